Source: an optimization exercise on an open RTL-to-GDS flow (aim: small area, a short achievable clock period and few clock cycles per item). Production flows keep margins and buffers that such runs may drop.
Only simulation tests tie the RTL to the original design; equivalence was not proved.
The runs stand in the order in which they began. Some may have run side by side, so a run need not build on the results above it, and the first need not be the original design.
The series may have gaps, and a smaller design here may also do less where the tests do not look.

==> config.mk <==
export PLATFORM = sky130hd
export DESIGN_NAME = MiniCalc2Core
export DESIGN_NICKNAME = MiniCalc2Core
export VERILOG_FILES = /design/flow/design.v
export SDC_FILE = /design/flow/constraint.sdc
export NUM_CORES = 4
export LEC_CHECK = 0
export CAP_MARGIN = 20
export CORE_MARGIN = 2
export CORE_UTILIZATION = 40
export PLACE_DENSITY = 0.6
export SLEW_MARGIN = 20
==> constraint.sdc <==
create_clock -name core_clock -period 10.0 [get_ports {Clk}]
set_input_delay 2.0000 -clock core_clock [delete_from_list [all_inputs] [get_ports {Clk}]]
set_output_delay 2.0000 -clock core_clock [all_outputs]
set_load 0.01 [all_outputs]
==> design.v <==
`timescale 1ns / 1ps
module RAM #(
    parameter DATA_WIDTH = 8,
    parameter ADDR_WIDTH = 8
) (
    input wire Clk,
    input wire [ADDR_WIDTH-1:0] Addr,
    input wire Write,
    input wire [DATA_WIDTH-1:0] Input,
    output reg [DATA_WIDTH-1:0] Output
);
    reg [DATA_WIDTH-1:0] Memory [0:(1<<ADDR_WIDTH)-1]; 
    always @(posedge Clk)
    begin
        if(Write)
            begin
                Memory[Addr] <= Input;
            end
        else
            begin
                Output <= Memory[Addr];
            end     
    end
endmodule
`timescale 1ns / 1ps
module Multiplier
#(
    parameter DATA_WIDTH = 16
)
(
   input wire [DATA_WIDTH-1:0] InputA,
   input wire [DATA_WIDTH-1:0] InputB,
   input wire Start,
   input wire Clk,
   input wire Reset,
   output reg [(2*DATA_WIDTH)-1:0] Product,
   output wire Ready
);
   reg [DATA_WIDTH:0] InputACopy;
   reg [(2*DATA_WIDTH)-1:0] InputBCopy;
   reg [$clog2(DATA_WIDTH):0] Bit; 
   assign Ready = (Bit == 0);
   always @(posedge Clk)
   begin
        if(Reset)
            begin
                Bit <= 0;
            end
        else if(Ready && Start)
        begin
                Bit <= DATA_WIDTH;
                Product <= 0;
                InputBCopy <= { {DATA_WIDTH{1'd0}}, InputB };
                InputACopy <= InputA;
            end
        else if(Bit)
            begin
                if(InputACopy[0] == 1'b1)
                begin
                    Product <= Product + InputBCopy;
                end
                InputACopy <= InputACopy >> 1;
                InputBCopy <= InputBCopy << 1;
                Bit <= Bit - 1;
            end
   end
endmodule
`timescale 1ns / 1ps
module SignDivider
#(
    parameter INPUT_BIT_WIDTH = 8
)
(
    input wire Clk,
    input wire Reset,
    input wire Start,
    input wire Sign,
    input wire [INPUT_BIT_WIDTH-1:0] Dividend,
    input wire [INPUT_BIT_WIDTH-1:0] Divider,
    output reg [INPUT_BIT_WIDTH-1:0] Quotient,
    output wire [INPUT_BIT_WIDTH-1:0] Remainder,
    output wire Ready
);
    reg [INPUT_BIT_WIDTH-1:0] QuotientBuf;
    reg [INPUT_BIT_WIDTH*2-1:0] DividendBuf;
    reg [INPUT_BIT_WIDTH*2-1:0] DividerBuf;
    reg [INPUT_BIT_WIDTH*2-1:0] Diff;
    reg [INPUT_BIT_WIDTH-1:0] NextQuotientBuf;
    reg [5:0] Bit; 
    reg OutputNegative;
    assign Ready = !Bit;
    assign Remainder = (!OutputNegative)?
      (DividendBuf[INPUT_BIT_WIDTH-1:0]):
      (~DividendBuf[INPUT_BIT_WIDTH-1:0] + 1'b1);
    always @(*)
        begin
            Diff = DividendBuf - DividerBuf;
            NextQuotientBuf = {QuotientBuf[INPUT_BIT_WIDTH-2:0], !Diff[INPUT_BIT_WIDTH*2-1]};
        end
    always @(posedge Clk)
        if(Reset)
            begin
                Bit <= 0;
            end
        else if(Ready && Start)
            begin
                Bit <= INPUT_BIT_WIDTH;
                Quotient <= 0;
                QuotientBuf <= 0;
                DividendBuf <= (!Sign || !Dividend[INPUT_BIT_WIDTH-1])?
                    (
                        {{INPUT_BIT_WIDTH{1'd0}},Dividend}
                    ):( 
                        {{INPUT_BIT_WIDTH{1'd0}},~Dividend + 1'b1}
                    );
                DividerBuf <= (!Sign || !Divider[INPUT_BIT_WIDTH-1])?
                    (
                        {1'b0,Divider,{(INPUT_BIT_WIDTH-1){1'd0}}}
                    ):( 
                        {1'b0,~Divider + 1'b1,{(INPUT_BIT_WIDTH-1){1'd0}}}
                    );
                OutputNegative <= (
                        Sign &&
                        (
                            (Divider[INPUT_BIT_WIDTH-1] && !Dividend[INPUT_BIT_WIDTH-1]) 
                            || (!Divider[INPUT_BIT_WIDTH-1] && Dividend[INPUT_BIT_WIDTH-1])
                        )
                    );
        end 
        else if(Bit > 0)
            begin
                QuotientBuf <= NextQuotientBuf;
                if(!Diff[INPUT_BIT_WIDTH*2-1])
                    begin
                        DividendBuf <= Diff;
                    end
                Quotient <= (!OutputNegative)?
                    (NextQuotientBuf):
                    (~NextQuotientBuf + 1'b1);
                DividerBuf <= DividerBuf >> 1;
                Bit <= Bit - 1'b1;
        end
endmodule
`timescale 1ns / 1ps
module MiniCalc2Core
#(
    parameter INSTR_BIT_WIDTH  = 8,
    parameter INPUT_BIT_WIDTH = 32,
    parameter STACK_ADDR_SIZE = 5,
    parameter STATE_BIT_WIDTH = 4,
    parameter CODE_INSTR_NOP    = 8'b00001111,
    parameter CODE_INSTR_ECHO   = 8'b00011111,
    parameter CODE_INSTR_PUSH   = 8'b00000001,
    parameter CODE_INSTR_POP    = 8'b00000010,
    parameter CODE_INSTR_COPY   = 8'b00000011,
    parameter CODE_INSTR_ADD    = 8'b00000100,
    parameter CODE_INSTR_SUB    = 8'b00000101,
    parameter CODE_INSTR_MUL    = 8'b00000110,
    parameter CODE_INSTR_DIV    = 8'b00001000,
    parameter CODE_INSTR_SWAP   = 8'b00001001,
    parameter CODE_INSTR_MOD    = 8'b00001010,
    parameter CODE_INSTR_GET    = 8'b00100000,
    parameter CODE_INSTR_LEN    = 8'b00100010,
    parameter CODE_INSTR_FLA    = 8'b00100100,
    parameter CODE_INSTR_ADDROT = 8'b00100001,
    parameter CODE_INSTR_CLS    = 8'b10000000,
    parameter STATE_IDLE = 0,
    parameter STATE_FETCH_OUT = 1,
    parameter STATE_FETCH_SEC = 2,
    parameter STATE_WAIT_DIV = 3,
    parameter STATE_WAIT_MOD = 4,
    parameter STATE_WAIT_MUL = 5,
    parameter STATE_EXECUTING_DIV = 6,
    parameter STATE_EXECUTING_MOD = 7,
    parameter STATE_EXECUTING_MUL = 8,
    parameter STATE_WAIT_MUL_INIT = 9
)
(
    input wire Clk,
    input wire Reset,
    input wire [0:INSTR_BIT_WIDTH-1] Instruction,
    input wire [0:INPUT_BIT_WIDTH-1] InputA,
    output reg [0:INPUT_BIT_WIDTH-1] OutputA,
    output reg [0:INPUT_BIT_WIDTH-1] StackFirst,
    output reg [0:INPUT_BIT_WIDTH-1] StackSecond,
    output reg [0:STACK_ADDR_SIZE-1] StackSize,
    input wire Execute,
    output wire Ready,
    output wire StackEmpty,
    output wire OperationalError,
    output reg ErrorStackUnderflow,
    output reg ErrorInvalidArg,
    output reg ErrorInvalidInstr,
    output reg ErrorOverflow
);
    reg [0:STATE_BIT_WIDTH-1] State;
    reg WaitFlag;
    reg RamWrite;
    reg [0:STACK_ADDR_SIZE-1] RamAddr;
    reg [INPUT_BIT_WIDTH-1:0] RamInput;
    wire [INPUT_BIT_WIDTH-1:0] RamOutput;
    assign Ready = ( State == STATE_IDLE && !WaitFlag );
    assign StackEmpty = (StackSize == 0);
    assign OperationalError = ( ErrorStackUnderflow | ErrorInvalidArg | ErrorInvalidInstr | ErrorOverflow );
    RAM #(
        .DATA_WIDTH(INPUT_BIT_WIDTH),
        .ADDR_WIDTH(STACK_ADDR_SIZE)
    ) ramModule (
        .Clk(Clk),
        .Addr(RamAddr),
        .Write(RamWrite),
        .Input(RamInput),
        .Output(RamOutput)
    );
    reg [0:INPUT_BIT_WIDTH-1] DividerInputA;
    reg [0:INPUT_BIT_WIDTH-1] DividerInputB;
    wire [0:INPUT_BIT_WIDTH-1] DividerQuotient;
    wire [0:INPUT_BIT_WIDTH-1] DividerRemainder;
    wire DividerReady;
    reg DividerStart;
    SignDivider #(
        .INPUT_BIT_WIDTH(INPUT_BIT_WIDTH)
    ) dividerModule (
        .Clk(Clk),
        .Reset(Reset),
        .Start(DividerStart),
        .Sign(1'b1),
        .Dividend(DividerInputA),
        .Divider(DividerInputB),
        .Quotient(DividerQuotient),
        .Remainder(DividerRemainder),
        .Ready(DividerReady)
    );
    reg [0:INPUT_BIT_WIDTH-1] MultiplierInputA;
    reg [0:INPUT_BIT_WIDTH-1] MultiplierInputB;
    wire [0:(2*INPUT_BIT_WIDTH-1)] MultiplierProduct;
    reg MultiplierStart;
    wire MultiplierReady;
    Multiplier #(
       .DATA_WIDTH(INPUT_BIT_WIDTH)
    ) multiplierModule (
       .Clk(Clk),
       .Reset(Reset),
       .InputA(MultiplierInputA),
       .InputB(MultiplierInputB),
       .Product(MultiplierProduct),
       .Start(MultiplierStart),
       .Ready(MultiplierReady)
    );
    reg [0:STACK_ADDR_SIZE-1] StackTraversePointer;
    always @(posedge Clk)
    begin
        RamWrite <= 0;
        if(Reset)
            begin
                State <= STATE_IDLE;
                WaitFlag <= 0;
                StackSize <= 0;
                StackFirst <= 0;
                StackSecond <= 0;
                OutputA <= 0;
                ErrorStackUnderflow <= 0;
                ErrorInvalidArg <= 0;
                ErrorInvalidInstr <= 0;
                ErrorOverflow <= 0;
                MultiplierStart <= 0;
                DividerStart <= 0;
            end
        else if(WaitFlag)
            begin
                WaitFlag <= 0;
                RamWrite <= 0;
            end
        else if(State == STATE_EXECUTING_DIV)
            begin
                if(DividerReady)
                    begin
                        StackFirst <= DividerQuotient;
                        StackSecond <= 0;
                        OutputA <= 0;
                        if(StackSize >= 3)
                            begin
                                State <= STATE_FETCH_SEC;
                                WaitFlag <= 1;
                                RamWrite <= 0;
                                RamAddr <= StackSize-3;
                            end
                        else
                            begin
                                State <= STATE_IDLE;
                                StackSecond <= 0;
                            end
                        StackSize <= StackSize-1;
                    end
            end
        else if(State == STATE_WAIT_DIV)
            begin
                if(DividerReady)
                    begin
                        State <= STATE_EXECUTING_DIV;
                        DividerStart <= 0;
                    end
            end
        else if(State == STATE_EXECUTING_MOD)
            begin
              if(DividerReady)
                begin
                StackFirst <= DividerRemainder;
                StackSecond <= 0;
                OutputA <= 0;
                if(StackSize >= 3)
                    begin
                        State <= STATE_FETCH_SEC;
                        WaitFlag <= 1;
                        RamWrite <= 0;
                        RamAddr <= StackSize-3;
                    end
                else
                    begin
                        State <= STATE_IDLE;
                        StackSecond <= 0;
                    end
                StackSize <= StackSize-1;
                end
            end
        else if(State == STATE_WAIT_MOD) 
            begin
                if(DividerReady)
                    begin
                        State <= STATE_EXECUTING_MOD;
                        DividerStart <= 0;
                    end
            end
        else if(State == STATE_EXECUTING_MUL)
            begin
                MultiplierStart <= 0;
                if(MultiplierReady)
                    begin
                        StackFirst <= MultiplierProduct;
                        OutputA <= 0;
                        StackSecond <= 0;
                        if(StackSize >= 3)
                            begin
                                State <= STATE_FETCH_SEC;
                                WaitFlag <= 1;
                                RamWrite <= 0;
                                RamAddr <= StackSize-3;
                            end
                        else
                            begin
                                State <= STATE_IDLE;
                                StackSecond <= 0;
                            end
                        StackSize <= StackSize-1;
                    end
            end
        else if(State == STATE_WAIT_MUL_INIT)
            begin
                if(!MultiplierReady)
                    begin
                        MultiplierStart <= 0;
                        State <= STATE_EXECUTING_MUL;
                    end
            end
        else if(State == STATE_WAIT_MUL)
            begin
                if(MultiplierReady)
                    begin
                        State <= STATE_WAIT_MUL_INIT;
                        MultiplierInputA <= StackFirst;
                        MultiplierInputB <= StackSecond;
                        MultiplierStart <= 1;
                    end
                else
                    begin
                        MultiplierStart <= 0;
                    end
            end
        else if(State == STATE_FETCH_SEC)
            begin
                State <= STATE_IDLE;
                StackSecond <= RamOutput;
            end
        else if(State == STATE_FETCH_OUT)
            begin
                State <= STATE_IDLE;
                OutputA <= RamOutput;
            end
        else if(State == STATE_IDLE && Execute)
            begin
                casez(Instruction)
                    CODE_INSTR_CLS:
                        begin
                            ErrorStackUnderflow <= 0;
                            ErrorInvalidArg <= 0;
                            ErrorInvalidInstr <= 0;
                            ErrorOverflow <= 0;
                            State <= STATE_IDLE;
                            StackSize <= 0;
                            StackFirst <= 0;
                            StackSecond <= 0;
                            OutputA <= 0;
                            RamWrite <= 0;
                            RamAddr <= 0;
                        end
                    CODE_INSTR_ECHO:
                        begin
                            ErrorStackUnderflow <= 0;
                            ErrorInvalidArg <= 0;
                            ErrorInvalidInstr <= 0;
                            ErrorOverflow <= 0;
                            State <= STATE_IDLE;
                            StackSize <= 0;
                            StackFirst <= InputA;
                            StackSecond <= 0;
                            OutputA <= InputA;
                        end
                    CODE_INSTR_NOP:
                        begin
                            ErrorStackUnderflow <= 0;
                            ErrorInvalidArg <= 0;
                            ErrorInvalidInstr <= 0;
                            ErrorOverflow <= 0;
                            State <= STATE_IDLE;
                            OutputA <= 0;
                        end
                    CODE_INSTR_ADDROT:
                        begin
                            if(StackSize > 0)
                                begin
                                    State <= STATE_IDLE;
                                    ErrorStackUnderflow <= 0;
                                    ErrorInvalidArg <= 0;
                                    ErrorInvalidInstr <= 0;
                                    ErrorOverflow <= 0;
                                    StackFirst <= { StackFirst[INPUT_BIT_WIDTH-23:INPUT_BIT_WIDTH-1], InputA[INPUT_BIT_WIDTH-8:INPUT_BIT_WIDTH-1] };
                                    OutputA <= 0;
                                end
                            else
                                begin
                                    ErrorStackUnderflow <= 1;
                                    ErrorInvalidArg <= 0;
                                    ErrorInvalidInstr <= 0;
                                    ErrorOverflow <= 0;
                                end
                        end
                    CODE_INSTR_PUSH:
                        begin
                            if(StackSize >= (1<<STACK_ADDR_SIZE) - 1)
                                begin
                                    ErrorStackUnderflow <= 0;
                                    ErrorInvalidArg <= 0;
                                    ErrorInvalidInstr <= 0;
                                    ErrorOverflow <= 1;
                                    State <= STATE_IDLE;
                                end
                            else
                                begin
                                    ErrorStackUnderflow <= 0;
                                    ErrorInvalidArg <= 0;
                                    ErrorInvalidInstr <= 0;
                                    ErrorOverflow <= 0;
                                    State <= STATE_IDLE;
                                    WaitFlag <= 1;
                                    StackFirst <= InputA;
                                    StackSecond <= StackFirst;
                                    OutputA <= InputA;
                                    if(StackSize >= 2)
                                        begin
                                            RamWrite <= 1;
                                            RamAddr <= StackSize-2;
                                            RamInput <= StackSecond;
                                        end
                                    StackSize <= StackSize+1;
                                end
                        end
                    CODE_INSTR_POP:
                        begin
                            if(StackSize == 0)
                                begin
                                    ErrorStackUnderflow <= 1;
                                    ErrorInvalidArg <= 0;
                                    ErrorInvalidInstr <= 0;
                                    ErrorOverflow <= 0;
                                    StackSize <= 0;
                                    StackFirst <= 0;
                                    StackSecond <= 0;
                                    OutputA <= 0;
                                    State <= STATE_IDLE;
                                end
                            else if(StackSize == 1)
                                begin
                                    ErrorStackUnderflow <= 0;
                                    ErrorInvalidArg <= 0;
                                    ErrorInvalidInstr <= 0;
                                    ErrorOverflow <= 0;
                                    StackSize <= 0;
                                    StackFirst <= 0;
                                    StackSecond <= 0;
                                    OutputA <= 0;
                                    State <= STATE_IDLE;
                                end
                            else if(StackSize == 2)
                                begin
                                    ErrorStackUnderflow <= 0;
                                    ErrorInvalidArg <= 0;
                                    ErrorInvalidInstr <= 0;
                                    ErrorOverflow <= 0;
                                    StackSize <= 1;
                                    StackFirst <= StackSecond;
                                    StackSecond <= 0;
                                    OutputA <= StackSecond;
                                    State <= STATE_IDLE;
                                end
                           else
                                begin
                                    ErrorStackUnderflow <= 0;
                                    ErrorInvalidArg <= 0;
                                    ErrorInvalidInstr <= 0;
                                    ErrorOverflow <= 0;
                                    State <= STATE_FETCH_SEC;
                                    WaitFlag <= 1;
                                    StackSize <= StackSize - 1;
                                    StackFirst <= StackSecond;
                                    OutputA <= StackSecond;
                                    StackSecond <= 0;
                                    RamWrite <= 0;
                                    RamAddr <= StackSize-3;
                                end
                        end
                    CODE_INSTR_COPY:
                        begin
                            if(StackSize >= (1<<STACK_ADDR_SIZE) - 1)
                                begin
                                    ErrorStackUnderflow <= 0;
                                    ErrorInvalidArg <= 0;
                                    ErrorInvalidInstr <= 0;
                                    ErrorOverflow <= 1;
                                    State <= STATE_IDLE;
                                end
                            else if(StackSize > 0)
                                begin
                                    ErrorStackUnderflow <= 0;
                                    ErrorInvalidArg <= 0;
                                    ErrorInvalidInstr <= 0;
                                    ErrorOverflow <= 0;
                                    State <= STATE_IDLE;
                                    WaitFlag <= 1;
                                    StackSecond <= StackFirst;
                                    OutputA <= StackFirst;
                                    if(StackSize >= 2)
                                        begin
                                            RamWrite <= 1;
                                            RamAddr <= StackSize-2;
                                            RamInput <= StackSecond;
                                        end
                                   StackSize <= StackSize+1;
                                end
                            else    
                                begin
                                    ErrorStackUnderflow <= 1;
                                    ErrorInvalidArg <= 0;
                                    ErrorInvalidInstr <= 0;
                                    ErrorOverflow <= 0;
                                end
                        end
                    CODE_INSTR_SWAP:
                        begin
                            if(StackSize > 1)
                                begin
                                    ErrorStackUnderflow <= 0;
                                    ErrorInvalidArg <= 0;
                                    ErrorInvalidInstr <= 0;
                                    ErrorOverflow <= 0;
                                    State <= STATE_IDLE;
                                    StackFirst <= StackSecond;
                                    StackSecond <= StackFirst;
                                    OutputA <= StackSecond;
                                end
                            else
                                begin
                                    ErrorStackUnderflow <= 1;
                                    ErrorInvalidArg <= 0;
                                    ErrorInvalidInstr <= 0;
                                    ErrorOverflow <= 0;
                                end
                        end
                    CODE_INSTR_GET:
                        begin
                            if(InputA >= StackSize)
                                begin
                                    State <= STATE_IDLE;
                                    OutputA <= 0;
                                end
                            else if(InputA == StackSize-1)
                                begin
                                    State <= STATE_IDLE;
                                    OutputA <= StackFirst;
                                end
                            else if(InputA == StackSize-2)
                                begin
                                    State <= STATE_IDLE;
                                    OutputA <= StackSecond;
                                end
                            else
                                begin
                                    State <= STATE_FETCH_OUT;
                                    WaitFlag <= 1;
                                    RamWrite <= 0;
                                    RamAddr <= InputA;
                                    OutputA <= 0;
                                end
                        end
                    CODE_INSTR_LEN:
                        begin
                            State <= STATE_IDLE;
                            OutputA <= StackSize;
                        end
                    CODE_INSTR_FLA:
                        begin
                            State <= STATE_IDLE;
                            OutputA <= { StackEmpty, ErrorStackUnderflow, ErrorInvalidArg, ErrorInvalidInstr, ErrorOverflow };
                        end
                    CODE_INSTR_ADD, CODE_INSTR_SUB, CODE_INSTR_MUL, CODE_INSTR_MOD, CODE_INSTR_DIV:
                        begin
                            if(StackSize > 1)
                                begin
                                    if(Instruction == CODE_INSTR_ADD)
                                        begin
                                            ErrorStackUnderflow <= 0;
                                            ErrorInvalidArg <= 0;
                                            ErrorInvalidInstr <= 0;
                                            ErrorOverflow <= 0;
                                            StackFirst <= StackSecond + StackFirst;
                                            OutputA <= 0;
                                            StackSecond <= 0;
                                            if(StackSize >= 3)
                                                begin
                                                    State <= STATE_FETCH_SEC;
                                                    WaitFlag <= 1;
                                                    RamWrite <= 0;
                                                    RamAddr <= StackSize-3;
                                                end
                                            else
                                                begin
                                                    State <= STATE_IDLE;
                                                    StackSecond <= 0;
                                                end
                                            StackSize <= StackSize-1;
                                        end
                                    else if(Instruction == CODE_INSTR_SUB)
                                        begin
                                            if(StackSecond < StackFirst)
                                                begin
                                                    ErrorStackUnderflow <= 0;
                                                    ErrorInvalidArg <= 1;
                                                    ErrorInvalidInstr <= 0;
                                                    ErrorOverflow <= 0;
                                                    OutputA <= 0;
                                                end
                                            else
                                                begin
                                                    ErrorStackUnderflow <= 0;
                                                    ErrorInvalidArg <= 0;
                                                    ErrorInvalidInstr <= 0;
                                                    ErrorOverflow <= 0;
                                                    StackFirst <= StackSecond - StackFirst;
                                                    OutputA <= 0;
                                                    StackSecond <= 0;
                                                    if(StackSize >= 3)
                                                        begin
                                                            State <= STATE_FETCH_SEC;
                                                            WaitFlag <= 1;
                                                            RamWrite <= 0;
                                                            RamAddr <= StackSize-3;
                                                        end
                                                    else
                                                        begin
                                                            State <= STATE_IDLE;
                                                            StackSecond <= 0;
                                                        end
                                                    StackSize <= StackSize-1;
                                                end
                                        end
                                    else if(Instruction == CODE_INSTR_MUL)
                                        begin
                                            ErrorStackUnderflow <= 0;
                                            ErrorInvalidArg <= 0;
                                            ErrorInvalidInstr <= 0;
                                            ErrorOverflow <= 0;
                                            State <= STATE_WAIT_MUL;
                                        end
                                    else if(Instruction == CODE_INSTR_MOD)
                                        begin
                                            if(StackFirst == 0)
                                                begin
                                                    ErrorStackUnderflow <= 0;
                                                    ErrorInvalidArg <= 1;
                                                    ErrorInvalidInstr <= 0;
                                                    ErrorOverflow <= 0;
                                                    OutputA <= 0;
                                                end
                                            else
                                                begin
                                                    ErrorStackUnderflow <= 0;
                                                    ErrorInvalidArg <= 0;
                                                    ErrorInvalidInstr <= 0;
                                                    ErrorOverflow <= 0;
                                                    State <= STATE_WAIT_MOD;
                                                    DividerInputA <= StackSecond;
                                                    DividerInputB <= StackFirst;
                                                    DividerStart <= 1;
                                                end
                                        end
                                    else if(Instruction == CODE_INSTR_DIV)
                                        begin
                                            if(StackFirst == 0)
                                                begin
                                                    ErrorStackUnderflow <= 0;
                                                    ErrorInvalidArg <= 1;
                                                    ErrorInvalidInstr <= 0;
                                                    ErrorOverflow <= 0;
                                                    OutputA <= 0;
                                                end
                                            else
                                                begin
                                                    ErrorStackUnderflow <= 0;
                                                    ErrorInvalidArg <= 0;
                                                    ErrorInvalidInstr <= 0;
                                                    ErrorOverflow <= 0;
                                                    State <= STATE_WAIT_DIV;
                                                    DividerInputA <= StackSecond;
                                                    DividerInputB <= StackFirst;
                                                    DividerStart <= 1;
                                                end
                                        end
                                end
                            else
                                begin
                                    ErrorStackUnderflow <= 1;
                                    ErrorInvalidArg <= 0;
                                    ErrorInvalidInstr <= 0;
                                    ErrorOverflow <= 0;
                                    OutputA <= 0;
                                end
                        end
                    default:
                        begin
                            State <= STATE_IDLE;
                            ErrorStackUnderflow <= 0;
                            ErrorInvalidArg <= 0;
                            ErrorInvalidInstr <= 1;
                            ErrorOverflow <= 0;
                            OutputA <= 0;
                        end
                endcase
            end
    end 
endmodule
==> run.sh <==
#!/bin/bash
# synth_recipe.tcl (not shown) runs the flow's synth.tcl, then flattens the netlist and writes it again
# the make line also repeats each setting of config.mk as NAME=value (left out here)
make -C /OpenROAD-flow-scripts/flow DESIGN_CONFIG=/design/flow/config.mk WORK_HOME=/design/flow/orfs CLKGATE_MAP_FILE= SYNTH_SCRIPT=/design/flow/synth_recipe.tcl finish
==> results of run 1 <==
[how the worst max path moves through the flow]
stage | cells after the start | to | slack [ns] | startpoint
after floorplan | 3 | dividerModule.DividendBuf[0] | 0.60 | Reset
after global placement | 10 | OutputA[1] | 3.98 | Instruction[2]
after detailed placement | 10 | OutputA[25] | 3.96 | Instruction[6]
after CTS | 11 | RamAddr[3] | 4.42 | StackFirst[16]
after global routing | 18 | dividerModule.Quotient[28] | 4.15 | dividerModule.DividendBuf[0]
final | 11 | RamAddr[1] | 4.23 | StackFirst[16]
[layout by cell type (no fill, tap or decap), drive strengths merged, types with 32 or more instances in the layout]
cell type / instances
edfxtp: 1506
nand2: 492
nor2: 410
a21oi: 330
mux4: 256
a22oi: 220
o21ai: 214
clkbuf: 211
inv: 180
ha: 178
buf: 157
clkdlybuf4s50: 149
dfxtp: 125
xor2: 119
xnor2: 93
nor3: 91
a21o: 80
o211ai: 80
clkinv: 75
nand3: 71
nand4: 62
o31ai: 61
a211oi: 55
and2: 48
nor4: 45
a221oi: 44
or3: 44
a22o: 43
o21a: 36
nand2b: 36
or4: 32
[metrics by stage]
| step | utilization (%) | std cells | cell area [µm²] | hold slack [ns] |
|---|---|---|---|---|
| 2_1_floorplan | - | 5644 | 76000 | 0.4448 |
| 3_3_place_gp | 43.06 | 8126 | 81040 | 0.4528 |
| 3_5_place_dp | 43.06 | 8126 | 81040 | 0.4682 |
| 4_1_cts | 45.95 | 8432 | 86480 | 0.4782 |
| 5_1_grt | 45.96 | 8436 | 86500 | 0.4974 |
| 6_report | 45.98 | 8450 | 86540 | 0.4702 |
[critical path, delay by kind of cell, from the launching register on]
family          cells  cell delay (ns)
fa+ha+maj           1             0.52
flops               1             0.94
buf+inv             1             0.28
simple gates        4             1.29
compound gates      5             2.33
[final cells by class]
| cell class | instances | area (µm²) |
|---|---|---|
| sequential | 1631 | 47730 |
| inverter | 177 | 664.4 |
| clock buffer | 211 | 4564 |
| fill | 16666 | 101700 |
| antenna | 17 | 42.54 |
| tap | 2495 | 3122 |
| clock inverter | 95 | 868.3 |
| timing repair buffer | 306 | 2703 |
| multi-input combinational | 3518 | 26840 |
[logic make-up (layout without fill, tap and decap cells)]
| logic type | Yosys count | count (layout) | synth area share (%) |
|---|---|---|---|
| and+or+nand+nor | 1437 | 1437 | 8.774 |
| buffers and inverters | 495 | 789 | 2.463 |
| AOI/OAI and AO/OA | 1399 | 1399 | 12.45 |
| adders and majority gates | 182 | 182 | 3.036 |
| DFF | 1631 | 1631 | 62.81 |
| muxes | 288 | 288 | 8.025 |
| xor gates and xnor gates | 212 | 212 | 2.443 |
| other | 0 | 17 | 0 |
[per-layer routing]
metal / GRT usage, % / up-vias / routed length, µm
met5: 0 / - / 54
met1: 35.72 / 26957 / 104100
met3: 5.794 / 633 / 25410
met2: 41.08 / 2891 / 119000
met4: 15.45 / 8 / 17180
li1: - / 22392 / -
==> reports/results.tsv, run 1 <==
stage	metric	value	unit
grt	pin count of the biggest net entering global routing	120	
grt	Tot GR Track Use	26.96	%
yosys	top-count cell post-synth	edfxtp_1	
floorplan	Die Width	439.9	µm
timing	max_slew headroom	20.15	%
drt	vias	52881	
worst_hold_path	worst hold path type	reg2reg	
critical_path	CP cell instances	inv_1, ha_1, nand2_1, or2_0, a31o_2, a21oi_1, a31oi_1, o31a_1, a21oi_1, nor2_1, nor4_1	
yosys	Async SR Flop Fraction	0	%
cells_and_area	max FFs per register	1024	
yosys	Syn Area/Cell	13.46	µm²
timing	Tcrit/Tclk final	57.66	%
cells_and_area	register bank with the most flops	ramModule.Memory	
critical_path	WP data required	10.43	ns
critical_path	crit end category	register	
critical_path	most frequent CP cell	a21oi_1	
timing	post-route worst setup slack	4.234	ns
floorplan	num rows	159	
critical_path	r2r endpoint	RamAddr[1]	
place	PortBufs	150	
drt	vias per cell	6.258	
clocking	TritonCTS clock tree	yes	
timing	Worst Max-Slew Pin Slew	1.187	ns
yosys	EDFF count, synth	1506	
worst_hold_path	Hold Crit Start	dividerModule.Bit[4]	
timing	Final Critical Period	5.766	ns
critical_path	crit path max fanout	9	
worst_hold_path	Hold EP	dividerModule.Bit[4]	
floorplan	io pins	151	
critical_path	reg-to-reg slack, setup	4.23	ns
run	Maximum Capacitance Violations	0	
clocking	clock tree root buffer cell	clkbuf_16	
drt	Iter 0 DRT Violations	6873	
critical_path	Reg2Reg Depth	11	
floorplan	core box area	188200	µm²
critical_path	Slowest Stage Delay on Critical Path	0.94	ns
place	detailed placement HPWL	177.4	mm
critical_path	FF-to-FF Start	StackFirst[16]	
yosys	area fraction of the dominant cell type after synthesis	59.51	%
clocking	clk slew on worst S/H paths	0.06	ns
yosys	Yosys reg bits	1631	
timing	Setup Skew	0.05463	ns
timing	Sum Neg Setup Slack	0	ns
critical_path	Crit Path Category	reg2reg	
yosys	Unique masters post-synth	86	
yosys	synth warn	4	
clocking	H-tree depth	4	
clocking	Clock Latency Late Sink	0.85	ns
yosys	top cell types by occurrence after synthesis	1506 x edfxtp_1, 492 x nand2_1, 410 x nor2_1	
timing	Final setup viols	0	
yosys	Syn Inst Count	5644	
run_status	outcome	timing/DRC/antenna clean	
cells_and_area	Final nets	6030	
place	pre-CTS setup slack	3.959	ns
floorplan	Die Y	439.9	µm
yosys	cell area after synthesis	75990	µm²
clocking	Clock Path Buffers	3	
clocking	TritonCTS buffer count	171	
timing	Final Hold Fails	0	
clocking	CTS resizes	0	
timing	RSZ-0062 raised after global routing	false	
drt	final wirelength	265.7	mm
critical_path	worst path arrival time	6.19	ns
drt	drt first pass iters	7	
worst_hold_path	hold path cells	2	
drt	# DRC	0	
clocking	clock sinks	1631	
cells_and_area	ratio of cells with drive above 1 in the final layout	12.85	%
drt	WL/cell	31.44	µm
floorplan	initial core utilization	40.38	%
critical_path	Worst Setup Start Kind	register	
floorplan	full die area	193500	µm²
cells_and_area	Syn-to-layout area delta	13.88	%
yosys	Synth area leader	edfxtp_1	
yosys	Seq/Total Area, Yosys	62.81	%
timing	fmax	173.4	MHz
critical_path	CP max stage cell	dfxtp_1	
drt	antenna viol nets, final	0	
grt	global-route wire length before repair	372.8	mm
grt	vias in the first global route	50463	
yosys	Area contributors post-synth	edfxtp_1 60%, mux4_2 7.6%, dfxtp_1 3.3%	
clocking	cts-stage hold buffer count	0	
grt	initial antenna violation count	17	
place	Final Wtd Congestion	1.009	
cells_and_area	biggest regs	ramModule.Memory (1024), dividerModule.DividendBuf (63), dividerModule.DividerBuf (63)	
timing	fin. max-slew vios	0	
clocking	Setup Fix Bufs, Post-CTS	0	
grt	total gr overflow	0	
yosys	Primary FF master, synth	edfxtp_1	
Testbench counts, summed over its fixed seeds: cycles 60,027, instrs 6,400.
Power of run 1 is not shown: the default activity estimate is doubtful for this run.
==> run 2, diff against run 1 <==
==> design.v (replaced) <==
`timescale 1ns / 1ps
module MiniCalc2Core (
    input  wire        Clk,
    input  wire        Reset,
    input  wire [0:7]  Instruction,
    input  wire [0:31] InputA,
    output wire [0:31] OutputA,
    output wire [0:31] StackFirst,
    output wire [0:31] StackSecond,
    output wire [0:4]  StackSize,
    input  wire        Execute,
    output wire        Ready,
    output wire        StackEmpty,
    output wire        OperationalError,
    output reg         ErrorStackUnderflow,
    output reg         ErrorInvalidArg,
    output reg         ErrorInvalidInstr,
    output reg         ErrorOverflow
);
    localparam [7:0] OP_NOP    = 8'h0F;
    localparam [7:0] OP_ECHO   = 8'h1F;
    localparam [7:0] OP_PUSH   = 8'h01;
    localparam [7:0] OP_POP    = 8'h02;
    localparam [7:0] OP_COPY   = 8'h03;
    localparam [7:0] OP_ADD    = 8'h04;
    localparam [7:0] OP_SUB    = 8'h05;
    localparam [7:0] OP_MUL    = 8'h06;
    localparam [7:0] OP_DIV    = 8'h08;
    localparam [7:0] OP_SWAP   = 8'h09;
    localparam [7:0] OP_MOD    = 8'h0A;
    localparam [7:0] OP_GET    = 8'h20;
    localparam [7:0] OP_ADDROT = 8'h21;
    localparam [7:0] OP_LEN    = 8'h22;
    localparam [7:0] OP_FLA    = 8'h24;
    localparam [7:0] OP_CLS    = 8'h80;
    localparam [2:0] S_IDLE = 3'd0;
    localparam [2:0] S_GET  = 3'd1;
    localparam [2:0] S_MUL  = 3'd2;
    localparam [2:0] S_DALN = 3'd3;
    localparam [2:0] S_DIT  = 3'd4;
    localparam [2:0] S_NEG  = 3'd5;
    reg [31:0] oa, s1, s2;
    reg [4:0]  n;
    reg [2:0]  st;
    reg [4:0]  raddr;
    reg [4:0]  cnt;
    reg        mp;
    reg        dneg;
    reg        dmod;
    wire [7:0]  op = Instruction;
    wire [31:0] in = InputA;
    assign OutputA          = oa;
    assign StackFirst       = s1;
    assign StackSecond      = s2;
    assign StackSize        = n;
    assign Ready            = (st == S_IDLE);
    assign StackEmpty       = (n == 5'd0);
    assign OperationalError = ErrorStackUnderflow | ErrorInvalidArg | ErrorInvalidInstr | ErrorOverflow;
    reg [31:0] mem [0:28];
    wire [4:0] wa = n - 5'd2;
    always @(posedge Clk)
        if (n >= 5'd2 && n <= 5'd30)
            mem[wa] <= s2;
    wire [31:0] rd = mem[raddr];
    wire [31:0] popv = (n >= 5'd3) ? rd : 32'd0;
    wire [31:0] sum = s2 + s1;
    wire [32:0] dif = {1'b0, s2} - {1'b0, s1};
    wire        sub_lt = dif[32];
    function [7:0] sigthermo(input [31:0] x);
        integer j;
        begin
            sigthermo[0] = 1'b0;
            for (j = 1; j < 8; j = j + 1)
                sigthermo[j] = ((x >> (4*j - 1)) == (32'hFFFFFFFF >> (4*j - 1))) ||
                               ((x >> (4*j - 1)) == 32'd0);
        end
    endfunction
    wire [7:0] th1 = sigthermo(s1);
    wire [7:0] th2 = sigthermo(s2);
    wire       s2_shorter = |(th2 & ~th1);
    function [32:0] booth(input [2:0] d, input [31:0] x);
        reg one, two, ng;
        reg [31:0] m;
        begin
            one = d[0] ^ d[1];
            two = (d[2] & ~d[1] & ~d[0]) | (~d[2] & d[1] & d[0]);
            ng  = d[2] & ~(d[1] & d[0]);
            m   = one ? x : (two ? {x[30:0], 1'b0} : 32'd0);
            booth = {ng, m ^ {32{ng}}};
        end
    endfunction
    wire [32:0] bp0 = booth({s1[1], s1[0], mp}, s2);
    wire [32:0] bp1 = booth({s1[3], s1[2], s1[1]}, s2);
    wire [31:0] csa_a = oa;
    wire [31:0] csa_b = bp0[31:0];
    wire [31:0] csa_c = {bp1[29:0], bp1[32], bp1[32]};
    wire [31:0] csa_s = csa_a ^ csa_b ^ csa_c;
    wire [31:0] csa_m = (csa_a & csa_b) | (csa_a & csa_c) | (csa_b & csa_c);
    wire [31:0] acc_nx = csa_s + {csa_m[30:0], bp1[32]} + {31'd0, bp0[32]};
    wire        mul_done = (s1[31:3] == 29'd0) || (s1[31:3] == {29{1'b1}});
    wire [31:0] neg1 = 32'd0 - s1;
    wire [31:0] neg2 = 32'd0 - s2;
    wire [31:0] abs1 = s1[31] ? neg1 : s1;
    wire [31:0] abs2 = s2[31] ? neg2 : s2;
    function [5:0] lzc(input [31:0] x);
        integer j;
        reg found;
        begin
            lzc = 6'd32;
            found = 1'b0;
            for (j = 31; j >= 0; j = j - 1)
                if (!found && x[j]) begin
                    lzc = 31 - j;
                    found = 1'b1;
                end
        end
    endfunction
    wire [5:0]  lz_r = lzc(oa);
    wire [5:0]  lz_d = lzc(s1);
    wire        d_fast = (lz_d < lz_r);
    wire [4:0]  d_sh = lz_d[4:0] - lz_r[4:0];
    wire [32:0] rdif = {1'b0, oa} - {1'b0, s1};
    wire        dge = ~rdif[32];
    wire [31:0] r_nx = dge ? rdif[31:0] : oa;
    wire [31:0] q_nx = {s2[30:0], dge};
    reg [31:0] oa_nx, s1_nx, s2_nx;
    reg [4:0]  n_nx, cnt_nx;
    reg [2:0]  st_nx;
    reg        mp_nx, dneg_nx, dmod_nx;
    reg        eu_nx, ea_nx, ei_nx, eo_nx;
    reg        get_acc;
    reg        fin;
    reg [31:0] fin_v;
    always @(*) begin
        oa_nx = oa; s1_nx = s1; s2_nx = s2; n_nx = n; st_nx = st;
        cnt_nx = cnt; mp_nx = mp; dneg_nx = dneg; dmod_nx = dmod;
        eu_nx = ErrorStackUnderflow; ea_nx = ErrorInvalidArg;
        ei_nx = ErrorInvalidInstr; eo_nx = ErrorOverflow;
        get_acc = 1'b0;
        fin = 1'b0;
        fin_v = 32'd0;
        case (st)
            S_IDLE: if (Execute) begin
                case (op)
                    OP_CLS: begin
                        {eu_nx, ea_nx, ei_nx, eo_nx} = 4'b0000;
                        n_nx = 5'd0; s1_nx = 32'd0; s2_nx = 32'd0; oa_nx = 32'd0;
                    end
                    OP_ECHO: begin
                        {eu_nx, ea_nx, ei_nx, eo_nx} = 4'b0000;
                        n_nx = 5'd0; s1_nx = in; s2_nx = 32'd0; oa_nx = in;
                    end
                    OP_NOP: begin
                        {eu_nx, ea_nx, ei_nx, eo_nx} = 4'b0000;
                        oa_nx = 32'd0;
                    end
                    OP_ADDROT: begin
                        if (n != 5'd0) begin
                            {eu_nx, ea_nx, ei_nx, eo_nx} = 4'b0000;
                            s1_nx = {1'b0, s1[22:0], in[7:0]};
                            oa_nx = 32'd0;
                        end else
                            {eu_nx, ea_nx, ei_nx, eo_nx} = 4'b1000;
                    end
                    OP_PUSH: begin
                        if (n == 5'd31)
                            {eu_nx, ea_nx, ei_nx, eo_nx} = 4'b0001;
                        else begin
                            {eu_nx, ea_nx, ei_nx, eo_nx} = 4'b0000;
                            s1_nx = in; s2_nx = s1; oa_nx = in; n_nx = n + 5'd1;
                        end
                    end
                    OP_COPY: begin
                        if (n == 5'd31)
                            {eu_nx, ea_nx, ei_nx, eo_nx} = 4'b0001;
                        else if (n == 5'd0)
                            {eu_nx, ea_nx, ei_nx, eo_nx} = 4'b1000;
                        else begin
                            {eu_nx, ea_nx, ei_nx, eo_nx} = 4'b0000;
                            s2_nx = s1; oa_nx = s1; n_nx = n + 5'd1;
                        end
                    end
                    OP_POP: begin
                        {eu_nx, ea_nx, ei_nx, eo_nx} = {n == 5'd0, 3'b000};
                        if (n <= 5'd1) begin
                            n_nx = 5'd0; s1_nx = 32'd0; s2_nx = 32'd0; oa_nx = 32'd0;
                        end else begin
                            n_nx = n - 5'd1; s1_nx = s2; oa_nx = s2; s2_nx = popv;
                        end
                    end
                    OP_SWAP: begin
                        if (n > 5'd1) begin
                            {eu_nx, ea_nx, ei_nx, eo_nx} = 4'b0000;
                            s1_nx = s2; s2_nx = s1; oa_nx = s2;
                        end else
                            {eu_nx, ea_nx, ei_nx, eo_nx} = 4'b1000;
                    end
                    OP_GET: begin
                        oa_nx = in;
                        get_acc = 1'b1;
                        st_nx = S_GET;
                    end
                    OP_LEN: oa_nx = {27'd0, n};
                    OP_FLA: oa_nx = {27'd0, n == 5'd0, ErrorStackUnderflow, ErrorInvalidArg,
                                     ErrorInvalidInstr, ErrorOverflow};
                    OP_ADD, OP_SUB, OP_MUL, OP_DIV, OP_MOD: begin
                        oa_nx = 32'd0;
                        if (n < 5'd2)
                            {eu_nx, ea_nx, ei_nx, eo_nx} = 4'b1000;
                        else if (op == OP_ADD) begin
                            {eu_nx, ea_nx, ei_nx, eo_nx} = 4'b0000;
                            s1_nx = sum; s2_nx = popv; n_nx = n - 5'd1;
                        end else if (op == OP_SUB) begin
                            if (sub_lt)
                                {eu_nx, ea_nx, ei_nx, eo_nx} = 4'b0100;
                            else begin
                                {eu_nx, ea_nx, ei_nx, eo_nx} = 4'b0000;
                                s1_nx = dif[31:0]; s2_nx = popv; n_nx = n - 5'd1;
                            end
                        end else if (op == OP_MUL) begin
                            {eu_nx, ea_nx, ei_nx, eo_nx} = 4'b0000;
                            mp_nx = 1'b0;
                            if (s2_shorter) begin
                                s1_nx = s2; s2_nx = s1;
                            end
                            st_nx = S_MUL;
                        end else begin
                            if (s1 == 32'd0)
                                {eu_nx, ea_nx, ei_nx, eo_nx} = 4'b0100;
                            else begin
                                {eu_nx, ea_nx, ei_nx, eo_nx} = 4'b0000;
                                oa_nx = abs2;
                                s1_nx = abs1;
                                dneg_nx = s1[31] ^ s2[31];
                                dmod_nx = (op == OP_MOD);
                                st_nx = S_DALN;
                            end
                        end
                    end
                    default: begin
                        {eu_nx, ea_nx, ei_nx, eo_nx} = 4'b0010;
                        oa_nx = 32'd0;
                    end
                endcase
            end
            S_GET: begin
                st_nx = S_IDLE;
                if (oa[31:5] != 27'd0 || oa[4:0] >= n)
                    oa_nx = 32'd0;
                else if (oa[4:0] == n - 5'd1)
                    oa_nx = s1;
                else if (oa[4:0] == n - 5'd2)
                    oa_nx = s2;
                else
                    oa_nx = rd;
            end
            S_MUL: begin
                if (mul_done) begin
                    fin = 1'b1; fin_v = acc_nx;
                end else begin
                    oa_nx = acc_nx;
                    s1_nx = {{4{s1[31]}}, s1[31:4]};
                    mp_nx = s1[3];
                    s2_nx = {s2[27:0], 4'd0};
                end
            end
            S_DALN: begin
                if (d_fast) begin
                    if (dneg && dmod) begin
                        s1_nx = oa; st_nx = S_NEG;
                    end else begin
                        fin = 1'b1; fin_v = dmod ? oa : 32'd0;
                    end
                end else begin
                    s1_nx = s1 << d_sh;
                    cnt_nx = d_sh;
                    s2_nx = 32'd0;
                    st_nx = S_DIT;
                end
            end
            S_DIT: begin
                if (cnt == 5'd0) begin
                    if (dneg) begin
                        s1_nx = dmod ? r_nx : q_nx; st_nx = S_NEG;
                    end else begin
                        fin = 1'b1; fin_v = dmod ? r_nx : q_nx;
                    end
                end else begin
                    oa_nx = r_nx;
                    s2_nx = q_nx;
                    s1_nx = {1'b0, s1[31:1]};
                    cnt_nx = cnt - 5'd1;
                end
            end
            S_NEG: begin
                fin = 1'b1; fin_v = neg1;
            end
            default: st_nx = S_IDLE;
        endcase
        if (fin) begin
            s1_nx = fin_v; s2_nx = popv; oa_nx = 32'd0; n_nx = n - 5'd1; st_nx = S_IDLE;
        end
    end
    always @(posedge Clk) begin
        if (Reset) begin
            st <= S_IDLE;
            n <= 5'd0;
            s1 <= 32'd0;
            s2 <= 32'd0;
            oa <= 32'd0;
            ErrorStackUnderflow <= 1'b0;
            ErrorInvalidArg <= 1'b0;
            ErrorInvalidInstr <= 1'b0;
            ErrorOverflow <= 1'b0;
            raddr <= 5'd0;
        end else begin
            st <= st_nx;
            n <= n_nx;
            s1 <= s1_nx;
            s2 <= s2_nx;
            oa <= oa_nx;
            ErrorStackUnderflow <= eu_nx;
            ErrorInvalidArg <= ea_nx;
            ErrorInvalidInstr <= ei_nx;
            ErrorOverflow <= eo_nx;
            raddr <= get_acc ? in[4:0] : (n_nx - 5'd3);
        end
        cnt <= cnt_nx;
        mp <= mp_nx;
        dneg <= dneg_nx;
        dmod <= dmod_nx;
    end
endmodule
==> run 2 against run 1 <==
Compared with the run above:
- sequential share of layout area decreased by 11 points
- routed wire length up 4.8%
- clock skew up 0.013 ns
- first-iteration DRC count rose by 11%
- final cell count decreased by 15%
- hold slack better by 0.25 ns
- clock-buffer cell count down 85
- design area down 21%
- critical endpoint is now oa[26]
- largest cell class unchanged
==> reports/results.tsv, run 2 <==
stage	metric	value	unit	change
run_status	outcome	timing/DRC/antenna clean		unchanged
clocking	cts-stage hold buffer count	0		unchanged
timing	Sum Neg Setup Slack	0	ns	unchanged
clocking	clk slew on worst S/H paths	0.07	ns	was 0.06 ns
cells_and_area	register bank with the most flops	mem		was ramModule.Memory
critical_path	Reg2Reg Depth	24		was 11
critical_path	reg-to-reg slack, setup	2.75	ns	was 4.23 ns
drt	vias per cell	6.939		was 6.258
clocking	TritonCTS clock tree	yes		unchanged
floorplan	core box area	150000	µm²	was 188200 µm²
clocking	Clock Path Buffers	3		unchanged
worst_hold_path	hold path cells	3		was 2
critical_path	crit end category	register		unchanged
drt	vias	49737		was 52881
cells_and_area	Syn-to-layout area delta	13.12	%	was 13.88%
worst_hold_path	worst hold path type	reg2reg		unchanged
place	detailed placement HPWL	189.5	mm	was 177.4 mm
cells_and_area	ratio of cells with drive above 1 in the final layout	16.62	%	was 12.85%
clocking	H-tree depth	3		was 4
drt	drt first pass iters	14		was 7
timing	RSZ-0062 raised after global routing	false		unchanged
clocking	clock tree root buffer cell	clkbuf_16		unchanged
yosys	synth warn	1		was 4
critical_path	Crit Path Category	reg2reg		unchanged
yosys	Synth area leader	edfxtp_1		unchanged
floorplan	full die area	154100	µm²	was 193500 µm²
critical_path	WP data required	10.63	ns	was 10.43 ns
cells_and_area	max FFs per register	928		was 1024
yosys	Yosys reg bits	1049		was 1631
cells_and_area	most common cell after layout, fill and taps aside	edfxtp_1		unchanged
drt	Iter 0 DRT Violations	7610		was 6873
clocking	TritonCTS buffer count	108		was 171
yosys	Primary FF master, synth	edfxtp_1		unchanged
clocking	Setup Fix Bufs, Post-CTS	0		unchanged
timing	Final setup viols	0		unchanged
clocking	clock sinks	1049		was 1631
critical_path	Worst Setup Start Kind	register		unchanged
yosys	Seq/Total Area, Yosys	50.28	%	was 62.81%
place	Post-DP Area	64780	µm²	was 81040 µm²
yosys	area fraction of the dominant cell type after synthesis	46.54	%	was 59.51%
yosys	Syn Inst Count	5001		was 5644
drt	WL/cell	38.84	µm	was 31.44 µm
drt	# DRC	0		unchanged
drt	final wirelength	278.4	mm	was 265.7 mm
yosys	EDFF count, synth	936		was 1506
yosys	top cell types by occurrence after synthesis	936 x edfxtp_1, 400 x nor2_1, 337 x a21oi_1		was 1506 x edfxtp_1, 492 x nand2_1, 410 x nor2_1
timing	max_slew headroom	9.958	%	was 20.15%
critical_path	crit path max fanout	56		was 9
timing	Final Hold Fails	0		unchanged
clocking	CTS resizes	0		unchanged
timing	fin. max-slew vios	0		unchanged
grt	total gr overflow	0		unchanged
floorplan	initial core utilization	40.28	%	was 40.38%
floorplan	num rows	142		was 159
grt	initial antenna violation count	24		was 17
yosys	Unique masters post-synth	104		was 86
timing	Worst Max-Slew Pin Slew	1.338	ns	was 1.187 ns
cells_and_area	Post-Layout Inst Area	68320	µm²	was 86540 µm²
run	Maximum Capacitance Violations	0		unchanged
timing	fmax	137.9	MHz	was 173.4 MHz
grt	vias in the first global route	47149		was 50463
clocking	Clock Latency Late Sink	0.76	ns	was 0.85 ns
place	PortBufs	150		unchanged
grt	Tot GR Track Use	35.78	%	was 26.96%
yosys	top-count cell post-synth	edfxtp_1		unchanged
critical_path	worst path arrival time	7.88	ns	was 6.19 ns
floorplan	io pins	151		unchanged
drt	antenna viol nets, final	0		unchanged
place	Final Wtd Congestion	1.115		was 1.009
cells_and_area	most frequent cells in the layout	936 x edfxtp_1, 366 x nor2_1, 335 x a21oi_1, 311 x nand2_1, 308 x mux4_2		was 1506 x edfxtp_1, 489 x nand2_1, 369 x nor2_1, 329 x a21oi_1, 256 x mux4_2
yosys	Area contributors post-synth	edfxtp_1 47%, mux4_2 11%, dfxtp_1 3.7%		was edfxtp_1 60%, mux4_2 7.6%, dfxtp_1 3.3%
yosys	Syn Area/Cell	12.08	µm²	was 13.46 µm²
grt	pin count of the biggest net entering global routing	104		was 120
timing	Tcrit/Tclk final	72.53	%	was 57.66%
grt	global-route wire length before repair	384.1	mm	was 372.8 mm
timing	Setup Skew	0.06742	ns	was 0.05463 ns
yosys	Async SR Flop Fraction	0	%	unchanged
timing	Final Critical Period	7.253	ns	was 5.766 ns
floorplan	Die Width	392.6	µm	was 439.9 µm
floorplan	Die Y	392.6	µm	was 439.9 µm
yosys	cell area after synthesis	60400	µm²	was 75990 µm²
cells_and_area	fillcell total	13705		was 16666
cells_and_area	Final nets	5287		was 6030
## run 2: cell count changes after synthesis, moves of 37 or more
cell / delta
a222oi_1: +86
a22oi_1: -123
clkbuf_1: +62
edfxtp_1: -570
inv_1: -64
mux2i_1: +93
mux4_2: +52
nand2_1: -176
o21ai_0: +54
o221ai_1: +37
o22ai_1: +37
## run 2: worst max-delay path, stage by stage (launching register included)
cell	delay [ns]
dfxtp_1	0.76
inv_1	0.31
a21oi_1	0.22
nor2_1	0.05
o21ai_0	0.15
a21oi_1	0.09
o21ai_0	0.32
o21ai_0	0.25
nand2_1	0.16
a21oi_1	0.08
o21ai_0	0.19
nor2b_1	0.33
ha_2	0.24
inv_1	0.06
fa_2	0.49
a211o_1	0.31
a21o_1	0.21
a2111oi_0	0.50
o32ai_2	0.15
buf_4	0.23
nand2_2	0.51
buf_4	0.72
nor2_4	0.37
o21a_1	0.22
o31a_1	0.10
## run 2: final cells by class
class / count / area, µm² / share of cell area (%)
timing repair buffer: 358 / 3078 / 4.505
clock buffer: 126 / 2770 / 4.055
sequential: 1049 / 30430 / 44.53
clock inverter: 72 / 673.1 / 0.9853
inverter: 115 / 431.7 / 0.6318
multi-input combinational: 3418 / 28380 / 41.55
tap: 2016 / 2522 / 3.692
antenna: 14 / 35.03 / 0.05128
## run 2: metal layers
layer / global-route usage [%] / vias to the layer above / wire [µm]
met3: 12.61 / 1138 / 32170
met1: 44.27 / 24984 / 103100
met4: 24.20 / 20 / 23570
met5: 0.8293 / - / 340
met2: 52.48 / 3598 / 119200
li1: - / 19997 / -
## run 2: per-stage QoR
step	cells	util (%)	setup slack [ns]	hold WS, ns
2_1_floorplan	5001	-	4.320	0.4949
3_3_place_gp	6954	43.19	3.095	0.6692
3_5_place_dp	6954	43.20	3.083	0.6633
4_1_cts	7152	45.50	3.050	0.6781
5_1_grt	7155	45.54	2.584	0.6967
6_report	7168	45.56	2.747	0.7187
## run 2: worst paths after layout
| path | from | to |
|---|---|---|
| setup reg to reg | s1[23] | oa[26] |
| hold / removal | cnt[0] | cnt[0] |
| hold reg to reg | cnt[0] | cnt[0] |
| setup / recovery | s1[23] | oa[26] |
## run 2: logic make-up after synthesis
family | count (synthesis) | share of synthesized area [%]
simple gates | 1163 | 9.053
xor+xnor | 193 | 2.799
buf+inv | 534 | 3.449
compound gates | 1437 | 16.41
fa+ha+maj | 194 | 4.466
flops | 1049 | 50.28
mux | 431 | 13.54
Testbench counts for the RTL of run 2, summed over its fixed seeds: cycles 12,740, instrs 6,400.
Power of run 2 is not shown: the default activity estimate is doubtful for this run.
==> run 3, diff against run 2 <==
==> design.v (replaced) <==
`timescale 1ns / 1ps
module MiniCalc2Core (
    input  wire        Clk,
    input  wire        Reset,
    input  wire [0:7]  Instruction,
    input  wire [0:31] InputA,
    output wire [0:31] OutputA,
    output wire [0:31] StackFirst,
    output wire [0:31] StackSecond,
    output wire [0:4]  StackSize,
    input  wire        Execute,
    output wire        Ready,
    output wire        StackEmpty,
    output wire        OperationalError,
    output reg         ErrorStackUnderflow,
    output reg         ErrorInvalidArg,
    output reg         ErrorInvalidInstr,
    output reg         ErrorOverflow
);
    localparam [7:0] OP_NOP    = 8'h0F;
    localparam [7:0] OP_ECHO   = 8'h1F;
    localparam [7:0] OP_PUSH   = 8'h01;
    localparam [7:0] OP_POP    = 8'h02;
    localparam [7:0] OP_COPY   = 8'h03;
    localparam [7:0] OP_ADD    = 8'h04;
    localparam [7:0] OP_SUB    = 8'h05;
    localparam [7:0] OP_MUL    = 8'h06;
    localparam [7:0] OP_DIV    = 8'h08;
    localparam [7:0] OP_SWAP   = 8'h09;
    localparam [7:0] OP_MOD    = 8'h0A;
    localparam [7:0] OP_GET    = 8'h20;
    localparam [7:0] OP_ADDROT = 8'h21;
    localparam [7:0] OP_LEN    = 8'h22;
    localparam [7:0] OP_FLA    = 8'h24;
    localparam [7:0] OP_CLS    = 8'h80;
    reg st_get, st_mul, st_dit, st_neg;
    wire idle = ~(st_get | st_mul | st_dit | st_neg);
    reg [31:0] oa, s1, s2;
    reg [4:0]  n;
    reg [4:0]  nm3;       
    reg [4:0]  gaddr;     
    reg [3:0]  cnt;
    reg        dneg;
    reg        dmod;
    reg        dhi;
    wire [7:0]  op = Instruction;
    wire [31:0] in = InputA;
    assign OutputA          = oa;
    assign StackFirst       = s1;
    assign StackSecond      = s2;
    assign StackSize        = n;
    assign Ready            = idle;
    assign StackEmpty       = (n == 5'd0);
    assign OperationalError = ErrorStackUnderflow | ErrorInvalidArg | ErrorInvalidInstr | ErrorOverflow;
    wire n_eq0  = (n == 5'd0);
    wire n_le1  = (n[4:1] == 4'd0);
    wire n_ge2  = ~n_le1;
    wire n_ge3  = n_ge2 & ~(n == 5'd2);
    wire n_eq31 = (n == 5'd31);
    reg [31:0] mem [0:28];
    wire [4:0] wa = n - 5'd2;
    always @(posedge Clk)
        if (n_ge2 && !n_eq31)
            mem[wa] <= s2;
    wire [4:0] ra = st_get ? gaddr : nm3;
    wire [31:0] rd = mem[ra];
    wire [31:0] popv = n_ge3 ? rd : 32'd0;
    wire [31:0] sum = s2 + s1;
    wire [31:0] rot = {1'b0, s1[22:0], in[7:0]};
    function [4:0] sigthermo(input [31:0] x);
        integer j;
        begin
            for (j = 1; j < 6; j = j + 1)
                sigthermo[j-1] = ((x >> (6*j - 1)) == (32'hFFFFFFFF >> (6*j - 1))) ||
                                 ((x >> (6*j - 1)) == 32'd0);
        end
    endfunction
    wire s2_shorter = |(sigthermo(s2) & ~sigthermo(s1));
    function [2:0] bctl(input [2:0] d);
        begin
            bctl[0] = d[0] ^ d[1];
            bctl[1] = (d[2] & ~d[1] & ~d[0]) | (~d[2] & d[1] & d[0]);
            bctl[2] = d[2] & ~(d[1] & d[0]);
        end
    endfunction
    function [32:0] booth(input [2:0] c, input [31:0] x);
        reg [31:0] m;
        begin
            m   = c[0] ? x : (c[1] ? {x[30:0], 1'b0} : 32'd0);
            booth = {c[2], m ^ {32{c[2]}}};
        end
    endfunction
    reg  [2:0]  bc0, bc1, bc2;
    wire [32:0] bp0 = booth(bc0, s2);
    wire [32:0] bp1 = booth(bc1, s2);
    wire [32:0] bp2 = booth(bc2, s2);
    wire [31:0] p1s = {bp1[29:0], bp1[32], bp1[32]};
    wire [31:0] p2s = {bp2[27:0], bp2[32], bp2[32], bp2[32], bp2[32]};
    wire [31:0] c1s = oa ^ bp0[31:0] ^ p1s;
    wire [31:0] c1m = (oa & bp0[31:0]) | (oa & p1s) | (bp0[31:0] & p1s);
    wire [31:0] c1c = {c1m[30:0], bp2[32]};
    wire [31:0] c2s = c1s ^ c1c ^ p2s;
    wire [31:0] c2m = (c1s & c1c) | (c1s & p2s) | (c1c & p2s);
    wire [31:0] c2c = {c2m[30:0], bp1[32]};
    wire [32:0] acc_w = {c2s, bp0[32]} + {c2c, bp0[32]};
    wire [31:0] acc_nx = acc_w[32:1];
    wire        mul_done = (s1[31:5] == 27'd0) || (s1[31:5] == {27{1'b1}});
    wire [31:0] neg1 = 32'd0 - s1;
    wire [31:0] neg2 = 32'd0 - s2;
    wire [31:0] abs1 = s1[31] ? neg1 : s1;
    wire [31:0] abs2 = s2[31] ? neg2 : s2;
    wire        s1_zero = (s1 == 32'd0);
    function [5:0] lzc(input [31:0] x);
        integer j;
        reg found;
        begin
            lzc = 6'd32;
            found = 1'b0;
            for (j = 31; j >= 0; j = j - 1)
                if (!found && x[j]) begin
                    lzc = 31 - j;
                    found = 1'b1;
                end
        end
    endfunction
    wire [31:0] xa = s2 ^ {32{s2[31]}};
    wire [31:0] xb = s1 ^ {32{s1[31]}};
    wire [31:0] ua = s2[31] ? {xa[30:0], 1'b1} : xa;
    wire [6:0]  sh_w = {1'b0, lzc({xb[31:1], 1'b1})} - {1'b0, lzc(ua)};
    function [31:0] smear(input [31:0] x);
        integer j;
        begin
            smear[31] = x[31];
            for (j = 30; j >= 0; j = j - 1)
                smear[j] = smear[j+1] | x[j];
        end
    endfunction
    wire        quick_lt = |(smear(xb) & ~smear(ua));
    wire [31:0] qres_mod = s1[31] ? neg2 : s2;
    wire [32:0] abs1_al = {1'b0, abs1} << {sh_w[4:1], 1'b0};
    wire [35:0] rr = {4'b0000, s2};
    wire [35:0] d1 = {3'b000, dhi & st_dit, s1};
    wire [35:0] d2 = {d1[34:0], 1'b0};
    wire [35:0] t1 = rr - d1;
    wire [35:0] t2 = rr - d2;
    wire [35:0] n1 = ~d1;
    wire [35:0] n2 = ~d2;
    wire [35:0] t3s = rr ^ n1 ^ n2;
    wire [35:0] t3c = (rr & n1) | (rr & n2) | (n1 & n2);
    wire [36:0] t3w = {t3s, 1'b1} + {t3c[34:0], 1'b1, 1'b1};
    wire [35:0] t3 = t3w[36:1];
    wire        q3 = ~t3[35];
    wire        q2 = ~t2[35];
    wire        q1 = ~t1[35];
    wire [31:0] q_nx = {oa[29:0], q2, q3 | (q1 & ~q2)};
    wire        sub_lt = t1[35];
    wire        dit_last = (cnt == 4'd0);
    wire        get_out = (oa[31:5] != 27'd0) || (oa[4:0] >= n);
    wire        get_s1  = (oa[4:0] == n - 5'd1);
    wire        get_s2  = (oa[4:0] == n - 5'd2);
    wire m_fin  = st_mul & mul_done;
    wire m_cont = st_mul & ~mul_done;
    wire d_last = st_dit & dit_last;
    wire d_cont = st_dit & ~dit_last;
    wire r3 = q3;
    wire r2 = q2 & ~q3;
    wire r1 = q1 & ~q2;
    wire r0 = ~q1;
    wire dl_r = d_last & dmod;
    wire dl_q = d_last & ~dmod;
    wire b_fin = m_fin | (d_last & ~dneg) | st_neg;
    wire b_neg = d_last & dneg;
    wire g_ok = st_get & ~get_out;
    wire g_s1 = g_ok & get_s1;
    wire g_s2 = g_ok & ~get_s1 & get_s2;
    wire g_rd = g_ok & ~get_s1 & ~get_s2;
    wire b_s1w = st_mul | st_dit | st_neg;
    wire b_s2w = b_fin | m_cont | (d_cont & q1);
    wire b_oaw = st_get | m_cont | d_cont | b_fin;
    wire [31:0] y_sh = {{6{s1[31]}}, s1[31:6]};
    wire [31:0] x_sh = {s2[25:0], 6'd0};
    wire [31:0] d_sh = {1'b0, dhi, s1[31:2]};
    wire       sel_s1_in, sel_s1_sum, sel_s1_t1, sel_s1_s2, sel_s1_rot, sel_s1_qm,
               sel_s1_abs, sel_s1_hold;
    wire       sel_s2_s1, sel_s2_pop, sel_s2_abs, sel_s2_hold;
    wire       sel_oa_in, sel_oa_s1, sel_oa_s2, sel_oa_n, sel_oa_fla, sel_oa_hold;
    wire       n_inc, n_dec, n_clr;
    wire       e_und, e_arg, e_ins, e_ovf, f_we;
    wire       d_get, d_mod, a_mul, a_dstart;
    MiniCalc2Dec dec (
        .op(op), .execute(Execute), .idle(idle),
        .n_eq0(n_eq0), .n_le1(n_le1), .n_eq31(n_eq31),
        .sub_lt(sub_lt), .s1_zero(s1_zero), .quick_lt(quick_lt), .s2_shorter(s2_shorter),
        .b_s1w(b_s1w), .b_s2w(b_s2w), .b_oaw(b_oaw), .b_fin(b_fin),
        .sel_s1_in(sel_s1_in), .sel_s1_sum(sel_s1_sum), .sel_s1_t1(sel_s1_t1),
        .sel_s1_s2(sel_s1_s2), .sel_s1_rot(sel_s1_rot), .sel_s1_qm(sel_s1_qm),
        .sel_s1_abs(sel_s1_abs), .sel_s1_hold(sel_s1_hold),
        .sel_s2_s1(sel_s2_s1), .sel_s2_pop(sel_s2_pop), .sel_s2_abs(sel_s2_abs),
        .sel_s2_hold(sel_s2_hold),
        .sel_oa_in(sel_oa_in), .sel_oa_s1(sel_oa_s1), .sel_oa_s2(sel_oa_s2),
        .sel_oa_n(sel_oa_n), .sel_oa_fla(sel_oa_fla), .sel_oa_hold(sel_oa_hold),
        .n_inc(n_inc), .n_dec(n_dec), .n_clr(n_clr),
        .e_und(e_und), .e_arg(e_arg), .e_ins(e_ins), .e_ovf(e_ovf), .f_we(f_we),
        .d_get(d_get), .d_mod(d_mod), .a_mul(a_mul), .a_dstart(a_dstart)
    );
    wire [31:0] s1_nx, s2_nx, oa_nx;
    MiniCalc2Sel #(.N(17)) s1_sel (
        .sel({sel_s1_in, sel_s1_sum, sel_s1_t1, sel_s1_s2, sel_s1_rot, sel_s1_qm,
              sel_s1_abs, sel_s1_hold,
              m_fin, m_cont, d_cont, dl_r & r3, dl_r & r2, dl_r & r1, dl_r & r0, dl_q,
              st_neg}),
        .d({in, sum, t1[31:0], s2, rot, qres_mod, abs1_al[31:0], s1,
            acc_nx, y_sh, d_sh, t3[31:0], t2[31:0], t1[31:0], s2, q_nx,
            neg1}),
        .y(s1_nx));
    MiniCalc2Sel #(.N(9)) s2_sel (
        .sel({sel_s2_s1, sel_s2_pop, sel_s2_abs, sel_s2_hold,
              b_fin, m_cont, d_cont & r3, d_cont & r2, d_cont & r1}),
        .d({s1, popv, abs2, s2,
            popv, x_sh, t3[31:0], t2[31:0], t1[31:0]}),
        .y(s2_nx));
    MiniCalc2Sel #(.N(11)) oa_sel (
        .sel({sel_oa_in, sel_oa_s1, sel_oa_s2, sel_oa_n, sel_oa_fla, sel_oa_hold,
              g_s1, g_s2, g_rd, m_cont, d_cont}),
        .d({in, s1, s2, {27'd0, n}, {27'd0, n_eq0, ErrorStackUnderflow, ErrorInvalidArg,
            ErrorInvalidInstr, ErrorOverflow}, oa,
            s1, s2, rd, acc_nx, q_nx}),
        .y(oa_nx));
    wire [4:0] n_nx   = n_clr ? 5'd0 : n_inc ? n + 5'd1 : n_dec ? n - 5'd1 : n;
    wire [4:0] nm3_nx = n_clr ? 5'd29 : n_inc ? n - 5'd2 : n_dec ? n - 5'd4 : nm3;
    always @(posedge Clk) begin
        if (Reset) begin
            st_get <= 1'b0;
            st_mul <= 1'b0;
            st_dit <= 1'b0;
            st_neg <= 1'b0;
            n <= 5'd0;
            nm3 <= 5'd29;
            s1 <= 32'd0;
            s2 <= 32'd0;
            oa <= 32'd0;
            ErrorStackUnderflow <= 1'b0;
            ErrorInvalidArg <= 1'b0;
            ErrorInvalidInstr <= 1'b0;
            ErrorOverflow <= 1'b0;
        end else begin
            st_get <= d_get;
            st_mul <= a_mul | m_cont;
            st_dit <= a_dstart | d_cont;
            st_neg <= b_neg;
            n <= n_nx;
            nm3 <= nm3_nx;
            s1 <= s1_nx;
            s2 <= s2_nx;
            oa <= oa_nx;
            if (f_we) begin
                ErrorStackUnderflow <= e_und;
                ErrorInvalidArg <= e_arg;
                ErrorInvalidInstr <= e_ins;
                ErrorOverflow <= e_ovf;
            end
        end
        if (d_get)
            gaddr <= in[4:0];
        if (st_mul) begin
            bc0 <= bctl(s1[7:5]);
            bc1 <= bctl(s1[9:7]);
            bc2 <= bctl(s1[11:9]);
        end else if (a_mul) begin
            bc0 <= s2_shorter ? bctl({s2[1:0], 1'b0}) : bctl({s1[1:0], 1'b0});
            bc1 <= s2_shorter ? bctl(s2[3:1]) : bctl(s1[3:1]);
            bc2 <= s2_shorter ? bctl(s2[5:3]) : bctl(s1[5:3]);
        end
        if (a_dstart) begin
            dneg <= s1[31] ^ s2[31];
            dmod <= d_mod;
        end
        if (a_dstart)
            dhi <= abs1_al[32];
        else if (st_dit)
            dhi <= 1'b0;
        if (a_dstart)
            cnt <= sh_w[4:1];
        else if (st_dit)
            cnt <= cnt - 4'd1;
    end
endmodule
module MiniCalc2Sel #(
    parameter N = 2
) (
    input  wire [N-1:0]    sel,
    input  wire [32*N-1:0] d,
    output reg  [31:0]     y
);
    integer k;
    always @(*) begin
        y = 32'd0;
        for (k = 0; k < N; k = k + 1)
            y = y | ({32{sel[k]}} & d[32*k +: 32]);
    end
endmodule
module MiniCalc2Dec (
    input  wire [7:0] op,
    input  wire       execute,
    input  wire       idle,
    input  wire       n_eq0,
    input  wire       n_le1,
    input  wire       n_eq31,
    input  wire       sub_lt,
    input  wire       s1_zero,
    input  wire       quick_lt,
    input  wire       s2_shorter,
    input  wire       b_s1w,
    input  wire       b_s2w,
    input  wire       b_oaw,
    input  wire       b_fin,
    output wire       sel_s1_in,
    output wire       sel_s1_sum,
    output wire       sel_s1_t1,
    output wire       sel_s1_s2,
    output wire       sel_s1_rot,
    output wire       sel_s1_qm,
    output wire       sel_s1_abs,
    output wire       sel_s1_hold,
    output wire       sel_s2_s1,
    output wire       sel_s2_pop,
    output wire       sel_s2_abs,
    output wire       sel_s2_hold,
    output wire       sel_oa_in,
    output wire       sel_oa_s1,
    output wire       sel_oa_s2,
    output wire       sel_oa_n,
    output wire       sel_oa_fla,
    output wire       sel_oa_hold,
    output wire       n_inc,
    output wire       n_dec,
    output wire       n_clr,
    output wire       e_und,
    output wire       e_arg,
    output wire       e_ins,
    output wire       e_ovf,
    output wire       f_we,
    output wire       d_get,
    output wire       d_mod,
    output wire       a_mul,
    output wire       a_dstart
);
    wire x = idle & execute;
    wire o_push = (op == 8'h01);
    wire o_pop  = (op == 8'h02);
    wire o_copy = (op == 8'h03);
    wire o_add  = (op == 8'h04);
    wire o_sub  = (op == 8'h05);
    wire o_mul  = (op == 8'h06);
    wire o_div  = (op == 8'h08);
    wire o_swap = (op == 8'h09);
    wire o_mod  = (op == 8'h0A);
    wire o_nop  = (op == 8'h0F);
    wire o_echo = (op == 8'h1F);
    wire o_get  = (op == 8'h20);
    wire o_arot = (op == 8'h21);
    wire o_len  = (op == 8'h22);
    wire o_fla  = (op == 8'h24);
    wire o_cls  = (op == 8'h80);
    wire o_bad  = ~(o_push | o_pop | o_copy | o_add | o_sub | o_mul | o_div | o_swap |
                    o_mod | o_nop | o_echo | o_get | o_arot | o_len | o_fla | o_cls);
    wire o_dm   = o_div | o_mod;
    wire o_ar   = o_add | o_sub | o_mul | o_dm;
    wire n_ge2  = ~n_le1;
    wire a_push  = x & o_push & ~n_eq31;
    wire a_copy  = x & o_copy & ~n_eq31 & ~n_eq0;
    wire a_pop2  = x & o_pop & n_ge2;
    wire a_popz  = x & o_pop & n_le1;
    wire a_swap  = x & o_swap & n_ge2;
    wire a_arot  = x & o_arot & ~n_eq0;
    wire a_add   = x & o_add & n_ge2;
    wire a_sub   = x & o_sub & n_ge2 & ~sub_lt;
    wire a_dq    = x & o_dm & n_ge2 & ~s1_zero & quick_lt;
    wire d_echo  = x & o_echo;
    wire d_cls   = x & o_cls;
    assign a_mul    = x & o_mul & n_ge2;
    assign a_dstart = x & o_dm & n_ge2 & ~s1_zero & ~quick_lt;
    assign d_get    = x & o_get;
    assign d_mod    = o_mod;
    assign sel_s1_in  = a_push | d_echo;
    assign sel_s1_sum = a_add;
    assign sel_s1_t1  = a_sub;
    assign sel_s1_s2  = a_pop2 | a_swap | (a_mul & s2_shorter);
    assign sel_s1_rot = a_arot;
    assign sel_s1_qm  = a_dq & o_mod;
    assign sel_s1_abs = a_dstart;
    assign sel_s1_hold = ~x ? ~b_s1w :
        ~((o_push & ~n_eq31) | o_echo | (o_add & n_ge2) | (o_sub & n_ge2 & ~sub_lt) |
          o_pop | (o_swap & n_ge2) | (o_arot & ~n_eq0) | (o_mul & n_ge2 & s2_shorter) |
          (o_dm & n_ge2 & ~s1_zero) | o_cls);
    assign sel_s2_s1  = a_push | a_copy | a_swap | (a_mul & s2_shorter);
    assign sel_s2_pop = a_pop2 | a_add | a_sub | a_dq;
    assign sel_s2_abs = a_dstart;
    assign sel_s2_hold = ~x ? ~b_s2w :
        ~((o_push & ~n_eq31) | (o_copy & ~n_eq31 & ~n_eq0) | (o_swap & n_ge2) |
          (o_mul & n_ge2 & s2_shorter) | o_pop | (o_add & n_ge2) |
          (o_sub & n_ge2 & ~sub_lt) | (o_dm & n_ge2 & ~s1_zero) | o_cls | o_echo);
    assign sel_oa_in  = a_push | d_echo | d_get;
    assign sel_oa_s1  = a_copy;
    assign sel_oa_s2  = a_pop2 | a_swap;
    assign sel_oa_n   = x & o_len;
    assign sel_oa_fla = x & o_fla;
    assign sel_oa_hold = ~x ? ~b_oaw :
        ~((o_push & ~n_eq31) | o_echo | o_get | (o_copy & ~n_eq31 & ~n_eq0) | o_pop |
          (o_swap & n_ge2) | o_len | o_fla | o_cls | o_nop | (o_arot & ~n_eq0) | o_ar |
          o_bad);
    assign n_inc = a_push | a_copy;
    assign n_dec = a_pop2 | a_add | a_sub | a_dq | b_fin;
    assign n_clr = a_popz | d_cls | d_echo;
    assign e_ovf = x & (o_push | o_copy) & n_eq31;
    assign e_und = x & (((o_copy | o_pop | o_arot) & n_eq0) | ((o_swap | o_ar) & n_le1));
    assign e_arg = x & n_ge2 & ((o_sub & sub_lt) | (o_dm & s1_zero));
    assign e_ins = x & o_bad;
    assign f_we  = b_fin | (x & ~(o_get | o_len | o_fla));
endmodule
==> flow/run.sh (new file) <==
#!/bin/bash
# Layout flow: the standard flow (standard.sh) with one change: the port
# buffers that global placement inserts are sky130_fd_sc_hd__buf_4 cells
# instead of the default pick (clkdlybuf4s50_1, a slow delay cell that the
# later resizing, limited to the same footprint, cannot replace). Every port
# still gets its buffer. ORFS writes each step's full log under orfs/logs/;
# make's own output goes to make.log in this folder.
set -euo pipefail
bash standard.sh "BUFFER_PORTS_ARGS=-buffer_cell sky130_fd_sc_hd__buf_4" finish > make.log 2>&1
==> standard.sh (new file) <==
#!/bin/bash
# synth_recipe.tcl (not shown) runs the flow's synth.tcl, then flattens the netlist and writes it again
# the make line also repeats each setting of config.mk as NAME=value (left out here)
make -C /OpenROAD-flow-scripts/flow DESIGN_CONFIG=/design/flow/config.mk WORK_HOME=/design/flow/orfs CLKGATE_MAP_FILE= SYNTH_SCRIPT=/design/flow/synth_recipe.tcl "${@:-finish}"
--- a/config.mk
+++ b/config.mk
@@ -10,3 +10,5 @@
 export CORE_UTILIZATION = 40
 export PLACE_DENSITY = 0.6
+export SETUP_SLACK_MARGIN = 5
 export SLEW_MARGIN = 20
+export SYNTH_HIERARCHICAL = 1
removed: run.sh
==> run 3 against run 2 <==
Compared with the run above:
- non-clock buffer count is 199 higher
- clock-buffer cell count is 12 higher
- routed wire length is 4.4% higher
- final cell count is 20% higher
- synthesized area is 10% higher
- clock skew is 0.0080 ns lower
- sequential share of layout area is 5.6 points lower
- hold slack worse by 0.20 ns
- highest routed layer unchanged
- die area is 9.9% higher
- global-route usage is 2.9 points lower
- still clean on timing, DRC and antenna
==> reports/results.tsv, run 3 <==
stage	metric	value	unit	change
run_status	outcome	timing/DRC/antenna clean		unchanged
critical_path	reg-to-reg slack, setup	4.40	ns	was 2.75 ns
worst_hold_path	Hold Crit Start	nm3[1]		was cnt[0]
critical_path	Crit Path Category	reg2reg		unchanged
drt	vias	56918		was 49737
cells_and_area	most common cell after layout, fill and taps aside	edfxtp_1		unchanged
cells_and_area	register area	30910	µm²	was 30430 µm²
yosys	Seq/Total Area, Yosys	46.33	%	was 50.28%
cells_and_area	register bank with the most flops	mem		unchanged
critical_path	worst path arrival time	6.22	ns	was 7.88 ns
timing	Final Hold Fails	0		unchanged
floorplan	io pins	151		unchanged
critical_path	WP data required	10.62	ns	was 10.63 ns
clocking	cts-stage hold buffer count	0		unchanged
worst_hold_path	Hold EP	nm3[1]		was cnt[0]
timing	fmax	178.4	MHz	was 137.9 MHz
yosys	synth warn	10		was 1
yosys	Area contributors post-synth	edfxtp_1 43%, mux4_2 7.6%, nand2_1 4.5%		was edfxtp_1 47%, mux4_2 11%, dfxtp_1 3.7%
critical_path	CP cell instances	buf_6, clkbuf_16, nand2_1, o21ai_1, xnor2_1, fa_1, inv_1, fa_1, ha_4, o21a_1, o2111a_2, o31ai_4, a2111oi_4, o21ai_4, o31ai_4, nor4_1, or3_1, xnor2_2, a222oi_1, nand3_1, nor2b_1		was inv_1, a21oi_1, nor2_1, o21ai_0, a21oi_1, o21ai_0, o21ai_0, nand2_1, a21oi_1, o21ai_0, nor2b_1, ha_2, inv_1, fa_2, a211o_1, a21o_1, a2111oi_0, o32ai_2, buf_4, nand2_2, buf_4, nor2_4, o21a_1, o31a_1
clocking	Clock Path Buffers	3		unchanged
yosys	area fraction of the dominant cell type after synthesis	42.89	%	was 46.54%
clocking	H-tree depth	3		unchanged
place	Final Wtd Congestion	1.018		was 1.115
drt	final wirelength	290.7	mm	was 278.4 mm
critical_path	Worst Setup Start Kind	register		unchanged
yosys	top cell types by occurrence after synthesis	949 x edfxtp_1, 790 x nand2_1, 323 x nand3_1		was 936 x edfxtp_1, 400 x nor2_1, 337 x a21oi_1
place	PortBufs	150		unchanged
cells_and_area	Final nets	6614		was 5287
floorplan	full die area	169400	µm²	was 154100 µm²
timing	Tcrit/Tclk final	56.05	%	was 72.53%
timing	RSZ-0062 raised after global routing	true		was false
timing	Setup Skew	0.05939	ns	was 0.06742 ns
cells_and_area	Multi-input gate area	35480	µm²	was 28380 µm²
cells_and_area	fillcell total	14744		was 13705
grt	vias in the first global route	53120		was 47149
critical_path	CP Buf/Inv Count	3		was 4
floorplan	Die Y	411.5	µm	was 392.6 µm
critical_path	r2r endpoint	s1[26]		was oa[26]
critical_path	Reg2Reg Depth	21		was 24
floorplan	initial core utilization	40.27	%	was 40.28%
yosys	Synth area leader	edfxtp_1		unchanged
drt	antenna viol nets, final	0		unchanged
yosys	Unique masters post-synth	108		was 104
yosys	Async SR Flop Fraction	0	%	unchanged
cells_and_area	ratio of cells with drive above 1 in the final layout	23.02	%	was 16.62%
clocking	clk slew on worst S/H paths	0.07	ns	about the same
yosys	cell area after synthesis	66440	µm²	was 60400 µm²
critical_path	crit path max fanout	16		was 56
yosys	Primary FF master, synth	edfxtp_1		unchanged
timing	Worst Max-Slew Pin Slew	1.187	ns	was 1.338 ns
clocking	TritonCTS clock tree	yes		unchanged
yosys	top-count cell post-synth	edfxtp_1		unchanged
critical_path	crit end category	register		unchanged
floorplan	core box area	165000	µm²	was 150000 µm²
yosys	EDFF count, synth	949		was 936
grt	pin count of the biggest net entering global routing	137		was 104
clocking	clock tree root buffer cell	clkbuf_16		unchanged
critical_path	CP max stage cell	a222oi_1		was dfxtp_1
yosys	Yosys reg bits	1063		was 1049
critical_path	Slowest Stage Delay on Critical Path	0.72	ns	was 0.76 ns
floorplan	Die Width	411.5	µm	was 392.6 µm
clocking	Clock Latency Late Sink	0.77	ns	was 0.76 ns
timing	Sum Neg Setup Slack	0	ns	unchanged
place	detailed placement HPWL	185.2	mm	was 189.5 mm
timing	fin. max-slew vios	0		unchanged
drt	WL/cell	33.92	µm	was 38.84 µm
run	Maximum Capacitance Violations	0		unchanged
critical_path	FF-to-FF Start	bc0[0]		was s1[23]
timing	Final setup viols	0		unchanged
cells_and_area	Syn-to-layout area delta	19.55	%	was 13.12%
timing	max_slew headroom	20.02	%	was 9.958%
grt	Tot GR Track Use	32.86	%	was 35.78%
drt	Iter 0 DRT Violations	9638		was 7610
drt	vias per cell	6.642		was 6.939
cells_and_area	most frequent cells in the layout	949 x edfxtp_1, 775 x nand2_1, 418 x buf_4, 316 x nand3_1, 275 x xnor2_1		was 936 x edfxtp_1, 366 x nor2_1, 335 x a21oi_1, 311 x nand2_1, 308 x mux4_2
timing	Final Critical Period	5.605	ns	was 7.253 ns
cells_and_area	max FFs per register	928		unchanged
clocking	TritonCTS buffer count	113		was 108
clocking	clock sinks	1063		was 1049
drt	drt first pass iters	26		was 14
yosys	Syn Inst Count	6004		was 5001
critical_path	CP top delay family	compound AO/OA/AOI/OAI gates		unchanged
floorplan	num rows	149		was 142
grt	global-route wire length before repair	400.5	mm	was 384.1 mm
grt	total gr overflow	0		unchanged
drt	# DRC	0		unchanged
grt	initial antenna violation count	22		was 24
yosys	Syn Area/Cell	11.07	µm²	was 12.08 µm²
worst_hold_path	hold path cells	2		was 3
worst_hold_path	worst hold path type	reg2reg		unchanged
## run 3: changes by cell type after synthesis, sizes merged, moves of 64 or more
cell	delta
nor2b	+104
mux2i	-64
a22oi	+70
inv	+96
nor2	-113
buf	+78
xnor2	+204
mux4	-84
a21oi	-136
a22o	+125
nand2	+472
nand3	+256
a221oi	+93
## run 3: layout make-up
type | instances | area share [%]
Multi-Input combinational cell | 4321 | 44.67
Clock buffer | 138 | 3.678
Sequential cell | 1063 | 38.92
Antenna cell | 11 | 0.03466
Clock inverter | 75 | 0.9199
Inverter | 215 | 1.120
Tap cell | 2189 | 3.448
Timing Repair Buffer | 557 | 7.205
## run 3: worst max-delay path by stage
stage / start / end / slack, ns / cells after the start
2_1_floorplan: s2[17] / s1[29] / 4.96 / 19
4_1_cts: bc1[0] / s1[26] / 4.51 / 20
6_report: bc0[0] / s1[26] / 4.40 / 21
3_3_place_gp: s1[12] / s1[13] / 2.41 / 23
5_1_grt: bc0[0] / s1[26] / 4.40 / 21
3_5_place_dp: s1[12] / s1[13] / 2.45 / 23
## run 3: modules after synthesis, one instance, submodules excluded, excerpt
module,cell area (µm²),times used,flops+latches,cells inside
MiniCalc2Core,59270,1,1063,5068
MiniCalc2Dec,752.0,1,0,120
## run 3: cell families (layout without fill, tap and decap cells)
logic type	after synthesis	in the layout	synth area share [%]
and+or+nand+nor	1899	1899	13.28
AOI/OAI and AO/OA	1413	1413	15.80
DFF	1063	1063	46.33
buffers and inverters	681	985	4.531
xor gates and xnor gates	365	365	4.812
adders and majority gates	300	300	6.757
muxes	282	282	8.486
other	1	73	0.005644
## run 3: what timing repair did
| action | CTS | global route |
|---|---|---|
| resized for setup | 389 | 275 |
| setup buffers | 110 | 81 |
| endpoints found under the setup margin | 103 | 89 |
| pin swaps | 101 | 141 |
| cloned | 15 | 14 |
## run 3: tightest hold or removal path: cells and delay by family (launching register included)
kind	cells	cell delay, ns
compound gates	1	0.07
flops	1	0.33
simple gates	1	0.07
## run 3: metal layers
layer  GRT usage [%]  vias up  part of all wire (%)
met3           11.18      932                    14
li1                -    23335                     -
met1           43.96    28389                    38
met5               0        -                 0.064
met4           14.55       18                   5.6
met2           48.14     4244                    42
## run 3: stage by stage
step	hold WS (ns)	area (µm²)	cells	setup slack [ns]	util [%]
2_1_floorplan	0.4373	66930	6065	4.964	-
3_3_place_gp	0.5041	70340	8123	2.408	42.63
3_5_place_dp	0.5158	70400	8125	2.454	42.67
4_1_cts	0.5247	77230	8463	4.507	46.81
5_1_grt	0.5573	79410	8562	4.401	48.13
6_report	0.5234	79430	8569	4.395	48.14
Testbench counts for the RTL of run 3, summed over its fixed seeds: cycles 9,947, instrs 6,400.
Power of run 3 is not shown: the default activity estimate is doubtful for this run.
==> run 4, diff against run 3 <==
--- a/design.v
+++ b/design.v
@@ -154,5 +154,5 @@
     wire        q1 = ~t1[35];
     wire [31:0] q_nx = {oa[29:0], q2, q3 | (q1 & ~q2)};
-    wire        sub_lt = t1[35];
+    wire        sub_lt = (s2 < s1);     
     wire        dit_last = (cnt == 4'd0);
     wire        get_out = (oa[31:5] != 27'd0) || (oa[4:0] >= n);
==> run.sh (new file) <==
#!/bin/bash
# synth_recipe.tcl (not shown) runs the flow's synth.tcl, then flattens the netlist and writes it again
# the make line also repeats each setting of config.mk as NAME=value (left out here)
make -C /OpenROAD-flow-scripts/flow DESIGN_CONFIG=/design/flow/config.mk WORK_HOME=/design/flow/orfs CLKGATE_MAP_FILE= SYNTH_SCRIPT=/design/flow/synth_recipe.tcl finish
removed: flow/run.sh
removed: standard.sh
==> run 4 against run 3 <==
Compared with the run above:
- final cell count is 0.70% lower
- highest routed layer unchanged
- critical endpoint is now oa[30]
- synthesized cell count fell by 2.2%
- die area decreased by 0.15%
- critical path depth is 2 higher
- synthesized area fell by 0.15%
==> reports/results.tsv, run 4 <==
stage	metric	value	unit	change
grt	pin count of the biggest net entering global routing	121		was 137
critical_path	CP top delay family	compound AO/OA/AOI/OAI gates		unchanged
critical_path	crit path max fanout	8		was 16
clocking	cts-stage hold buffer count	0		unchanged
clocking	TritonCTS buffer count	110		was 113
critical_path	reg-to-reg slack, setup	4.52	ns	was 4.40 ns
cells_and_area	max FFs per register	928		unchanged
critical_path	WP data required	10.66	ns	was 10.62 ns
yosys	Seq/Total Area, Yosys	46.40	%	was 46.33%
clocking	Clock Path Buffers	3		unchanged
drt	# DRC	0		unchanged
cells_and_area	most frequent cells in the layout	949 x edfxtp_1, 566 x nand2_1, 333 x buf_4, 324 x nand3_1, 296 x xnor2_1		was 949 x edfxtp_1, 775 x nand2_1, 418 x buf_4, 316 x nand3_1, 275 x xnor2_1
critical_path	Reg2Reg Depth	23		was 21
yosys	Syn Inst Count	5874		was 6004
yosys	area fraction of the dominant cell type after synthesis	42.96	%	was 42.89%
critical_path	CP Buf/Inv Count	4		was 3
critical_path	CP Depth	23		was 21
cells_and_area	most common cell after layout, fill and taps aside	edfxtp_1		unchanged
run_status	outcome	timing/DRC/antenna clean		unchanged
clocking	clock tree root buffer cell	clkbuf_16		unchanged
clocking	H-tree depth	3		unchanged
timing	RSZ-0062 raised after global routing	true		unchanged
yosys	cell area after synthesis	66340	µm²	was 66440 µm²
yosys	Primary FF master, synth	edfxtp_1		unchanged
critical_path	crit end category	register		unchanged
grt	vias in the first global route	53950		was 53120
yosys	synth warn	10		unchanged
yosys	Async SR Flop Fraction	0	%	unchanged
critical_path	CP cell instances	buf_12, nor2b_4, buf_12, buf_6, a22oi_1, xor2_1, fa_1, inv_1, fa_1, ha_4, or2_4, a311o_1, nand3_2, a31oi_4, o21a_1, o41a_1, a311oi_2, xnor2_2, a22o_1, a221oi_2, and3_1, nand2_1, nor2b_1		was buf_6, clkbuf_16, nand2_1, o21ai_1, xnor2_1, fa_1, inv_1, fa_1, ha_4, o21a_1, o2111a_2, o31ai_4, a2111oi_4, o21ai_4, o31ai_4, nor4_1, or3_1, xnor2_2, a222oi_1, nand3_1, nor2b_1
drt	vias per cell	6.637		was 6.642
cells_and_area	Syn-to-layout area delta	21.80	%	was 19.55%
critical_path	Slowest Stage Delay on Critical Path	0.51	ns	was 0.72 ns
floorplan	full die area	169100	µm²	was 169400 µm²
yosys	top-count cell post-synth	edfxtp_1		unchanged
worst_hold_path	worst hold path type	reg2reg		unchanged
drt	final wirelength	284.3	mm	was 290.7 mm
timing	Final Hold Fails	0		unchanged
timing	Sum Neg Setup Slack	0	ns	unchanged
floorplan	Die Y	411.2	µm	was 411.5 µm
yosys	Yosys reg bits	1063		unchanged
grt	total gr overflow	0		unchanged
cells_and_area	Final nets	6572		was 6614
worst_hold_path	hold path cells	2		unchanged
clocking	clock sinks	1063		unchanged
floorplan	Die Width	411.2	µm	was 411.5 µm
critical_path	FF-to-FF Start	bc0[0]		unchanged
cells_and_area	register bank with the most flops	mem		unchanged
timing	fin. max-slew vios	0		unchanged
floorplan	num rows	149		unchanged
grt	initial antenna violation count	17		was 22
drt	drt first pass iters	13		was 26
timing	Setup Skew	0.09557	ns	was 0.05939 ns
floorplan	io pins	151		unchanged
run	Maximum Capacitance Violations	0		unchanged
critical_path	r2r endpoint	oa[30]		was s1[26]
place	detailed placement HPWL	177.1	mm	was 185.2 mm
critical_path	worst path arrival time	6.14	ns	was 6.22 ns
drt	vias	56473		was 56918
critical_path	Worst Setup Start Kind	register		unchanged
yosys	Syn Area/Cell	11.29	µm²	was 11.07 µm²
timing	fmax	182.4	MHz	was 178.4 MHz
clocking	TritonCTS clock tree	yes		unchanged
worst_hold_path	Hold Crit Start	nm3[1]		unchanged
clocking	clk slew on worst S/H paths	0.07	ns	about the same
worst_hold_path	Hold EP	nm3[1]		unchanged
drt	antenna viol nets, final	0		unchanged
grt	global-route wire length before repair	396.2	mm	was 400.5 mm
place	Final Wtd Congestion	0.9959		was 1.018
cells_and_area	ratio of cells with drive above 1 in the final layout	23.40	%	was 23.02%
timing	Final setup viols	0		unchanged
timing	Worst Max-Slew Pin Slew	1.203	ns	was 1.187 ns
grt	Tot GR Track Use	32.33	%	was 32.86%
clocking	Clock Latency Late Sink	0.80	ns	was 0.77 ns
floorplan	initial core utilization	40.25	%	was 40.27%
yosys	Unique masters post-synth	103		was 108
floorplan	core box area	164800	µm²	was 165000 µm²
yosys	EDFF count, synth	949		unchanged
timing	max_slew headroom	19.80	%	was 20.02%
place	PortBufs	150		unchanged
yosys	Synth area leader	edfxtp_1		unchanged
timing	Final Critical Period	5.481	ns	was 5.605 ns
timing	Tcrit/Tclk final	54.81	%	was 56.05%
critical_path	CP max stage cell	fa_1		was a222oi_1
drt	WL/cell	33.41	µm	was 33.92 µm
yosys	Area contributors post-synth	edfxtp_1 43%, mux4_2 7.6%, xnor2_1 4.1%		was edfxtp_1 43%, mux4_2 7.6%, nand2_1 4.5%
critical_path	Crit Path Category	reg2reg		unchanged
yosys	top cell types by occurrence after synthesis	949 x edfxtp_1, 579 x nand2_1, 335 x nand3_1		was 949 x edfxtp_1, 790 x nand2_1, 323 x nand3_1
drt	Iter 0 DRT Violations	9019		was 9638
run 4: layer usage:
metal	vias to the layer above	GRT usage, %	share of wire [%]
met4	22	17.94	7.1
met5	-	0.08479	0.065
met1	28110	41.17	37
met3	1069	9.929	13
li1	23260	-	-
met2	4012	48.95	43
run 4: tightest hold or removal path, delay by kind of cell, from the launching register on:
| kind | cells | cell delay, ns |
|---|---|---|
| AOI/OAI and AO/OA | 1 | 0.06 |
| and+or+nand+nor | 1 | 0.07 |
| DFF | 1 | 0.33 |
run 4: kinds of logic (layout without fill, tap and decap cells):
kind of cell | after synthesis | count (layout) | share of synthesized area, %
adder cells (fa/ha/maj) | 300 | 300 | 6.767
flip-flops | 1063 | 1063 | 46.40
XOR/XNOR | 381 | 381 | 5.041
other | 1 | 67 | 0.005653
AO/OA/AOI/OAI | 1443 | 1443 | 16.30
multiplexers | 292 | 292 | 8.655
buffers and inverters | 673 | 1052 | 4.411
AND/OR/NAND/NOR | 1721 | 1722 | 12.43
run 4: modules after synthesis, one instance, submodules excluded, excerpt:
| module | copies in the design | area (µm²) |
|---|---|---|
| MiniCalc2Core | 1 | 59180 |
| MiniCalc2Dec | 1 | 752.0 |
run 4: timing repair:
| action | CTS | global route |
|---|---|---|
| setup buffers | 217 | 66 |
| pin swaps | 140 | 214 |
| endpoints found under the setup margin | 113 | 109 |
| cloned | 18 | 11 |
| gates resized for setup | 542 | 225 |
run 4: worst max-delay path by stage:
stage                       from     end  slack [ns]
after floorplan           s1[31]  s1[19]        4.99
after global placement    s1[31]  s1[29]        2.82
after detailed placement  s1[31]  s1[29]        2.77
after CTS                 bc1[0]  oa[30]        4.54
after global routing      bc0[0]  oa[30]        4.38
final                     bc0[0]  oa[30]        4.52
run 4: per-stage QoR:
| step | util [%] | area, µm² | cells | worst slack, ns | hold WS, ns |
|---|---|---|---|---|---|
| after global routing | 49.02 | 80790 | 8504 | 4.377 | 0.5511 |
| after global placement | 42.92 | 70740 | 7994 | 2.821 | 0.5164 |
| after detailed placement | 42.92 | 70740 | 7994 | 2.772 | 0.5059 |
| final | 49.03 | 80800 | 8509 | 4.519 | 0.5080 |
| after floorplan | - | 66870 | 5935 | 4.985 | 0.4373 |
| after CTS | 47.95 | 79020 | 8427 | 4.542 | 0.5166 |
run 4: cell type report:
| type | count | area (µm²) |
|---|---|---|
| timing repair buffer | 644 | 6937 |
| antenna | 5 | 12.51 |
| sequential | 1063 | 30910 |
| clock inverter | 64 | 609.3 |
| clock buffer | 134 | 2843 |
| inverter | 209 | 900.9 |
| multi-input combinational | 4200 | 35840 |
| fill | 14691 | 84000 |
| tap | 2189 | 2739 |
| timing repair inverter | 1 | 5.005 |
Testbench counts for the RTL of run 4, summed over its fixed seeds: cycles 9,947, instrs 6,400.
Power of run 4 is not shown: the default activity estimate is doubtful for this run.
==> run 5, diff against run 4 <==
==> flow/run.sh (new file) <==
#!/bin/bash
# Layout flow: the standard flow (standard.sh) with one change: the port
# buffers that global placement inserts are sky130_fd_sc_hd__buf_4 cells
# instead of the default pick (clkdlybuf4s50_1, a slow delay cell that the
# later resizing, limited to the same footprint, cannot replace). Every port
# still gets its buffer. ORFS writes each step's full log under orfs/logs/;
# make's own output goes to make.log in this folder.
set -euo pipefail
bash standard.sh "BUFFER_PORTS_ARGS=-buffer_cell sky130_fd_sc_hd__buf_4" finish > make.log 2>&1
==> standard.sh (new file) <==
#!/bin/bash
# synth_recipe.tcl (not shown) runs the flow's synth.tcl, then flattens the netlist and writes it again
# the make line also repeats each setting of config.mk as NAME=value (left out here)
make -C /OpenROAD-flow-scripts/flow DESIGN_CONFIG=/design/flow/config.mk WORK_HOME=/design/flow/orfs CLKGATE_MAP_FILE= SYNTH_SCRIPT=/design/flow/synth_recipe.tcl "${@:-finish}"
--- a/config.mk
+++ b/config.mk
@@ -9,4 +9,6 @@
 export CORE_MARGIN = 2
 export CORE_UTILIZATION = 40
+export CTS_CLUSTER_DIAMETER = 100
+export CTS_CLUSTER_SIZE = 24
 export PLACE_DENSITY = 0.6
 export SETUP_SLACK_MARGIN = 5
removed: run.sh
==> run 5 against run 4 <==
Compared with the run above:
- hold slack better by 0.017 ns
- die area unchanged
- core utilization down 1.5 points
- via count down 0.85%
- critical path depth up 3
- synthesized cell count unchanged
- routed wire length down 1.2%
- critical path type unchanged
- critical endpoint is now s1[13]
==> reports/results.tsv, run 5 <==
stage	metric	value	unit	change
drt	drt first pass iters	9		was 13
floorplan	full die area	169100	µm²	unchanged
cells_and_area	most frequent cells in the layout	949 x edfxtp_1, 566 x nand2_1, 490 x buf_4, 328 x nand3_1, 295 x xnor2_1		was 949 x edfxtp_1, 566 x nand2_1, 333 x buf_4, 324 x nand3_1, 296 x xnor2_1
critical_path	WP data required	10.58	ns	was 10.66 ns
critical_path	crit path max fanout	7		was 8
worst_hold_path	hold path cells	2		unchanged
critical_path	FF-to-FF Start	s2[0]		was bc0[0]
critical_path	Crit Path Category	reg2reg		unchanged
place	detailed placement HPWL	179.8	mm	was 177.1 mm
grt	initial antenna violation count	15		was 17
clocking	TritonCTS buffer count	56		was 110
yosys	Yosys reg bits	1063		unchanged
place	Post-DP Area	70410	µm²	was 70740 µm²
cells_and_area	register area	30910	µm²	about the same
cells_and_area	register bank with the most flops	mem		unchanged
yosys	Unique masters post-synth	103		unchanged
clocking	H-tree depth	2		was 3
yosys	Syn Inst Count	5874		unchanged
yosys	Area contributors post-synth	edfxtp_1 43%, mux4_2 7.6%, xnor2_1 4.1%		unchanged
timing	Final setup viols	0		unchanged
timing	Sum Neg Setup Slack	0	ns	unchanged
yosys	top-count cell post-synth	edfxtp_1		unchanged
yosys	Primary FF master, synth	edfxtp_1		unchanged
floorplan	core box area	164800	µm²	unchanged
clocking	Clock Path Buffers	3		unchanged
floorplan	Die Width	411.2	µm	unchanged
cells_and_area	Multi-input gate area	35780	µm²	was 35840 µm²
floorplan	io pins	151		unchanged
yosys	area fraction of the dominant cell type after synthesis	42.96	%	unchanged
drt	WL/cell	33.44	µm	was 33.41 µm
place	Final Wtd Congestion	1.009		was 0.9959
yosys	top cell types by occurrence after synthesis	949 x edfxtp_1, 579 x nand2_1, 335 x nand3_1		unchanged
drt	antenna viol nets, final	0		unchanged
run	Maximum Capacitance Violations	0		unchanged
worst_hold_path	Hold EP	nm3[1]		unchanged
yosys	Async SR Flop Fraction	0	%	unchanged
floorplan	initial core utilization	40.25	%	unchanged
yosys	cell area after synthesis	66340	µm²	unchanged
drt	# DRC	0		unchanged
clocking	clock sinks	1063		unchanged
clocking	cts-stage hold buffer count	0		unchanged
cells_and_area	ratio of cells with drive above 1 in the final layout	24.59	%	was 23.40%
grt	vias in the first global route	53314		was 53950
timing	Final Critical Period	5.623	ns	was 5.481 ns
yosys	Syn Area/Cell	11.29	µm²	unchanged
cells_and_area	most common cell after layout, fill and taps aside	edfxtp_1		unchanged
timing	Tcrit/Tclk final	56.23	%	was 54.81%
cells_and_area	max FFs per register	928		unchanged
grt	global-route wire length before repair	394.6	mm	was 396.2 mm
cells_and_area	Core Util, Final	47.50	%	was 49.03%
grt	total gr overflow	0		unchanged
yosys	synth warn	10		unchanged
cells_and_area	Syn-to-layout area delta	18.01	%	was 21.80%
grt	pin count of the biggest net entering global routing	117		was 121
critical_path	r2r endpoint	s1[13]		was oa[30]
yosys	Synth area leader	edfxtp_1		unchanged
place	PortBufs	150		unchanged
critical_path	Reg2Reg Depth	26		was 23
timing	RSZ-0062 raised after global routing	true		unchanged
clocking	clk slew on worst S/H paths	0.11	ns	was 0.07 ns
clocking	Clock Latency Late Sink	0.77	ns	was 0.80 ns
timing	max_slew headroom	16.44	%	was 19.80%
critical_path	worst path arrival time	6.20	ns	was 6.14 ns
critical_path	crit end category	register		unchanged
timing	fin. max-slew vios	0		unchanged
drt	vias	55995		was 56473
cells_and_area	fillcell total	14784		was 14691
drt	Iter 0 DRT Violations	8681		was 9019
worst_hold_path	Hold Crit Start	nm3[1]		unchanged
drt	final wirelength	280.8	mm	was 284.3 mm
yosys	EDFF count, synth	949		unchanged
drt	vias per cell	6.667		was 6.637
timing	Worst Max-Slew Pin Slew	1.249	ns	was 1.203 ns
grt	Tot GR Track Use	32.20	%	was 32.33%
worst_hold_path	worst hold path type	reg2reg		unchanged
run_status	outcome	timing/DRC/antenna clean		unchanged
cells_and_area	Post-Layout Inst Area	78290	µm²	was 80800 µm²
critical_path	Worst Setup Start Kind	register		unchanged
clocking	clock tree root buffer cell	clkbuf_16		unchanged
yosys	Seq/Total Area, Yosys	46.40	%	unchanged
cells_and_area	Final nets	6510		was 6572
timing	Final Hold Fails	0		unchanged
floorplan	num rows	149		unchanged
timing	fmax	177.8	MHz	was 182.4 MHz
clocking	TritonCTS clock tree	yes		unchanged
critical_path	reg-to-reg slack, setup	4.38	ns	was 4.52 ns
floorplan	Die Y	411.2	µm	unchanged
timing	Setup Skew	0.1238	ns	was 0.09557 ns
run 5: cell types whose count changed in the layout (fill, tap and decap cells not counted), moves of 12 or more:
cell             before  now
nor2_1              221  233
clkinv_1             31    1
a22oi_2              36   53
buf_12               60   45
clkdlybuf4s50_1     149    0
buf_4               333  490
clkbuf_16           117   59
a22oi_1             211  194
run 5: cell families after synthesis:
logic type                 count (synthesis)  synth area share (%)
buffers and inverters                    673                 4.411
and+or+nand+nor                         1721                 12.43
DFF                                     1063                 46.40
xor gates and xnor gates                 381                 5.041
adders and majority gates                300                 6.767
muxes                                    292                 8.655
other                                      1              0.005653
AOI/OAI and AO/OA                       1443                 16.30
run 5: how the worst max path moves through the flow:
stage / startpoint / to / depth (start not counted)
3_5_place_dp: s1[19] / s1[13] / 22
6_report: s2[0] / s1[13] / 26
4_1_cts: bc0[0] / oa[30] / 23
2_1_floorplan: s1[31] / s1[19] / 25
5_1_grt: s2[0] / s1[13] / 26
3_3_place_gp: s1[19] / s1[13] / 22
run 5: layout make-up:
type / count / area share (%)
multi-input combinational: 4201 / 45.70
sequential: 1063 / 39.48
timing repair buffer: 635 / 7.861
tap: 2189 / 3.498
clock buffer: 80 / 1.959
inverter: 209 / 1.155
clock inverter: 13 / 0.3069
antenna: 8 / 0.02557
timing repair inverter: 1 / 0.009589
run 5: modules after synthesis, one instance, submodules excluded, a selection:
module         times used  cells
MiniCalc2Core           1   4938
MiniCalc2Dec            1    120
run 5: repair_timing:
item	4_1_cts	5_1_grt
pin swaps	194	127
hold endpoints to repair	0	0
setup buffers	217	64
endpoints found under the setup margin	120	94
gates cloned	20	2
gates resized for setup	539	152
run 5: per-stage QoR:
stage,std cells,hold WS (ns),setup WS (ns)
3_3_place_gp,7992,0.5174,2.036
2_1_floorplan,5935,0.4373,4.985
5_1_grt,8392,0.5549,4.320
3_5_place_dp,7995,0.5065,1.969
6_report,8399,0.5248,4.377
4_1_cts,8325,0.5234,4.489
run 5: metal layers:
layer / GRT usage [%] / part of all wire, %
met1: 41.70 / 37
met2: 48.50 / 43
met3: 9.768 / 13
met4: 16.89 / 6.8
met5: 0.1131 / 0.083
run 5: critical path, stage by stage, from the launching register on:
cell and delay (ns):
dfxtp_4 0.37, buf_12 0.11, clkinvlp_4 0.09, ha_4 0.18, fa_2 0.34, nand2b_4 0.16
a21boi_4 0.14, o21ai_2 0.08, a32oi_2 0.34, a211oi_4 0.10, buf_6 0.15, or2_4 0.26
o31a_1 0.32, a21oi_4 0.20, a31o_4 0.22, a31oi_4 0.28, nor2_1 0.19, and4_4 0.26
a31oi_2 0.04, nand2_2 0.17, o22ai_4 0.14, buf_12 0.24, a22oi_2 0.31, nand2_1 0.10
a221oi_2 0.29, nand3_1 0.17, nor2b_1 0.16
Power of run 5 is not shown: the default activity estimate is doubtful for this run.
==> run 6, diff against run 5 <==
==> run.sh (new file) <==
#!/bin/bash
# synth_recipe.tcl (not shown) runs the flow's synth.tcl, then flattens the netlist and writes it again
# the make line also repeats each setting of config.mk as NAME=value (left out here)
make -C /OpenROAD-flow-scripts/flow DESIGN_CONFIG=/design/flow/config.mk WORK_HOME=/design/flow/orfs CLKGATE_MAP_FILE= SYNTH_SCRIPT=/design/flow/synth_recipe.tcl finish
removed: flow/run.sh
removed: standard.sh
==> run 6 against run 5 <==
Compared with the run above:
- sequential cell count unchanged
- routed wire length up 0.69%
- sequential share of layout area shrank 0.50 points
- global-route usage shrank 0.52 points
- critical path depth shrank 5
- design area rose by 1.3%
- hold slack worse by 0.0070 ns
- maximum frequency up 2.9%
- first-iteration DRC count grew 3.0%
- die area is the same
- largest cell class unchanged
==> reports/results.tsv, run 6 <==
stage	metric	value	unit	change
run_status	outcome	timing/DRC/antenna clean		unchanged
cells_and_area	Final nets	6556		was 6510
worst_hold_path	worst hold path type	reg2reg		unchanged
yosys	Yosys reg bits	1063		unchanged
clocking	Clock Latency Late Sink	0.79	ns	was 0.77 ns
critical_path	reg-to-reg slack, setup	4.53	ns	was 4.38 ns
drt	WL/cell	33.46	µm	was 33.44 µm
cells_and_area	Syn-to-layout area delta	19.57	%	was 18.01%
floorplan	core box area	164800	µm²	unchanged
cells_and_area	register area	30920	µm²	was 30910 µm²
cells_and_area	most frequent cells in the layout	949 x edfxtp_1, 565 x nand2_1, 369 x buf_4, 330 x nand3_1, 293 x xnor2_1		was 949 x edfxtp_1, 566 x nand2_1, 490 x buf_4, 328 x nand3_1, 295 x xnor2_1
clocking	clk slew on worst S/H paths	0.10	ns	was 0.11 ns
cells_and_area	ratio of cells with drive above 1 in the final layout	22.61	%	was 24.59%
timing	Final Critical Period	5.466	ns	was 5.623 ns
timing	Worst Max-Slew Pin Slew	1.226	ns	was 1.249 ns
timing	post-route worst setup slack	4.534	ns	was 4.377 ns
yosys	top cell types by occurrence after synthesis	949 x edfxtp_1, 579 x nand2_1, 335 x nand3_1		unchanged
drt	vias	56388		was 55995
yosys	Synth area leader	edfxtp_1		unchanged
floorplan	io pins	151		unchanged
cells_and_area	Core Util, Final	48.13	%	was 47.50%
cells_and_area	fillcell total	14768		was 14784
place	detailed placement HPWL	177.1	mm	was 179.8 mm
floorplan	Die Width	411.2	µm	unchanged
timing	fmax	182.9	MHz	was 177.8 MHz
critical_path	CP Buf/Inv Count	3		was 4
cells_and_area	most common cell after layout, fill and taps aside	edfxtp_1		unchanged
timing	Final setup viols	0		unchanged
yosys	top-count cell post-synth	edfxtp_1		unchanged
cells_and_area	max FFs per register	928		unchanged
critical_path	Crit Path Category	reg2reg		unchanged
critical_path	worst path arrival time	6.12	ns	was 6.20 ns
clocking	clock sinks	1063		unchanged
drt	Iter 0 DRT Violations	8944		was 8681
place	pre-CTS setup slack	2.772	ns	was 1.969 ns
drt	# DRC	0		unchanged
grt	Tot GR Track Use	31.68	%	was 32.20%
grt	initial antenna violation count	13		was 15
floorplan	Die Y	411.2	µm	unchanged
critical_path	CP cell instances	inv_2, buf_12, xnor2_2, fa_1, inv_2, fa_1, ha_4, a21o_1, a21o_1, a311o_1, nand3_2, a31oi_4, o21a_1, o41a_1, a311oi_2, xnor2_2, a22o_1, a221oi_2, and3_1, nand2_1, nor2b_1		
clocking	Clock Path Buffers	3		unchanged
yosys	Primary FF master, synth	edfxtp_1		unchanged
critical_path	CP top delay family	compound AO/OA/AOI/OAI gates		unchanged
yosys	area fraction of the dominant cell type after synthesis	42.96	%	unchanged
critical_path	crit end category	register		unchanged
timing	Tcrit/Tclk final	54.66	%	was 56.23%
drt	drt first pass iters	11		was 9
critical_path	crit path max fanout	13		was 7
critical_path	Worst Setup Start Kind	register		unchanged
place	PortBufs	150		unchanged
grt	vias in the first global route	53053		was 53314
timing	RSZ-0062 raised after global routing	true		unchanged
clocking	clock tree root buffer cell	clkbuf_16		unchanged
cells_and_area	Post-Layout Cell Count	8452		was 8399
yosys	Seq/Total Area, Yosys	46.40	%	unchanged
critical_path	CP max stage cell	edfxtp_1		was dfxtp_4
timing	max_slew headroom	18.09	%	was 16.44%
cells_and_area	register bank with the most flops	mem		unchanged
drt	antenna viol nets, final	0		unchanged
drt	vias per cell	6.672		was 6.667
yosys	EDFF count, synth	949		unchanged
yosys	Syn Area/Cell	11.29	µm²	unchanged
clocking	TritonCTS buffer count	59		was 56
yosys	Unique masters post-synth	103		unchanged
run	Maximum Capacitance Violations	0		unchanged
floorplan	full die area	169100	µm²	unchanged
timing	Final Hold Fails	0		unchanged
yosys	synth warn	10		unchanged
drt	final wirelength	282.8	mm	was 280.8 mm
timing	fin. max-slew vios	0		unchanged
place	Placed Cells incl. Taps	7994		was 7995
grt	total gr overflow	0		unchanged
floorplan	num rows	149		unchanged
critical_path	Slowest Stage Delay on Critical Path	0.60	ns	was 0.37 ns
floorplan	initial core utilization	40.25	%	unchanged
clocking	H-tree depth	2		unchanged
yosys	cell area after synthesis	66340	µm²	unchanged
grt	pin count of the biggest net entering global routing	121		was 117
timing	Setup Skew	0.08591	ns	was 0.1238 ns
critical_path	WP data required	10.65	ns	was 10.58 ns
yosys	Area contributors post-synth	edfxtp_1 43%, mux4_2 7.6%, xnor2_1 4.1%		unchanged
grt	global-route wire length before repair	389.6	mm	was 394.6 mm
yosys	Async SR Flop Fraction	0	%	unchanged
yosys	Syn Inst Count	5874		unchanged
clocking	TritonCTS clock tree	yes		unchanged
place	Final Wtd Congestion	0.9959		was 1.009
cells_and_area	Multi-input gate area	35730	µm²	was 35780 µm²
timing	Sum Neg Setup Slack	0	ns	unchanged
==> run 6: cell counts after synthesis <==
Identical to the previous run, type by type.
==> run 6: timing repair <==
| action | 4_1_cts | 5_1_grt |
|---|---|---|
| setup buffers | 180 | 139 |
| cloned | 14 | 14 |
| resized for setup | 466 | 264 |
| hold buffers | 0 | 0 |
| endpoints found under the setup margin | 113 | 112 |
| pin swaps | 112 | 145 |
==> run 6: Yosys stat by module (local to each module, per instance), a selection <==
module,flops+latches,times used
MiniCalc2Dec,0,1
MiniCalc2Core,1063,1
==> run 6: worst register-to-register path, delay by kind of cell, from the launching register on <==
kind | cells | cell delay (ns)
AOI/OAI and AO/OA | 9 | 2.26
xor gates and xnor gates | 2 | 0.34
adders and majority gates | 3 | 1.28
buffers and inverters | 3 | 0.41
DFF | 1 | 0.60
and+or+nand+nor | 4 | 0.50
==> run 6: cells by family after synthesis <==
logic type / after synthesis / share of synthesized area [%]
xor gates and xnor gates: 381 / 5.041
muxes: 292 / 8.655
AOI/OAI and AO/OA: 1443 / 16.30
and+or+nand+nor: 1721 / 12.43
DFF: 1063 / 46.40
buffers and inverters: 673 / 4.411
adders and majority gates: 300 / 6.767
other: 1 / 0.005653
==> run 6: area by class of cell <==
cell class / instances / share of cell area (%)
multi-input cells: 4200 / 45.05
flip-flops and latches: 1063 / 38.98
clock buffers: 87 / 1.994
clock inverters: 16 / 0.3533
well taps: 2189 / 3.453
inverters: 209 / 1.150
repair buffers: 679 / 8.988
repair inverters: 1 / 0.009464
diodes: 8 / 0.02524
==> run 6: metal layers <==
metal | vias up | track usage [%] | share of wire (%)
met5 | - | 0.1696 | 0.059
met4 | 12 | 16.33 | 6.9
met3 | 1035 | 8.340 | 13
met2 | 4028 | 48.42 | 44
met1 | 28114 | 41.36 | 37
li1 | 23199 | - | -
==> run 6: stage by stage <==
step	hold slack (ns)	instance area, µm²
after floorplan	0.4373	66870
after global placement	0.5164	70740
after detailed placement	0.5059	70740
after CTS	0.5205	76630
after global routing	0.5614	79300
final	0.5178	79320
==> run 6: path summary, 6_finish.rpt <==
path | startpoint | endpoint | cells after the start
min | nm3[1] | nm3[1] | 2
max | bc1[2] | oa[30] | 21
min reg2reg | nm3[1] | nm3[1] | 2
max reg2reg | bc1[2] | oa[30] | 21
Power of run 6 is not shown: the default activity estimate is doubtful for this run.

-- re-timing with driven ports --
Ports are ideal in the flow. The routed layouts listed here were re-timed in OpenROAD. Step 1 assumes that a clkbuf_16 drives the clock port and a buf_2 every other input. Step 2 moves the port delays by t, midway between the first and last clock arrival at a register: inputs arrive t later, outputs are due t later. That takes back most of the time a late clock gives input paths. Slacks: ideal / step 1 / step 2; pairs: ideal / step 1.
run	t, ns	setup slack, ns	worst setup path after step 2
run 1	0.914	4.234 / 4.234 / 3.758	input to register
run 2	0.806	2.747 / 2.747 / 2.443	input to register
run 3	0.818	4.395 / 4.395 / 4.395	register to register
run 4	0.842	4.519 / 4.519 / 4.197	input to register
run 5	0.791	4.377 / 4.377 / 4.377	register to register
run 6	0.825	4.534 / 4.534 / 4.185	input to register
After both steps setup and hold are still met in every run listed. The setup slack of run 1, which loses most, moves by 0.000 ns with the drivers and by -0.476 ns with both steps.
